Context: an optimization exercise on an open-source flow, tuned for small area. The choices shown serve that exercise and are no tape-out recipe.
The RTL was checked by simulation tests, not by an equivalence proof against the original design.
Order is by start time. A run may have started before the one above it ended, and the first run may already hold edits.
Not every run is shown, and edits may drop behaviour that the tests do not exercise.
Power and IR drop assume default switching activity.

==> flow/design.v <==
`timescale 1ns / 1ps
module spi_master #( parameter integer DIV_COEF = 0 ) (
    input               clk_in,          
    input               nrst,            
    input               request,         
    input   [4:0]       nbits,           
    input  [31:0]       mosi_data,       
    output [31:0]       miso_data,       
    output              ready,           
    output              spi_oe,          
    output              spi_csn,         
    output              spi_sck,         
    output              spi_mosi,        
    output              spi_mosi_oe,     
    input               spi_mosi_in,     
    input               spi_miso         
);
    localparam PROFILE = "3W __";
    localparam
        STATE_Idle = 0,
        STATE_Run = 1,
        STATE_High = 2,
        STATE_Low = 3,
        STATE_Finish = 4,
        STATE_End = 5,
        STATE_Config = 6;
    reg [2:0] state;
    reg csnff;
    reg sckff;
    reg mosiff;
    reg readyff;
    reg [31:0] mosi_reg;
    reg [31:0] miso_reg;
    reg [4:0] nbits_reg;
    reg [4:0] bit_counter;
    reg oe;
    reg rd;
    reg spi3w;
    reg rd_tri;
    assign spi_mosi_oe = !(!oe || (spi3w && rd_tri));
    assign spi_mosi = mosiff;
    assign ready = readyff;
    assign miso_data = miso_reg;
    assign spi_oe = oe;
    assign spi_csn = csnff;
    assign spi_sck = sckff;
    localparam integer div_coef_i = (DIV_COEF == 0) ? 10000 : DIV_COEF - 1;
    localparam [15:0] div_coef_ = div_coef_i[15:0];
    reg divider_out;
    reg [15:0] divider;
    reg [15:0] div_coef;
    reg configure;
    always @(posedge clk_in) begin
        if (!nrst || configure) begin
            divider <= 0;
            divider_out <= 0;
            if (!nrst) begin
                div_coef <= div_coef_;
            end
            if (nrst && configure) begin
                div_coef <= (nbits == 5'd0) && (mosi_data[31] && mosi_data[23]) ? mosi_data[15:0] : div_coef;
            end
        end else begin
            if (divider <= div_coef) begin
                divider <= divider + 16'd1;
                divider_out <= 0;
            end else begin
                divider <= 0;
                divider_out <= 1;
            end
        end
    end
    always @(posedge clk_in) begin
        if (!nrst) begin
            rd_tri <= 0;
            spi3w <= 0;
            configure <= 0;
            oe <= 0;
            rd <= 0;
            csnff <= 1;
            sckff <= 1;
            mosiff <= 1;
            readyff <= 0;
            mosi_reg <= 0;
            miso_reg <= 0;
            nbits_reg <= 0;
            bit_counter <= 0;
            state <= STATE_Idle;
        end else begin
            case (state)
                STATE_Idle: begin
                    configure <= 0;
                    csnff <= 1;
                    sckff <= 1;
                    mosiff <= 1;
                    if (request) begin
                        if (nbits == 5'd0) begin
                            spi3w <= (nbits == 5'd0) && (mosi_data[31] && mosi_data[24]) ? mosi_data[16] : spi3w;
                            configure <= 1;      
                        end else begin
                            oe <= 1;
                            mosi_reg <= mosi_data;
                            nbits_reg <= nbits;
                            bit_counter <= nbits;
                            csnff <= 0;
                            readyff <= 0;
                            state <= STATE_Run;
                        end
                    end
                end
                STATE_Run: begin
                    if (nbits_reg == 5'd31) begin
                        rd <= mosi_reg[31];
                        state <= STATE_High;
                    end else begin
                        mosi_reg <= mosi_reg << 1;
                        nbits_reg <= nbits_reg + 5'd1;
                    end
                end
                STATE_High: if (divider_out) begin
                    sckff <= 0;
                    mosiff <= mosi_reg[31];
                    state <= STATE_Low;
                        if (bit_counter == (nbits - 5'd8)) begin
                            if (spi3w && rd) begin
                                rd_tri <= 1;
                            end
                        end
                end
                STATE_Low: if (divider_out) begin
                    sckff <= 1;
                    miso_reg <= {miso_reg[30:0], spi3w ? spi_mosi_in : rd ? spi_miso : 1'b0};
                    if (bit_counter == 5'd0) begin
                        state <= STATE_Finish;
                    end else begin
                        bit_counter <= bit_counter - 5'd1;
                        mosi_reg <= mosi_reg << 1;
                        state <= STATE_High;
                    end
                end
                STATE_Finish: if (divider_out) begin
                    csnff <= 1;
                    state <= STATE_End;
                end
                STATE_End: if (divider_out) begin
                    readyff <= 1;
                    rd <= 0;
                    oe <= 0;
                    rd_tri <= 0;
                    state <= STATE_Idle;
                end
            endcase
        end
    end
endmodule
==> flow/run.sh <==
#!/bin/bash
# synth_recipe.tcl (not shown) runs the flow's synth.tcl, then flattens the netlist and writes it again
# the make line also repeats each setting of config.mk as NAME=value (left out here)
make -C /OpenROAD-flow-scripts/flow DESIGN_CONFIG=/design/flow/config.mk WORK_HOME=/design/flow/orfs CLKGATE_MAP_FILE= SYNTH_SCRIPT=/design/flow/synth_recipe.tcl finish
==> flow/config.mk <==
export PLATFORM = sky130hd
export DESIGN_NAME = spi_master
export DESIGN_NICKNAME = spi_master
export VERILOG_FILES = /design/flow/design.v
export SDC_FILE = /design/flow/constraint.sdc
export NUM_CORES = 4
export LEC_CHECK = 0
export CAP_MARGIN = 20
export CORE_MARGIN = 2
export CORE_UTILIZATION = 40
export SLEW_MARGIN = 20
==> flow/constraint.sdc <==
create_clock -name core_clock -period 5.0 [get_ports {clk_in}]
set_input_delay 1.0000 -clock core_clock [delete_from_list [all_inputs] [get_ports {clk_in}]]
set_output_delay 1.0000 -clock core_clock [all_outputs]
set_load 0.01 [all_outputs]
==> out/results.env, run 1 <==
ROUTED-WL-MET2_UM=6184
GLOBAL_ROUTE.USAGE.TOTAL_PCT=16.63
STATIC-LEAKAGE-POWER_nW=2.842
CTS_HOLD_BUF=0
CTS_POST_SETUP_BUFFERS_INSERTED=0
PLACED_AREA_MM2=0.006648
NUMPLACEDINSTANCES=863
POST_SYNTHESIS_COMPOUND_GATE_AREA_FRACTION_PCT=18.11
FINISH.CELL_COUNT_WITHOUT_FILLERS=895
GRT.OVERFLOW.TOTAL=0
CTS_NUM_SINKS=119
POSTSYNTHCELLCOUNT=640
RUN_STATUS='no timing/DRC/antenna violations'
BUFFER_PORTS.INSERTED=79
DRT-MET1-WL_UM=5831
SYNTHMUXAREASHARE_PCT=5.877
DRTITER0DRC=316
ANTENNA_VIOLATING_NETS_POST_ROUTE=0
NUMBER_OF_NETS_IN_THE_FINISHED_DESIGN=767
DR_WL_MET3_UM=480
SHARE_OF_FINAL_LAYOUT_STANDARD_CELLS_STRONGER_THAN_DRIVE_STRENGTH_1_PCT=10.91
FINAL.SETUP.TNS_NS=0
POST_SYNTHESIS_NET_COUNT=705
WORST_HOLD_PATH_TYPE='register to register'
POSTCTSRESIZEDCELLS=0
SYNTH_TOP_AREA_SHARE_PCT=35.61
MAX_SLEW_VIOLATION_COUNT=0
TIMING_LIMITED_MAXIMUM_FREQUENCY_GHz=0.3347
ROUTE.DETAILED.WL_PER_INST_UM=14.24
H-TREE-DEPTH=4
POWER.DENSITY_mW_PER_MM2=472.4
CRITICAL_PATH_ARRIVAL_NS=3.03
FINALCLOCKSKEW_NS=0.008758
YOSYS-TOP-CELLS-AREA='sky130_fd_sc_hd__dfxtp_1, sky130_fd_sc_hd__edfxtp_1, sky130_fd_sc_hd__a211oi_2, sky130_fd_sc_hd__nand2_1, sky130_fd_sc_hd__mux2i_1'
DESIGN_AREA_MM2=0.007297
SYNTH-SEQ-AREA-SHARE_PCT=43.91
YOSYSWARNINGS=1
UNREPAIRED_SETUP_ENDPOINTS_AFTER_GLOBAL_ROUTING='no'
FINAL_PERIOD_MINUS_WORST_SETUP_SLACK_NS=2.988
POST_SYNTH_FA_HA_MAJ_AREA_FRACTION_PCT=4.970
ROUTED-VIA-COUNT=4676
TIMING_HOLD_VIOLATIONS_FINAL=0
BUFFER_TYPE_AT_THE_CLOCK_TREE_ROOT='sky130_fd_sc_hd__clkbuf_16'
IOPINCOUNT=80
DRT-PASS1-ITER-COUNT=7
DRC=0
AVERAGE_CELL_AREA_AFTER_SYNTHESIS_UM2=9.048
SLEW-LIMIT-HEADROOM_PCT=50.18
DESIGN.CORE.AREA_MM2=0.01399
CTS.CLK_SLEW.WORST_PATHS_NS=0.05
SYNTH_TOP_FAMILY_BY_AREA='simple AND/OR/NAND/NOR gates'
GRT_MAX_DEGREE=65
NUMBER_OF_GLOBAL_ROUTE_VIAS_BEFORE_REPAIR=4344
DIE_H_UM=124.3
STARTPOINT_TYPE='input pin'
TIMING.CRITICAL_PATH.REQUIRED_NS=5.04
CP-END-KIND='register'
SYN_TO_FINAL_GROWTH_PCT=26.02
CRITPATHMAXFANOUT=16
SYNTH_XOR_XNOR_AREA_SHARE_PCT=3.025
DIE_AREA_MM2=0.01545
ROWS=43
GRT_FIRST_PASS_WIRELENGTH_UM=21180
TOP_LAYER_USED='met4'
CTS_TREE='done'
CLOCK_INSERTION_DELAY_WORST_SKEW_NS=0.42
SYNTH_LARGEST_AREA_CELL='sky130_fd_sc_hd__dfxtp_1'
DIE_WIDTH_UM=124.3
ANTENNA_FOUND_INITIAL=0
AVG_VIAS_PER_CELL=5.225
CRIT_SHARE_POST_ROUTE_PCT=59.76
IR_WORST_VDD_mV=0.3060
TIMING.FINAL.SETUP_VIOLATIONS=0
NUM_ANTENNA_CELLS=0
POST_SYNTH_AND_OR_NAND_NOR_AREA_FRACTION_PCT=18.93
POST_SYNTHESIS_INSTANCE_AREA_MM2=0.005791
DETAIL_ROUTE.WIRELENGTH_UM=12750
SYNTH_SEQ_CELLS=119
PLACEMENT.SETUP.WORST_SLACK_NS=1.579
CRITICAL_PATH_CLASS='input pin to register'
INITIAL_UTILIZATION_PCT=41.40
YOSYS.CELL_TYPES.COUNT=48
MAXIMUM_ROOT_TO_SINK_BUFFER_COUNT=2
PLACE_CONGESTION=0.8684
HPWLAFTERDP_UM=8787
MAX_CAP_VIOLATIONS=0
WHS_NS=0.4572
CTS_BUFFERS=17
WORST_SLACK_NS=2.012
TIGHTEST_SLEW_NS=0.7473
## routing by layer
| metal | vias up | global-route usage, % |
|---|---|---|
| li1 | 2392 | - |
| met1 | 2168 | 20.75 |
| met2 | 99 | 27.16 |
| met3 | 17 | 4.124 |
| met4 | 0 | 7.535 |
| met5 | - | 0 |
## Yosys cell counts, drive strengths merged
cell	n
or4b	1
nor2	54
or2	6
o21ai	14
nand3	13
a21oi	61
xor2	8
clkbuf	28
nor4	4
o221a	1
nor2b	3
or3	3
dfxtp	103
o211ai	2
or3b	1
a211oi	50
and3	14
o22ai	2
nor4b	1
o31ai	4
and2	2
nor3b	2
nand4	11
buf	14
ha	23
xnor2	12
o32ai	3
mux2i	34
a222oi	1
a21boi	2
and4	2
or4	1
nand3b	2
and4b	1
nand2	91
nor3	12
inv	25
o2bb2ai	1
edfxtp	16
a221oi	1
a41o	1
nand2b	10
## cell families after synthesis
family          Yosys count
compound gates          143
xor+xnor                 20
fa+ha+maj                23
buf+inv                  67
flops                   119
mux                      34
simple gates            234
## cells in the final DEF (no fill, tap or decap), drive strengths merged, types with 3 or more instances in the layout
cell	n
dfxtp	103
nand2	91
clkdlybuf4s50	79
a21oi	61
nor2	54
a211oi	50
mux2i	34
inv	26
ha	23
clkbuf	21
edfxtp	16
and3	14
o21ai	14
nand3	13
nor3	12
xnor2	12
nand4	11
nand2b	10
xor2	8
or2	6
buf	6
nor4	4
o31ai	4
bufinv	4
clkinv	4
nor2b	3
o32ai	3
or3	3
## power by group
part           switching [mW]  leakage (nW)  internal [mW]  total (mW)
combinational           0.495          1.54          0.378       0.872
sequential              0.123         0.989           1.13        1.25
clock                   0.435         0.315          0.889        1.32
## path summary, 6_finish.rpt
kind                      from      endpoint  slack (ns)  depth (start not counted)
setup / recovery      nbits[1]   div_coef[0]        2.01                          4
hold / removal    miso_reg[30]  miso_reg[31]        0.46                          2
setup reg to reg      state[0]  mosi_reg[13]        2.08                          7
hold reg to reg   miso_reg[30]  miso_reg[31]        0.46                          2
## per-stage QoR
step | total power, mW | utilization [%]
5_1_grt | 3.639 | 52.16
2_1_floorplan | 2.000 | -
4_1_cts | 3.482 | 52.16
6_report | 3.447 | 52.16
3_3_place_gp | 2.116 | 47.52
3_5_place_dp | 2.147 | 47.52
## area by class of cell
cell class | instances | area (um2)
Fill cell | 1286 | 6691
Clock inverter | 11 | 167.7
Multi-Input combinational cell | 454 | 2950
Tap cell | 180 | 225.2
Sequential cell | 119 | 2542
Timing Repair Buffer | 85 | 835.8
Clock buffer | 21 | 481.7
Inverter | 25 | 93.84
## critical path, cell delays in order
cell                              delay [ns]
sky130_fd_sc_hd__clkdlybuf4s50_1        0.52
sky130_fd_sc_hd__or4_1                  0.58
sky130_fd_sc_hd__nor2_1                 0.28
sky130_fd_sc_hd__a41o_1                 0.65
==> run 2: changes to the inputs <==
==> flow/design.v (replaced) <==
`timescale 1ns / 1ps
module spi_master #( parameter integer DIV_COEF = 0 ) (
    input               clk_in,          
    input               nrst,            
    input               request,         
    input   [4:0]       nbits,           
    input  [31:0]       mosi_data,       
    output [31:0]       miso_data,       
    output              ready,           
    output              spi_oe,          
    output              spi_csn,         
    output              spi_sck,         
    output              spi_mosi,        
    output              spi_mosi_oe,     
    input               spi_mosi_in,     
    input               spi_miso         
);
    localparam integer div_coef_i = (DIV_COEF == 0) ? 10000 : DIV_COEF - 1;
    localparam [15:0] div_coef_ = div_coef_i[15:0];
    localparam [2:0]
        S_IDLE0  = 3'd0,     
        S_IDLE1  = 3'd1,     
        S_RUN    = 3'd2,     
        S_FIRST  = 3'd3,     
        S_HIGH   = 3'd4,
        S_LOW    = 3'd5,
        S_FINISH = 3'd6,
        S_END    = 3'd7;
    reg [2:0]  state;
    reg [4:0]  cnt;          
    reg [31:0] miso_reg;
    reg        rd;
    reg        rd_tri;
    reg        spi3w;
    wire idle = (state == S_IDLE0) || (state == S_IDLE1);
    wire cfg_req = request && (nbits == 5'd0);
    wire mosi_bit = mosi_data[cnt];
    assign ready = (state == S_IDLE1);
    assign spi_oe = !idle;
    assign spi_csn = idle || (state == S_END);
    assign spi_sck = (state != S_LOW);
    assign spi_mosi = (state == S_RUN || state == S_FIRST) ? 1'b1 : mosi_bit;
    assign spi_mosi_oe = !idle && !(spi3w && rd_tri);
    assign miso_data = miso_reg;
    reg [15:0] divider;
    reg [15:0] div_coef;
    reg configure;
    wire div_hit = (divider == div_coef);
    wire tick = &divider;    
    always @(posedge clk_in) begin
        if (!nrst)
            div_coef <= div_coef_;
        else if (configure && (nbits == 5'd0) && mosi_data[31] && mosi_data[23])
            div_coef <= mosi_data[15:0];
        if (!nrst || configure || div_hit)
            divider <= 16'hFFFF;
        else
            divider <= divider + 16'd1;
    end
    always @(posedge clk_in) begin
        if (!nrst) begin
            configure <= 1'b0;
            spi3w <= 1'b0;
            state <= S_IDLE0;
        end else begin
            configure <= idle && cfg_req;
            if (idle && cfg_req && mosi_data[31] && mosi_data[24])
                spi3w <= mosi_data[16];
            case (state)
                S_IDLE0, S_IDLE1: if (request && !cfg_req) state <= S_RUN;
                S_RUN:    if (cnt == nbits) state <= S_FIRST;
                S_FIRST:  if (tick) state <= S_LOW;
                S_HIGH:   if (tick) state <= S_LOW;
                S_LOW:    if (tick) state <= (cnt == 5'd0) ? S_FINISH : S_HIGH;
                S_FINISH: if (tick) state <= S_END;
                S_END:    if (tick) state <= S_IDLE1;
            endcase
        end
    end
    always @(posedge clk_in) begin
        case (state)
            S_IDLE0, S_IDLE1: begin
                cnt <= 5'd31;
                rd_tri <= 1'b0;
            end
            S_RUN: begin
                if (cnt == nbits)
                    rd <= mosi_bit;
                else
                    cnt <= cnt - 5'd1;
            end
            S_HIGH: if (tick) begin
                cnt <= cnt - 5'd1;
                if (cnt == nbits - 5'd7 && spi3w && rd)
                    rd_tri <= 1'b1;
            end
            S_LOW: if (tick)
                miso_reg <= {miso_reg[30:0], spi3w ? spi_mosi_in : rd ? spi_miso : 1'b0};
            default: ;
        endcase
    end
endmodule
==> run 2 against run 1 <==
Still clean. First-iteration DRC count fell by 71%. Cell area fell by 36%. Total power fell by 54%. Critical path depth rose by 3. Worst hold slack got worse by 0.0078 ns. Register-to-register slack improved by 0.36 ns. Critical path type is now input pin to output port. Critical endpoint is now spi_mosi.
==> out/results.env, run 2 <==
RUN_STATUS='no timing/DRC/antenna violations'  # unchanged
TIMING_HOLD_VIOLATIONS_FINAL=0  # unchanged
FILLERS=831  # was 1,286
PLACE_CONGESTION=0.8347  # was 0.8684
POST_SYNTHESIS_INSTANCE_AREA_MM2=0.003652  # was 0.005791 mm2
YS_DOMINANT_REG_CELL='sky130_fd_sc_hd__edfxtp_1'  # was sky130_fd_sc_hd__dfxtp_1
FINAL_PERIOD_MINUS_WORST_SETUP_SLACK_NS=3.745  # was 2.988 ns
ANTENNA_VIOLATING_NETS_POST_ROUTE=0  # unchanged
CRITICAL_PATH_ARRIVAL_NS=2.75  # was 3.03 ns
MOST_INSTANTIATED_LIBRARY_CELL_AFTER_SYNTHESIS='sky130_fd_sc_hd__nand2_1'  # was sky130_fd_sc_hd__dfxtp_1
NUM_ANTENNA_CELLS=0  # unchanged
MULTIINPUTGATEAREA_MM2=0.001609  # was 0.002950 mm2
DIE_WIDTH_UM=99.56  # was 124.3 um
CRIT_SHARE_POST_ROUTE_PCT=74.90  # was 59.76%
FINAL_COMMON_CELL='sky130_fd_sc_hd__clkdlybuf4s50_1'  # was sky130_fd_sc_hd__dfxtp_1
IOPINCOUNT=80  # unchanged
GLOBAL_ROUTE.USAGE.TOTAL_PCT=16.53  # was 16.63%
SYNTH_SEQ_CELLS=76  # was 119
MAXIMUM_ROOT_TO_SINK_BUFFER_COUNT=2  # unchanged
HPWLAFTERDP_UM=5917  # was 8787 um
MAX_SLEW_VIOLATION_COUNT=0  # unchanged
SHARE_OF_FINAL_LAYOUT_STANDARD_CELLS_STRONGER_THAN_DRIVE_STRENGTH_1_PCT=8.983  # was 10.91%
CTS_NUM_SINKS=76  # was 119
POST_SYNTHESIS_NET_COUNT=388  # was 705
SYNTH_TOP_AREA_SHARE_PCT=32.07  # was 35.61%
AVG_VIAS_PER_CELL=5.092  # was 5.225
DESIGN_AREA_MM2=0.004703  # was 0.007297 mm2
TIGHTEST_SLEW_NS=0.8997  # was 0.7473 ns
CRITICAL_PATH_CLASS='input pin to output port'  # was input pin to register
YOSYS.CELL_TYPES.COUNT=54  # was 48
SYN_TO_FINAL_GROWTH_PCT=28.78  # was 26.02%
SYNTH.TOP_CELLS.BY_COUNT='sky130_fd_sc_hd__nand2_1, sky130_fd_sc_hd__edfxtp_1, sky130_fd_sc_hd__dfxtp_1'  # was sky130_fd_sc_hd__dfxtp_1, sky130_fd_sc_hd__nand2_1, sky130_fd_sc_hd__a21oi_1
POSTCTSRESIZEDCELLS=0  # unchanged
IR_WORST_VDD_mV=0.1682  # was 0.3060 mV
CTS_BUFFERS=9  # was 17
CTS_HOLD_BUF=0  # unchanged
ROWS=34  # was 43
SYNTH-ASYNC-RESET-RATIO_PCT=0  # unchanged
ROUTE.DETAILED.WL_PER_INST_UM=14.95  # was 14.24 um
PLACED_AREA_MM2=0.004503  # was 0.006648 mm2
PWR-SHARE-SEQ_PCT=47.8  # was 36.3%
YOSYSWARNINGS=1  # unchanged
DRT-PASS1-ITER-COUNT=4  # was 7
SYNTH_LARGEST_AREA_CELL='sky130_fd_sc_hd__edfxtp_1'  # was sky130_fd_sc_hd__dfxtp_1
DIE_AREA_MM2=0.009911  # was 0.01545 mm2
FINALCLOCKSKEW_NS=0.01170  # was 0.008758 ns
DRC=0  # unchanged
BUFFER_TYPE_AT_THE_CLOCK_TREE_ROOT='sky130_fd_sc_hd__clkbuf_8'  # was sky130_fd_sc_hd__clkbuf_16
FINAL.SETUP.TNS_NS=0  # unchanged
INITIAL_UTILIZATION_PCT=41.47  # was 41.40%
GRT.OVERFLOW.TOTAL=0  # unchanged
SWITCHING_SHARE_PCT=30.22  # was 30.54%
SYNTH_EDF_COUNT=39  # was 16
BUFFER_PORTS.INSERTED=79  # unchanged
MAX_CAP_VIOLATIONS=0  # unchanged
YOSYS-TOP-CELLS-AREA='sky130_fd_sc_hd__edfxtp_1, sky130_fd_sc_hd__dfxtp_1, sky130_fd_sc_hd__nand2_1, sky130_fd_sc_hd__xnor2_1, sky130_fd_sc_hd__mux2i_1'  # was sky130_fd_sc_hd__dfxtp_1, sky130_fd_sc_hd__edfxtp_1, sky130_fd_sc_hd__a211oi_2, sky130_fd_sc_hd__nand2_1, sky130_fd_sc_hd__mux2i_1
CTS_POST_SETUP_BUFFERS_INSERTED=0  # unchanged
GRT_FIRST_PASS_WIRELENGTH_UM=12910  # was 21,180 um
POWER.DENSITY_mW_PER_MM2=340.5  # was 472.4 mW/mm2
CTS.CLK_SLEW.WORST_PATHS_NS=0.08  # was 0.05 ns
CTS_TREE='done'  # unchanged
MOSTFREQUENTLAYOUTCELLS='sky130_fd_sc_hd__clkdlybuf4s50_1, sky130_fd_sc_hd__nand2_1, sky130_fd_sc_hd__edfxtp_1, sky130_fd_sc_hd__dfxtp_1, sky130_fd_sc_hd__xnor2_1'  # was sky130_fd_sc_hd__dfxtp_1, sky130_fd_sc_hd__nand2_1, sky130_fd_sc_hd__clkdlybuf4s50_1, sky130_fd_sc_hd__a21oi_1, sky130_fd_sc_hd__nor2_1
SLEW-LIMIT-HEADROOM_PCT=39.76  # was 50.18%
DIE_H_UM=99.56  # was 124.3 um
ANTENNA_FOUND_INITIAL=0  # unchanged
H-TREE-DEPTH=3  # was 4
LARGEST_REGISTER_FFS=32
P_INT_mW=1.118  # was 2.394 mW
STATIC-LEAKAGE-POWER_nW=1.718  # was 2.842 nW
SEQUENTIAL_CELL_AREA_MM2=0.001912  # was 0.002542 mm2
AVERAGE_CELL_AREA_AFTER_SYNTHESIS_UM2=10.71  # was 9.048 um2
P_CLK_SHARE_PCT=28.9  # was 38.4%
SYNTH-SEQ-AREA-SHARE_PCT=52.35  # was 43.91%
STARTPOINT_TYPE='input pin'  # unchanged
CLOCK_INSERTION_DELAY_WORST_SKEW_NS=0.33  # was 0.42 ns
WORST_HOLD_PATH_TYPE='register to register'  # unchanged
ROUTED-VIA-COUNT=2704  # was 4,676
DETAIL_ROUTE.WIRELENGTH_UM=7938  # was 12,750 um
NUMBER_OF_GLOBAL_ROUTE_VIAS_BEFORE_REPAIR=2662  # was 4,344
TIMING_LIMITED_MAXIMUM_FREQUENCY_GHz=0.2670  # was 0.3347 GHz
TIMING.FINAL.SETUP_VIOLATIONS=0  # unchanged
COMB_POWER_SHARE_PCT=23.3  # was 25.3%
NUMBER_OF_NETS_IN_THE_FINISHED_DESIGN=465  # was 767
GRT_MAX_DEGREE=33  # was 65
DESIGN.CORE.AREA_MM2=0.008806  # was 0.01399 mm2
CP-END-KIND='output port'  # was register
DRTITER0DRC=92  # was 316
POSTSYNTHCELLCOUNT=341  # was 640
TOTAL_SWITCHING_POWER_mW=0.4840  # was 1.053 mW
TIMING.CRITICAL_PATH.REQUIRED_NS=4.00  # was 5.04 ns
CRITPATHMAXFANOUT=2  # was 16
UNREPAIRED_SETUP_ENDPOINTS_AFTER_GLOBAL_ROUTING='no'  # unchanged
## run 2: cell count changes after synthesis, sizes merged, moves of 16 or more
cell,change
a211oi,-50
ha,-18
a21oi,-57
mux2i,-17
nand2,-21
nor2,-48
edfxtp,+23
dfxtp,-66
inv,-16
clkbuf,-21
## run 2: worst max-delay path, cell delays in order
cell and delay [ns]:
sky130_fd_sc_hd__clkdlybuf4s50_1 0.49, sky130_fd_sc_hd__mux2i_1 0.08, sky130_fd_sc_hd__a311oi_1 0.27, sky130_fd_sc_hd__and3_1 0.19, sky130_fd_sc_hd__a31oi_1 0.05, sky130_fd_sc_hd__nand4_1 0.12, sky130_fd_sc_hd__clkdlybuf4s50_1 0.54
## run 2: power groups by stage
stage / combinational (mW) / clock [mW] / sequential, mW
finish: 0.373 / 0.463 / 0.766
global route: 0.415 / 0.499 / 0.776
CTS: 0.378 / 0.475 / 0.766
detailed placement: 0.376 / 0 / 0.779
global placement: 0.368 / 0 / 0.778
floorplan: 0.283 / 0 / 0.750
## run 2: layout make-up
| cell class | instances | area share (%) |
|---|---|---|
| tap | 108 | 2.873 |
| clock inverter | 7 | 1.623 |
| inverter | 9 | 0.7183 |
| multi-input combinational | 240 | 34.21 |
| timing repair buffer | 82 | 17.29 |
| clock buffer | 9 | 2.634 |
| sequential | 76 | 40.65 |
## run 2: per-layer routing
| layer | track usage (%) | vias up | share of wire (%) |
|---|---|---|---|
| met2 | 26.20 | 66 | 46 |
| met5 | 0 | - | 0 |
| met4 | 5.479 | 0 | 0.86 |
| met1 | 22.37 | 1261 | 50 |
| met3 | 3.865 | 5 | 4.0 |
| li1 | - | 1372 | - |
## run 2: cell families (layout without fill, tap and decap cells)
kind of cell | Yosys count | after routing | synth area share [%]
AOI/OAI and AO/OA | 48 | 48 | 9.593
xor gates and xnor gates | 36 | 36 | 8.633
adders and majority gates | 5 | 5 | 1.713
buffers and inverters | 25 | 107 | 3.734
DFF | 76 | 76 | 52.35
muxes | 17 | 17 | 4.659
and+or+nand+nor | 134 | 134 | 19.32
## run 2: worst paths after layout
kind | to | start | slack [ns] | depth (start not counted)
max | spi_mosi | mosi_data[15] | 1.25 | 7
min | divider[0] | divider[0] | 0.45 | 1
max reg2reg | cnt[3] | divider[0] | 2.44 | 5
min reg2reg | divider[0] | divider[0] | 0.45 | 1
## run 2: through the flow
stage          setup slack [ns]  utilization [%]  cells  total power [mW]  hold WS [ns]
6_report                  1.255            53.41    531             1.602        0.4495
5_1_grt                   1.098            53.41    531             1.689        0.4624
4_1_cts                   1.275            53.41    531             1.619        0.4541
3_5_place_dp              1.294            51.14    515             1.155        0.4347
3_3_place_gp              1.275            51.14    515             1.146        0.4286
2_1_floorplan             1.069                -    341             1.033        0.4076
==> run 3: changes to the inputs <==
==> flow/flow/run.sh (new file) <==
#!/bin/bash
# Standard ORFS layout (standard.sh) with two changes:
#  - port buffers use the smallest buffer cell (buffer_ports -buffer_cell)
#  - CTS does not insert dummy loads
set -euo pipefail
export BUFFER_PORTS_ARGS="-buffer_cell sky130_fd_sc_hd__buf_1"
export CTS_ARGS="-sink_clustering_enable -repair_clock_nets -dont_use_dummy_load"
bash standard.sh > standard.log 2>&1
==> flow/standard.sh (new file) <==
#!/bin/bash
# synth_recipe.tcl (not shown) runs the flow's synth.tcl, then flattens the netlist and writes it again
# the make line also repeats each setting of config.mk as NAME=value (left out here)
make -C /OpenROAD-flow-scripts/flow DESIGN_CONFIG=/design/flow/config.mk WORK_HOME=/design/flow/orfs CLKGATE_MAP_FILE= SYNTH_SCRIPT=/design/flow/synth_recipe.tcl "${@:-finish}"
removed: flow/run.sh
==> run 3 against run 2 <==
Setup slack improved by 0.32 ns. Sequential share of layout area rose by 5.7 points. First-iteration DRC count down 11%. Non-clock buffer count decreased by 1. Total power fell by 9.3%. Fmax grew 9.3%. Global-route usage decreased by 0.63 points. Register-to-register slack better by 0.04 ns. Combinational power shrank 16%. Sequential power up 2.9%. Synthesized cell count unchanged. Critical path type is now register to output port.
==> out/results.env, run 3 <==
BUFFER_TYPE_AT_THE_CLOCK_TREE_ROOT='sky130_fd_sc_hd__clkbuf_8'  # unchanged
TIMING.RR.START='divider[0]'  # unchanged
CRITICAL_PATH_CLASS='register to output port'  # was input pin to output port
DRC=0  # unchanged
NUM_ANTENNA_CELLS=0  # unchanged
ROWS=34  # unchanged
CTS.CLK_SLEW.WORST_PATHS_NS=0.09  # was 0.08 ns
DRT-PASS1-ITER-COUNT=4  # unchanged
CTS_POST_SETUP_BUFFERS_INSERTED=0  # unchanged
PLACED_AREA_MM2=0.004001  # was 0.004503 mm2
CTS_BUFFERS=9  # unchanged
TIGHTEST_SLEW_NS=0.9723  # was 0.8997 ns
WORST_HOLD_PATH_TYPE='register to register'  # unchanged
SYNTH.TOP_CELLS.BY_COUNT='sky130_fd_sc_hd__nand2_1, sky130_fd_sc_hd__edfxtp_1, sky130_fd_sc_hd__dfxtp_1'  # unchanged
DETAIL_ROUTE.WIRELENGTH_UM=7639  # was 7938 um
SYNTH_LARGEST_AREA_CELL='sky130_fd_sc_hd__edfxtp_1'  # unchanged
WORST_CASE_REGISTER_TO_REGISTER_SETUP_SLACK_NS=2.48  # was 2.44 ns
WHS_NS=0.4301  # was 0.4495 ns
FINISH.CELL_COUNT_WITHOUT_FILLERS=523  # was 531
HOLD_DEPTH=0  # was 1
YOSYS.CELL_TYPES.COUNT=54  # unchanged
ROUTE.DETAILED.WL_PER_INST_UM=14.61  # was 14.95 um
SYNTH_SEQ_CELLS=76  # unchanged
GRT_FIRST_PASS_WIRELENGTH_UM=12360  # was 12,910 um
RUN_STATUS='no timing/DRC/antenna violations'  # unchanged
INITIAL_UTILIZATION_PCT=41.47  # unchanged
FINAL_PERIOD_MINUS_WORST_SETUP_SLACK_NS=3.427  # was 3.745 ns
NUMBER_OF_GLOBAL_ROUTE_VIAS_BEFORE_REPAIR=2529  # was 2,662
SYN_TO_FINAL_GROWTH_PCT=12.95  # was 28.78%
SYNTH_TOP_AREA_SHARE_PCT=32.07  # unchanged
FINAL.SETUP.TNS_NS=0  # unchanged
DESIGN.CORE.AREA_MM2=0.008806  # unchanged
YOSYSWARNINGS=1  # unchanged
NUMBER_OF_NETS_IN_THE_FINISHED_DESIGN=464  # was 465
TIMING_LIMITED_MAXIMUM_FREQUENCY_GHz=0.2918  # was 0.2670 GHz
FINAL_CORE_UTILIZATION_PCT=46.85  # was 53.41%
GLOBAL_ROUTE.USAGE.TOTAL_PCT=15.90  # was 16.53%
DIE_H_UM=99.56  # unchanged
CRITPATHMAXFANOUT=21  # was 2
PLACEMENT.SETUP.WORST_SLACK_NS=1.893  # was 1.294 ns
YS_DOMINANT_REG_CELL='sky130_fd_sc_hd__edfxtp_1'  # unchanged
WORSTREGTOREGCELLS=5  # unchanged
POSTCTSRESIZEDCELLS=0  # unchanged
GRT.OVERFLOW.TOTAL=0  # unchanged
POWER.DENSITY_mW_PER_MM2=352.3  # was 340.5 mW/mm2
BUFFER_PORTS.INSERTED=79  # unchanged
AVERAGE_CELL_AREA_AFTER_SYNTHESIS_UM2=10.71  # unchanged
REPORT.POWER.TOTAL_mW=1.453  # was 1.602 mW
TIMING.FINAL.SETUP_VIOLATIONS=0  # unchanged
POSTSYNTHCELLCOUNT=341  # unchanged
SYNTH-SEQ-AREA-SHARE_PCT=52.35  # unchanged
POST_SYNTHESIS_INSTANCE_AREA_MM2=0.003652  # unchanged
UNREPAIRED_SETUP_ENDPOINTS_AFTER_GLOBAL_ROUTING='no'  # unchanged
DIE_AREA_MM2=0.009911  # unchanged
ROUTED-VIA-COUNT=2743  # was 2,704
CTS_TREE='done'  # unchanged
DESIGN_AREA_MM2=0.004125  # was 0.004703 mm2
STATIC-LEAKAGE-POWER_nW=1.470  # was 1.718 nW
FINAL_COMMON_CELL='sky130_fd_sc_hd__buf_1'  # was sky130_fd_sc_hd__clkdlybuf4s50_1
POST_SYNTHESIS_NET_COUNT=388  # unchanged
CTS_NUM_SINKS=76  # unchanged
ANTENNA_VIOLATING_NETS_POST_ROUTE=0  # unchanged
FINALCLOCKSKEW_NS=0.02853  # was 0.01170 ns
FILLERS=838  # was 831
SYNTH_EDF_COUNT=39  # unchanged
CLOCK_INSERTION_DELAY_WORST_SKEW_NS=0.35  # was 0.33 ns
AVG_VIAS_PER_CELL=5.245  # was 5.092
H-TREE-DEPTH=3  # unchanged
DIE_WIDTH_UM=99.56  # unchanged
REGTOREGENDPOINT='cnt[1]'  # was cnt[3]
MAX_CAP_VIOLATIONS=0  # unchanged
MAXIMUM_ROOT_TO_SINK_BUFFER_COUNT=2  # unchanged
MOST_INSTANTIATED_LIBRARY_CELL_AFTER_SYNTHESIS='sky130_fd_sc_hd__nand2_1'  # unchanged
CAPTURE_ENDPOINT_OF_THE_WORST_HOLD_PATH='miso_reg[31]'  # was divider[0]
CRITPATHLAUNCH='cnt[0]'  # was mosi_data[15]
DRTITER0DRC=82  # was 92
PLACE_CONGESTION=0.7826  # was 0.8347
TIMING.CRITICAL_PATH.REQUIRED_NS=4.00  # about the same
CRITICAL_PATH_ARRIVAL_NS=2.43  # was 2.75 ns
CP-END-KIND='output port'  # unchanged
CTS_HOLD_BUF=0  # unchanged
ANTENNA_FOUND_INITIAL=0  # unchanged
WORST_SLACK_NS=1.573  # was 1.255 ns
CRIT_SHARE_POST_ROUTE_PCT=68.54  # was 74.90%
LARGEST_REGISTER_FFS=32  # unchanged
GRT_MAX_DEGREE=33  # unchanged
MAX_SLEW_VIOLATION_COUNT=0  # unchanged
NUMPLACEDINSTANCES=514  # was 515
MOSTFREQUENTLAYOUTCELLS='sky130_fd_sc_hd__buf_1, sky130_fd_sc_hd__nand2_1, sky130_fd_sc_hd__edfxtp_1, sky130_fd_sc_hd__dfxtp_1, sky130_fd_sc_hd__xnor2_1'  # was sky130_fd_sc_hd__clkdlybuf4s50_1, sky130_fd_sc_hd__nand2_1, sky130_fd_sc_hd__edfxtp_1, sky130_fd_sc_hd__dfxtp_1, sky130_fd_sc_hd__xnor2_1
SLEW-LIMIT-HEADROOM_PCT=35.18  # was 39.76%
TIMING_HOLD_VIOLATIONS_FINAL=0  # unchanged
SYNTH-ASYNC-RESET-RATIO_PCT=0  # unchanged
STARTPOINT_TYPE='register'  # was input pin
IR_WORST_VDD_mV=0.1164  # was 0.1682 mV
WORST_HOLD_STARTPOINT='miso_reg[30]'  # was divider[0]
HPWLAFTERDP_UM=5690  # was 5917 um
IOPINCOUNT=80  # unchanged
YOSYS-TOP-CELLS-AREA='sky130_fd_sc_hd__edfxtp_1, sky130_fd_sc_hd__dfxtp_1, sky130_fd_sc_hd__nand2_1, sky130_fd_sc_hd__xnor2_1, sky130_fd_sc_hd__mux2i_1'  # unchanged
SHARE_OF_FINAL_LAYOUT_STANDARD_CELLS_STRONGER_THAN_DRIVE_STRENGTH_1_PCT=7.229  # was 8.983%
[run 3: cell families (layout without fill, tap and decap cells)]
family / Yosys count / count (layout) / synth area share, %
buffers and inverters: 25 / 99 / 3.734
adders and majority gates: 5 / 5 / 1.713
xor gates and xnor gates: 36 / 36 / 8.633
and+or+nand+nor: 134 / 134 / 19.32
AOI/OAI and AO/OA: 48 / 48 / 9.593
muxes: 17 / 17 / 4.659
DFF: 76 / 76 / 52.35
[run 3: routing by layer]
layer  up-vias  GRT usage, %  routed length, um  share of wire, %
met5         -             0                  0                 0
met4         0         6.849                 71              0.93
met3         6         3.022                426               5.6
met2        97         23.75               3501                46
met1      1275         22.54               3640                48
li1       1365             -                  -                 -
[run 3: worst max-delay path, stage by stage, from the launching register on]
cell,delay (ns)
sky130_fd_sc_hd__edfxtp_1,0.98
sky130_fd_sc_hd__mux2i_1,0.31
sky130_fd_sc_hd__a22oi_1,0.14
sky130_fd_sc_hd__and3_1,0.20
sky130_fd_sc_hd__a31oi_1,0.19
sky130_fd_sc_hd__nand4_1,0.13
sky130_fd_sc_hd__buf_1,0.14
[run 3: final cells by class]
type | count | area, um2 | area share, %
Inverter | 9 | 33.78 | 0.8189
Sequential cell | 76 | 1912 | 46.35
Multi-Input combinational cell | 240 | 1609 | 39.01
Timing Repair Buffer | 81 | 311.5 | 7.552
Tap cell | 108 | 135.1 | 3.276
Clock buffer | 9 | 123.9 | 3.003
[run 3: worst max-delay path by stage]
stage | depth (start not counted) | to | slack, ns
floorplan | 5 | miso_reg[0] | 1.07
global placement | 6 | spi_mosi | 1.98
detailed placement | 6 | spi_mosi | 1.89
CTS | 6 | spi_mosi | 1.54
global route | 6 | spi_mosi | 1.40
finish | 6 | spi_mosi | 1.57
[run 3: power by group]
group	switching, mW	leakage (nW)	total (mW)	internal [mW]
sequential	0.0893	0.651	0.788	0.699
combinational	0.161	0.755	0.314	0.153
clock	0.190	0.0647	0.351	0.161
total	0.441	1.47	1.45	1.01
==> run 4: changes to the inputs <==
==> flow/flow/run.sh (replaced) <==
#!/bin/bash
# Standard ORFS layout (standard.sh) with two changes:
#  - port buffers use the smallest buffer cell (buffer_ports -buffer_cell)
#  - CTS does not insert dummy loads
set -euo pipefail
export BUFFER_PORTS_ARGS="-buffer_cell sky130_fd_sc_hd__buf_1"
export CTS_ARGS="-sink_clustering_enable -repair_clock_nets -dont_use_dummy_load -buf_list sky130_fd_sc_hd__clkbuf_8"
bash standard.sh > standard.log 2>&1
==> run 4 against run 3 <==
Still clean on timing, DRC and antenna. Area after synthesis unchanged. Cell area unchanged. Die area unchanged. Via count unchanged. Largest power group unchanged. Highest routed layer unchanged.
==> out/results.env, run 4 <==
ANTENNA_FOUND_INITIAL=0  # unchanged
PLACE_CONGESTION=0.7826  # unchanged
MAX_SLEW_VIOLATION_COUNT=0  # unchanged
REPORT.POWER.TOTAL_mW=1.453  # unchanged
ROWS=34  # unchanged
DIE_H_UM=99.56  # unchanged
YOSYS.CELL_TYPES.COUNT=54  # unchanged
NUMBER_OF_GLOBAL_ROUTE_VIAS_BEFORE_REPAIR=2529  # unchanged
CTS_HOLD_BUF=0  # unchanged
DRT-PASS1-ITER-COUNT=4  # unchanged
CTS_TREE='done'  # unchanged
AVERAGE_CELL_AREA_AFTER_SYNTHESIS_UM2=10.71  # unchanged
SYNTH_LARGEST_AREA_CELL='sky130_fd_sc_hd__edfxtp_1'  # unchanged
DETAIL_ROUTE.WIRELENGTH_UM=7639  # unchanged
NUM_ANTENNA_CELLS=0  # unchanged
FINALCLOCKSKEW_NS=0.02853  # unchanged
FINAL_COMMON_CELL='sky130_fd_sc_hd__buf_1'  # unchanged
CTS.CLK_SLEW.WORST_PATHS_NS=0.09  # about the same
TIMING_HOLD_VIOLATIONS_FINAL=0  # unchanged
MOST_INSTANTIATED_LIBRARY_CELL_AFTER_SYNTHESIS='sky130_fd_sc_hd__nand2_1'  # unchanged
CRITICAL_PATH_CLASS='register to output port'  # unchanged
USE_MET2_PCT=23.75  # unchanged
ROUTE.DETAILED.WL_PER_INST_UM=14.61  # unchanged
TIMING_LIMITED_MAXIMUM_FREQUENCY_GHz=0.2918  # unchanged
SHARE_OF_FINAL_LAYOUT_STANDARD_CELLS_STRONGER_THAN_DRIVE_STRENGTH_1_PCT=7.229  # unchanged
SLEW-LIMIT-HEADROOM_PCT=35.18  # unchanged
DRC=0  # unchanged
DESIGN.CORE.AREA_MM2=0.008806  # unchanged
LARGEST_REGISTER_FFS=32  # unchanged
IR_WORST_VDD_mV=0.1164  # unchanged
POSTCTSRESIZEDCELLS=0  # unchanged
MAX_CAP_VIOLATIONS=0  # unchanged
GRT_FIRST_PASS_WIRELENGTH_UM=12360  # unchanged
YOSYS-TOP-CELLS-AREA='sky130_fd_sc_hd__edfxtp_1, sky130_fd_sc_hd__dfxtp_1, sky130_fd_sc_hd__nand2_1, sky130_fd_sc_hd__xnor2_1, sky130_fd_sc_hd__mux2i_1'  # unchanged
GLOBAL_ROUTE.USAGE.TOTAL_PCT=15.90  # unchanged
DIE_AREA_MM2=0.009911  # unchanged
HPWLAFTERDP_UM=5690  # unchanged
ANTENNA_VIOLATING_NETS_POST_ROUTE=0  # unchanged
POSTSYNTHCELLCOUNT=341  # unchanged
STARTPOINT_TYPE='register'  # unchanged
CP-END-KIND='output port'  # unchanged
INITIAL_UTILIZATION_PCT=41.47  # unchanged
SYNTH_EDF_COUNT=39  # unchanged
CLOCK_INSERTION_DELAY_WORST_SKEW_NS=0.35  # about the same
IOPINCOUNT=80  # unchanged
CRIT_SHARE_POST_ROUTE_PCT=68.54  # unchanged
FINAL.SETUP.TNS_NS=0  # unchanged
FILLERS=838  # unchanged
GRT_UTIL_MET3_PCT=3.022  # unchanged
GRT_MOST_USED_LAYER='met2'  # unchanged
GRT_MAX_DEGREE=33  # unchanged
PLACEMENT.SETUP.WORST_SLACK_NS=1.893  # unchanged
YS_DOMINANT_REG_CELL='sky130_fd_sc_hd__edfxtp_1'  # unchanged
BUFFER_TYPE_AT_THE_CLOCK_TREE_ROOT='sky130_fd_sc_hd__clkbuf_8'  # unchanged
YOSYSWARNINGS=1  # unchanged
CTS_BUFFERS=9  # unchanged
DIE_WIDTH_UM=99.56  # unchanged
POWER.DENSITY_mW_PER_MM2=352.3  # unchanged
AVG_VIAS_PER_CELL=5.245  # unchanged
GRT.OVERFLOW.TOTAL=0  # unchanged
BUFFER_PORTS.INSERTED=79  # unchanged
MOSTFREQUENTLAYOUTCELLS='sky130_fd_sc_hd__buf_1, sky130_fd_sc_hd__nand2_1, sky130_fd_sc_hd__edfxtp_1, sky130_fd_sc_hd__dfxtp_1, sky130_fd_sc_hd__xnor2_1'  # unchanged
CTS_NUM_SINKS=76  # unchanged
GLOBALROUTEMET1UTIL_PCT=22.54  # unchanged
POST_SYNTHESIS_NET_COUNT=388  # unchanged
FINAL_PERIOD_MINUS_WORST_SETUP_SLACK_NS=3.427  # unchanged
TIMING.CRITICAL_PATH.REQUIRED_NS=4.00  # about the same
NUMBER_OF_NETS_IN_THE_FINISHED_DESIGN=464  # unchanged
UNREPAIRED_SETUP_ENDPOINTS_AFTER_GLOBAL_ROUTING='no'  # unchanged
SYN_TO_FINAL_GROWTH_PCT=12.95  # unchanged
SYNTH_TOP_AREA_SHARE_PCT=32.07  # unchanged
SYNTH.TOP_CELLS.BY_COUNT='sky130_fd_sc_hd__nand2_1, sky130_fd_sc_hd__edfxtp_1, sky130_fd_sc_hd__dfxtp_1'  # unchanged
MAXIMUM_ROOT_TO_SINK_BUFFER_COUNT=2  # unchanged
DRTITER0DRC=82  # unchanged
POST_SYNTHESIS_INSTANCE_AREA_MM2=0.003652  # unchanged
WHS_NS=0.4301  # unchanged
CRITICAL_PATH_ARRIVAL_NS=2.43  # about the same
SYNTH_SEQ_CELLS=76  # unchanged
CTS_POST_SETUP_BUFFERS_INSERTED=0  # unchanged
RUN_STATUS='no timing/DRC/antenna violations'  # unchanged
TIMING.FINAL.SETUP_VIOLATIONS=0  # unchanged
STATIC-LEAKAGE-POWER_nW=1.470  # unchanged
SYNTH-ASYNC-RESET-RATIO_PCT=0  # unchanged
SYNTH-SEQ-AREA-SHARE_PCT=52.35  # unchanged
H-TREE-DEPTH=3  # unchanged
TIGHTEST_SLEW_NS=0.9723  # unchanged
ROUTED-VIA-COUNT=2743  # unchanged
WORST_HOLD_PATH_TYPE='register to register'  # unchanged
CRITPATHMAXFANOUT=21  # unchanged
WORST_SLACK_NS=1.573  # unchanged
-- run 4: final cells by class --
class | instances | area, um2 | share of cell area (%)
multi-input cells | 240 | 1609 | 39.01
flip-flops and latches | 76 | 1912 | 46.35
inverters | 9 | 33.78 | 0.8189
repair buffers | 81 | 311.5 | 7.552
well taps | 108 | 135.1 | 3.276
clock buffers | 9 | 123.9 | 3.003
-- run 4: logic make-up after synthesis --
logic type / share of synthesized area, %
AOI/OAI and AO/OA: 9.593
xor gates and xnor gates: 8.633
adders and majority gates: 1.713
buffers and inverters: 3.734
DFF: 52.35
muxes: 4.659
and+or+nand+nor: 19.32
-- run 4: worst max-delay path, cell delays in order, from the launching register on --
cell and delay [ns]:
sky130_fd_sc_hd__edfxtp_1 0.98, sky130_fd_sc_hd__mux2i_1 0.31, sky130_fd_sc_hd__a22oi_1 0.14, sky130_fd_sc_hd__and3_1 0.20, sky130_fd_sc_hd__a31oi_1 0.19, sky130_fd_sc_hd__nand4_1 0.13, sky130_fd_sc_hd__buf_1 0.14
-- run 4: power by group --
part | internal, mW | total [mW] | switching (mW) | leakage [nW]
clock | 0.161 | 0.351 | 0.190 | 0.0647
combinational | 0.153 | 0.314 | 0.161 | 0.755
sequential | 0.699 | 0.788 | 0.0893 | 0.651
total | 1.01 | 1.45 | 0.441 | 1.47
-- run 4: layer usage --
layer,up-vias,part of all wire [%]
li1,1365,-
met1,1275,48
met2,97,46
met3,6,5.6
met4,0,0.93
met5,-,0
-- run 4: path summary, 6_finish.rpt --
kind,start,endpoint,slack [ns],cells after the start
max,cnt[0],spi_mosi,1.57,6
min,miso_reg[30],miso_reg[31],0.43,0
max reg2reg,divider[0],cnt[1],2.48,5
min reg2reg,miso_reg[30],miso_reg[31],0.43,0
-- run 4: per-stage QoR --
stage / cell area [um2] / std cells / util [%]
floorplan: 3652 / 341 / -
global placement: 4001 / 514 / 45.44
detailed placement: 4001 / 514 / 45.44
CTS: 4125 / 523 / 46.85
global route: 4125 / 523 / 46.85
finish: 4125 / 523 / 46.85
==> run 5: changes to the inputs <==
--- a/flow/design.v
+++ b/flow/design.v
@@ -30,7 +30,6 @@
     reg [4:0]  cnt;          
     reg [31:0] miso_reg;
     reg        rd;
-    reg        rd_tri;
     reg        spi3w;
     wire idle = (state == S_IDLE0) || (state == S_IDLE1);
     wire cfg_req = request && (nbits == 5'd0);
@@ -40,22 +39,24 @@
     assign spi_csn = idle || (state == S_END);
     assign spi_sck = (state != S_LOW);
     assign spi_mosi = (state == S_RUN || state == S_FIRST) ? 1'b1 : mosi_bit;
-    assign spi_mosi_oe = !idle && !(spi3w && rd_tri);
+    wire rd_tri = ({1'b0, cnt} + 6'd8 <= {1'b0, nbits});
+    assign spi_mosi_oe = !idle && !(spi3w && rd && rd_tri);
     assign miso_data = miso_reg;
     reg [15:0] divider;
     reg [15:0] div_coef;
+    reg divider_out;
     reg configure;
-    wire div_hit = (divider == div_coef);
-    wire tick = &divider;    
+    wire [15:0] coef_d = !nrst ? div_coef_ :
+        (configure && (nbits == 5'd0) && mosi_data[31] && mosi_data[23]) ? mosi_data[15:0] : div_coef;
+    wire wrap = &divider;
+    wire tick = divider_out;
     always @(posedge clk_in) begin
-        if (!nrst)
-            div_coef <= div_coef_;
-        else if (configure && (nbits == 5'd0) && mosi_data[31] && mosi_data[23])
-            div_coef <= mosi_data[15:0];
-        if (!nrst || configure || div_hit)
-            divider <= 16'hFFFF;
+        div_coef <= coef_d;
+        if (!nrst || configure || wrap)
+            divider <= coef_d;
         else
-            divider <= divider + 16'd1;
+            divider <= divider - 16'd1;
+        divider_out <= nrst && !configure && wrap;
     end
     always @(posedge clk_in) begin
         if (!nrst) begin
@@ -81,7 +82,6 @@
         case (state)
             S_IDLE0, S_IDLE1: begin
                 cnt <= 5'd31;
-                rd_tri <= 1'b0;
             end
             S_RUN: begin
                 if (cnt == nbits)
@@ -89,11 +89,8 @@
                 else
                     cnt <= cnt - 5'd1;
             end
-            S_HIGH: if (tick) begin
+            S_HIGH: if (tick)
                 cnt <= cnt - 5'd1;
-                if (cnt == nbits - 5'd7 && spi3w && rd)
-                    rd_tri <= 1'b1;
-            end
             S_LOW: if (tick)
                 miso_reg <= {miso_reg[30:0], spi3w ? spi_mosi_in : rd ? spi_miso : 1'b0};
             default: ;
==> flow/flow/run.sh (replaced) <==
#!/bin/bash
# Standard ORFS layout (standard.sh) with smaller port buffers and a
# CTS without dummy loads.
set -euo pipefail
export BUFFER_PORTS_ARGS="-buffer_cell sky130_fd_sc_hd__buf_1"
export CTS_ARGS="-sink_clustering_enable -repair_clock_nets -dont_use_dummy_load -buf_list sky130_fd_sc_hd__clkbuf_16 -sink_clustering_size 40 -sink_clustering_max_diameter 200"
bash standard.sh > standard.log 2>&1
==> run 5 against run 4 <==
Total power decreased by 9.1%. Clock skew decreased by 0.018 ns. Critical endpoint is now spi_mosi_oe. Register-to-register slack improved by 0.16 ns. Still clean. Final cell count shrank 8.4%. Sequential share of layout area grew 0.34 points. Clock-buffer cell count unchanged. Wire length decreased by 1.9%.
==> out/results.env, run 5 <==
SYNTH_TOP_AREA_SHARE_PCT=33.01  # was 32.07%
STARTPOINT_TYPE='input pin'  # was register
GRT_MAX_DEGREE=33  # unchanged
MAXIMUM_ROOT_TO_SINK_BUFFER_COUNT=2  # unchanged
DRT-MET1-WL_UM=3688  # was 3640 um
MAX_SLEW_VIOLATION_COUNT=0  # unchanged
CRITICAL_PATH_ARRIVAL_NS=2.43  # about the same
YOSYS.CELL_TYPES.COUNT=47  # was 54
DR_WL_MET3_UM=514  # was 426 um
IOPINCOUNT=80  # unchanged
BUFFER_TYPE_AT_THE_CLOCK_TREE_ROOT='sky130_fd_sc_hd__clkbuf_16'  # was sky130_fd_sc_hd__clkbuf_8
AVG_VIAS_PER_CELL=5.213  # was 5.245
SYNTH.TOP_CELLS.BY_COUNT='sky130_fd_sc_hd__dfxtp_1, sky130_fd_sc_hd__edfxtp_1, sky130_fd_sc_hd__nor2_1'  # was sky130_fd_sc_hd__nand2_1, sky130_fd_sc_hd__edfxtp_1, sky130_fd_sc_hd__dfxtp_1
POST_SYNTHESIS_INSTANCE_AREA_MM2=0.003457  # was 0.003652 mm2
TOP_LAYER_USED='met4'  # unchanged
TIGHTEST_SLEW_NS=1.063  # was 0.9723 ns
STATIC-LEAKAGE-POWER_nW=1.501  # was 1.470 nW
POSTCTSRESIZEDCELLS=0  # unchanged
SYN_TO_FINAL_GROWTH_PCT=17.84  # was 12.95%
SYNTH-ASYNC-RESET-RATIO_PCT=0  # unchanged
MOSTFREQUENTLAYOUTCELLS='sky130_fd_sc_hd__buf_1, sky130_fd_sc_hd__edfxtp_1, sky130_fd_sc_hd__dfxtp_1, sky130_fd_sc_hd__nor2_1, sky130_fd_sc_hd__mux2i_1'  # was sky130_fd_sc_hd__buf_1, sky130_fd_sc_hd__nand2_1, sky130_fd_sc_hd__edfxtp_1, sky130_fd_sc_hd__dfxtp_1, sky130_fd_sc_hd__xnor2_1
ROUTED-WL-MET2_UM=3237  # was 3501 um
INITIAL_UTILIZATION_PCT=41.66  # was 41.47%
SLEW-LIMIT-HEADROOM_PCT=28.87  # was 35.18%
NUM_ANTENNA_CELLS=0  # unchanged
SYNTH_LARGEST_AREA_CELL='sky130_fd_sc_hd__edfxtp_1'  # unchanged
GRT_FIRST_PASS_WIRELENGTH_UM=12360  # unchanged
ROWS=33  # was 34
CRIT_SHARE_POST_ROUTE_PCT=68.52  # was 68.54%
PLACEMENT.SETUP.WORST_SLACK_NS=1.597  # was 1.893 ns
FINAL_PERIOD_MINUS_WORST_SETUP_SLACK_NS=3.426  # was 3.427 ns
ANTENNA_FOUND_INITIAL=0  # unchanged
TIMING.CRITICAL_PATH.REQUIRED_NS=4.00  # about the same
CRITPATHMAXFANOUT=4  # was 21
GLOBAL_ROUTE.USAGE.TOTAL_PCT=16.55  # was 15.90%
CTS_NUM_SINKS=76  # unchanged
ROUTED-VIA-COUNT=2497  # was 2,743
ANTENNA_VIOLATING_NETS_POST_ROUTE=0  # unchanged
CLOCK_INSERTION_DELAY_WORST_SKEW_NS=0.33  # was 0.35 ns
DRC=0  # unchanged
SHARE_OF_FINAL_LAYOUT_STANDARD_CELLS_STRONGER_THAN_DRIVE_STRENGTH_1_PCT=8.289  # was 7.229%
TIMING_HOLD_VIOLATIONS_FINAL=0  # unchanged
RUN_STATUS='no timing/DRC/antenna violations'  # unchanged
YOSYS-TOP-CELLS-AREA='sky130_fd_sc_hd__edfxtp_1, sky130_fd_sc_hd__dfxtp_1, sky130_fd_sc_hd__mux2i_1, sky130_fd_sc_hd__ha_1, sky130_fd_sc_hd__nor2_1'  # was sky130_fd_sc_hd__edfxtp_1, sky130_fd_sc_hd__dfxtp_1, sky130_fd_sc_hd__nand2_1, sky130_fd_sc_hd__xnor2_1, sky130_fd_sc_hd__mux2i_1
FINISH.CELL_COUNT_WITHOUT_FILLERS=479  # was 523
PLACE_CONGESTION=0.8170  # was 0.7826
ROUTE.DETAILED.WL_PER_INST_UM=15.65  # was 14.61 um
CTS_POST_SETUP_BUFFERS_INSERTED=0  # unchanged
FINAL.SETUP.TNS_NS=0  # unchanged
CP-END-KIND='output port'  # unchanged
IR_WORST_VDD_mV=0.1345  # was 0.1164 mV
WORST_HOLD_PATH_TYPE='register to register'  # unchanged
GRT.OVERFLOW.TOTAL=0  # unchanged
DRTITER0DRC=114  # was 82
BUFFER_PORTS.INSERTED=79  # unchanged
DIE_WIDTH_UM=96.97  # was 99.56 um
SYNTH_SEQ_CELLS=76  # unchanged
YOSYSWARNINGS=1  # unchanged
MAX_CAP_VIOLATIONS=0  # unchanged
CTS.CLK_SLEW.WORST_PATHS_NS=0.05  # was 0.09 ns
CTS_HOLD_BUF=0  # unchanged
FINALCLOCKSKEW_NS=0.01101  # was 0.02853 ns
NUMBER_OF_NETS_IN_THE_FINISHED_DESIGN=428  # was 464
DIE_AREA_MM2=0.009402  # was 0.009911 mm2
DRT-PASS1-ITER-COUNT=4  # unchanged
TIMING_LIMITED_MAXIMUM_FREQUENCY_GHz=0.2919  # was 0.2918 GHz
HPWLAFTERDP_UM=5507  # was 5690 um
NUMBER_OF_GLOBAL_ROUTE_VIAS_BEFORE_REPAIR=2405  # was 2,529
YS_DOMINANT_REG_CELL='sky130_fd_sc_hd__edfxtp_1'  # unchanged
SYNTH_EDF_COUNT=38  # was 39
WORST_SLACK_NS=1.574  # was 1.573 ns
CTS_TREE='done'  # unchanged
SYNTH-SEQ-AREA-SHARE_PCT=55.01  # was 52.35%
POST_SYNTHESIS_NET_COUNT=347  # was 388
CRITICAL_PATH_CLASS='input pin to output port'  # was register to output port
POSTSYNTHCELLCOUNT=295  # was 341
TIMING.FINAL.SETUP_VIOLATIONS=0  # unchanged
LARGEST_REGISTER_FFS=32  # unchanged
H-TREE-DEPTH=3  # unchanged
FINAL_COMMON_CELL='sky130_fd_sc_hd__buf_1'  # unchanged
DETAIL_ROUTE.WIRELENGTH_UM=7496  # was 7639 um
POWER.DENSITY_mW_PER_MM2=324.4  # was 352.3 mW/mm2
DIE_H_UM=96.97  # was 99.56 um
AVERAGE_CELL_AREA_AFTER_SYNTHESIS_UM2=11.72  # was 10.71 um2
NUMPLACEDINSTANCES=470  # was 514
UNREPAIRED_SETUP_ENDPOINTS_AFTER_GLOBAL_ROUTING='no'  # unchanged
CTS_BUFFERS=9  # unchanged
FILLERS=768  # was 838
DESIGN.CORE.AREA_MM2=0.008299  # was 0.008806 mm2
REPORT.POWER.TOTAL_mW=1.321  # was 1.453 mW
run 5: per-stage QoR:
| stage | instance area, um2 | hold slack [ns] | utilization [%] |
|---|---|---|---|
| 6_report | 4074 | 0.4448 | 49.09 |
| 2_1_floorplan | 3457 | 0.4125 | - |
| 5_1_grt | 4074 | 0.4563 | 49.09 |
| 4_1_cts | 4074 | 0.4486 | 49.09 |
| 3_3_place_gp | 3849 | 0.4336 | 46.37 |
| 3_5_place_dp | 3849 | 0.4348 | 46.37 |
run 5: final cells by class:
class	instances	area, um2	share of cell area (%)
Sequential cell	76	1902	46.68
Multi-Input combinational cell	193	1444	35.44
Timing Repair Buffer	82	319.1	7.832
Clock buffer	9	225.2	5.528
Tap cell	105	131.4	3.225
Inverter	14	52.55	1.290
run 5: kinds of logic after synthesis:
logic type | Yosys count | share of synthesized area, %
AO/OA/AOI/OAI | 27 | 5.212
XOR/XNOR | 19 | 4.814
adder cells (fa/ha/maj) | 10 | 3.836
buffers and inverters | 26 | 3.221
flip-flops | 76 | 55.01
multiplexers | 40 | 13.43
AND/OR/NAND/NOR | 97 | 14.48
run 5: worst paths after layout:
check | startpoint | end | slack, ns | cells past startpoint
worst max register to register | cnt[0] | cnt[3] | 2.64 | 8
worst min register to register | miso_reg[17] | miso_reg[18] | 0.44 | 0
worst min-delay path | miso_reg[17] | miso_reg[18] | 0.44 | 0
worst max-delay path | nbits[4] | spi_mosi_oe | 1.57 | 8
run 5: worst max-delay path: stages:
cell and delay [ns]:
sky130_fd_sc_hd__buf_1 0.22, sky130_fd_sc_hd__inv_1 0.09, sky130_fd_sc_hd__fa_1 0.49, sky130_fd_sc_hd__nand2b_1 0.08, sky130_fd_sc_hd__a21oi_1 0.13, sky130_fd_sc_hd__o22ai_1 0.09, sky130_fd_sc_hd__a31oi_1 0.16, sky130_fd_sc_hd__buf_1 0.17
run 5: where the power goes:
group / internal [mW] / total, mW / leakage, nW / switching [mW]
Sequential: 0.663 / 0.681 / 0.647 / 0.0179
Clock: 0.315 / 0.526 / 0.111 / 0.211
Combinational: 0.0541 / 0.115 / 0.743 / 0.0606
run 5: layer usage:
metal | global-route usage [%] | vias to the layer above
li1 | - | 1221
met1 | 23.89 | 1179
met2 | 24.57 | 92
met3 | 4.769 | 5
met4 | 4.009 | 0
met5 | 0 | -
==> run 6: changes to the inputs <==
==> flow/flow/run.sh (replaced) <==
#!/bin/bash
# Standard ORFS layout (standard.sh) with smaller port buffers and a
# CTS without dummy loads.
set -euo pipefail
export BUFFER_PORTS_ARGS="-buffer_cell sky130_fd_sc_hd__buf_1"
export CTS_ARGS="-sink_clustering_enable -repair_clock_nets -dont_use_dummy_load -buf_list sky130_fd_sc_hd__clkbuf_8 -sink_clustering_size 25 -sink_clustering_max_diameter 100"
bash standard.sh > standard.log 2>&1
==> run 6 against run 5 <==
Sequential cell count stayed put. Area after synthesis unchanged. Sequential power hardly changed. Clock skew increased by 0.0089 ns. Still clean on timing, DRC and antenna. Setup slack better by 0.0096 ns. Via count fell by 0.32%.
==> out/results.env, run 6 <==
RUN_STATUS='no timing/DRC/antenna violations'  # unchanged
HPWLAFTERDP_UM=5507  # unchanged
ROUTE.DETAILED.WL_PER_INST_UM=15.66  # was 15.65 um
CRITPATHMAXFANOUT=4  # unchanged
SYNTH_TOP_FAMILY_BY_AREA='simple AND/OR/NAND/NOR gates'  # unchanged
SYNTH.TOP_CELLS.BY_COUNT='sky130_fd_sc_hd__dfxtp_1, sky130_fd_sc_hd__edfxtp_1, sky130_fd_sc_hd__nor2_1'  # unchanged
POSTSYNTHCELLCOUNT=295  # unchanged
DESIGN.CORE.AREA_MM2=0.008299  # unchanged
GRT_MOST_USED_LAYER='met2'  # unchanged
POST_SYNTHESIS_NET_COUNT=347  # unchanged
AVERAGE_CELL_AREA_AFTER_SYNTHESIS_UM2=11.72  # unchanged
CTS_BUFFERS=9  # unchanged
DRT-PASS1-ITER-COUNT=4  # unchanged
MOSTFREQUENTLAYOUTCELLS='sky130_fd_sc_hd__buf_1, sky130_fd_sc_hd__edfxtp_1, sky130_fd_sc_hd__dfxtp_1, sky130_fd_sc_hd__nor2_1, sky130_fd_sc_hd__mux2i_1'  # unchanged
YOSYSWARNINGS=1  # unchanged
COMB_POWER_SHARE_PCT=10.0  # was 8.7%
POST_SYNTHESIS_INSTANCE_AREA_MM2=0.003457  # unchanged
DRTITER0DRC=98  # was 114
CTS_POST_SETUP_BUFFERS_INSERTED=0  # unchanged
AVG_VIAS_PER_CELL=5.196  # was 5.213
POSTCTSRESIZEDCELLS=0  # unchanged
TOTAL_SWITCHING_POWER_mW=0.2667  # was 0.2892 mW
CRITICAL_PATH_ARRIVAL_NS=2.42  # was 2.43 ns
GRT_MAX_DEGREE=33  # unchanged
CP-END-KIND='output port'  # unchanged
BUFFER_TYPE_AT_THE_CLOCK_TREE_ROOT='sky130_fd_sc_hd__clkbuf_8'  # was sky130_fd_sc_hd__clkbuf_16
DETAIL_ROUTE.WIRELENGTH_UM=7501  # was 7496 um
WORST_SLACK_NS=1.584  # was 1.574 ns
CTS_HOLD_BUF=0  # unchanged
GRT_UTIL_MET3_PCT=3.974  # was 4.769%
YS_DOMINANT_REG_CELL='sky130_fd_sc_hd__edfxtp_1'  # unchanged
MAX_SLEW_VIOLATION_COUNT=0  # unchanged
WORST_CASE_REGISTER_TO_REGISTER_SETUP_SLACK_NS=2.65  # was 2.64 ns
TIMING.RR.START='cnt[0]'  # unchanged
WORSTREGTOREGCELLS=8  # unchanged
CRIT_SHARE_POST_ROUTE_PCT=68.33  # was 68.52%
STATIC-LEAKAGE-POWER_nW=1.455  # was 1.501 nW
TIMING_HOLD_VIOLATIONS_FINAL=0  # unchanged
BUFFER_PORTS.INSERTED=79  # unchanged
INITIAL_UTILIZATION_PCT=41.66  # unchanged
WORST_HOLD_STARTPOINT='miso_reg[17]'  # unchanged
CTS_TREE='done'  # unchanged
CTS.CLK_SLEW.WORST_PATHS_NS=0.06  # was 0.05 ns
FINAL.SETUP.TNS_NS=0  # unchanged
FINAL_PERIOD_MINUS_WORST_SETUP_SLACK_NS=3.416  # was 3.426 ns
GLOBALROUTEMET1UTIL_PCT=23.33  # was 23.89%
TIGHTEST_SLEW_NS=1.065  # was 1.063 ns
MAXIMUM_ROOT_TO_SINK_BUFFER_COUNT=2  # unchanged
WHS_NS=0.4470  # was 0.4448 ns
SWITCHING_SHARE_PCT=23.33  # was 21.88%
WORST_HOLD_PATH_TYPE='register to register'  # unchanged
POST_SYNTH_FA_HA_MAJ_AREA_FRACTION_PCT=3.836  # unchanged
FINALCLOCKSKEW_NS=0.01990  # was 0.01101 ns
P_INT_mW=0.8767  # was 1.032 mW
LARGEST_REGISTER_FFS=32  # unchanged
ROUTED-VIA-COUNT=2489  # was 2,497
HOLD_DEPTH=0  # unchanged
SYN_TO_FINAL_GROWTH_PCT=14.91  # was 17.84%
DIE_AREA_MM2=0.009402  # unchanged
DIE_WIDTH_UM=96.97  # unchanged
GRT_FIRST_PASS_WIRELENGTH_UM=12300  # was 12,360 um
IOPINCOUNT=80  # unchanged
SYNTH_EDF_COUNT=38  # unchanged
H-TREE-DEPTH=3  # unchanged
FINAL_COMMON_CELL='sky130_fd_sc_hd__buf_1'  # unchanged
PLACEMENT.SETUP.WORST_SLACK_NS=1.597  # unchanged
SYNTHMUXAREASHARE_PCT=13.43  # unchanged
SYNTH_XOR_XNOR_AREA_SHARE_PCT=4.814  # unchanged
ROWS=33  # unchanged
STARTPOINT_TYPE='input pin'  # unchanged
MAX_CAP_VIOLATIONS=0  # unchanged
SYNTH-ASYNC-RESET-RATIO_PCT=0  # unchanged
CAPTURE_ENDPOINT_OF_THE_WORST_HOLD_PATH='miso_reg[18]'  # unchanged
ANTENNA_VIOLATING_NETS_POST_ROUTE=0  # unchanged
GRT.OVERFLOW.TOTAL=0  # unchanged
CRITICAL_PATH_CLASS='input pin to output port'  # unchanged
TIMING.CRITICAL_PATH.REQUIRED_NS=4.00  # about the same
NUM_ANTENNA_CELLS=0  # unchanged
PWR-SHARE-SEQ_PCT=59.4  # was 51.5%
UNREPAIRED_SETUP_ENDPOINTS_AFTER_GLOBAL_ROUTING='no'  # unchanged
POST_SYNTH_AND_OR_NAND_NOR_AREA_FRACTION_PCT=14.48  # unchanged
USE_MET2_PCT=24.73  # was 24.57%
POST_SYNTHESIS_COMPOUND_GATE_AREA_FRACTION_PCT=5.212  # unchanged
REGTOREGENDPOINT='cnt[3]'  # unchanged
SYNTH-SEQ-AREA-SHARE_PCT=55.01  # unchanged
YOSYS.CELL_TYPES.COUNT=47  # unchanged
CLOCK_INSERTION_DELAY_WORST_SKEW_NS=0.34  # was 0.33 ns
YOSYS-TOP-CELLS-AREA='sky130_fd_sc_hd__edfxtp_1, sky130_fd_sc_hd__dfxtp_1, sky130_fd_sc_hd__mux2i_1, sky130_fd_sc_hd__ha_1, sky130_fd_sc_hd__nor2_1'  # unchanged
TIMING_LIMITED_MAXIMUM_FREQUENCY_GHz=0.2927  # was 0.2919 GHz
SYNTH_LARGEST_AREA_CELL='sky130_fd_sc_hd__edfxtp_1'  # unchanged
TIMING.FINAL.SETUP_VIOLATIONS=0  # unchanged
SLEW-LIMIT-HEADROOM_PCT=28.75  # was 28.87%
SYNTH_TOP_AREA_SHARE_PCT=33.01  # unchanged
P_CLK_SHARE_PCT=30.5  # was 39.8%
ANTENNA_FOUND_INITIAL=0  # unchanged
PLACE_CONGESTION=0.8170  # unchanged
NUMBER_OF_NETS_IN_THE_FINISHED_DESIGN=428  # unchanged
DIE_H_UM=96.97  # unchanged
GLOBAL_ROUTE.USAGE.TOTAL_PCT=16.42  # was 16.55%
SHARE_OF_FINAL_LAYOUT_STANDARD_CELLS_STRONGER_THAN_DRIVE_STRENGTH_1_PCT=8.289  # unchanged
NUMBER_OF_GLOBAL_ROUTE_VIAS_BEFORE_REPAIR=2439  # was 2,405
IR_WORST_VDD_mV=0.1143  # was 0.1345 mV
SYNTH_SEQ_CELLS=76  # unchanged
DRC=0  # unchanged
POWER.DENSITY_mW_PER_MM2=287.8  # was 324.4 mW/mm2
CTS_NUM_SINKS=76  # unchanged
[run 6: cell count changes in the layout (fill, tap and decap cells not counted)]
cell	before	now
sky130_fd_sc_hd__clkbuf_16	9	0
sky130_fd_sc_hd__clkbuf_8	0	9
[run 6: cell type report]
| type | instances | area, um2 |
|---|---|---|
| fillers | 784 | 4327 |
| flip-flops and latches | 76 | 1902 |
| multi-input cells | 193 | 1444 |
| repair buffers | 82 | 319.1 |
| well taps | 105 | 131.4 |
| clock buffers | 9 | 123.9 |
| inverters | 14 | 52.55 |
[run 6: worst max path at each step]
stage | start | end | slack (ns)
floorplan | mosi_data[15] | spi_mosi | 1.95
detailed placement | nbits[4] | spi_mosi_oe | 1.60
CTS | nbits[4] | spi_mosi_oe | 1.58
global route | nbits[4] | spi_mosi_oe | 1.43
finish | nbits[4] | spi_mosi_oe | 1.58
global placement | mosi_data[7] | spi_mosi | 1.62
[run 6: metrics by stage]
stage / util [%] / cell area (um2) / power, mW / instances
3_3_place_gp: 46.37 / 3849 / 0.8054 / 470
6_report: 47.87 / 3973 / 1.143 / 479
5_1_grt: 47.87 / 3973 / 1.198 / 479
3_5_place_dp: 46.37 / 3849 / 0.8084 / 470
2_1_floorplan: - / 3457 / 0.7691 / 295
4_1_cts: 47.87 / 3973 / 1.157 / 479
[run 6: logic make-up (layout without fill, tap and decap cells)]
logic type,Yosys count,in the layout
flops,76,76
simple gates,97,97
compound gates,27,27
buf+inv,26,105
mux,40,40
fa+ha+maj,10,10
xor+xnor,19,19
[run 6: worst max-delay path: stages]
cell,delay [ns]
sky130_fd_sc_hd__buf_1,0.22
sky130_fd_sc_hd__inv_1,0.09
sky130_fd_sc_hd__fa_1,0.49
sky130_fd_sc_hd__nand2b_1,0.07
sky130_fd_sc_hd__a21oi_1,0.13
sky130_fd_sc_hd__o22ai_1,0.09
sky130_fd_sc_hd__a31oi_1,0.16
sky130_fd_sc_hd__buf_1,0.17
[run 6: power by group through the flow]
stage / Sequential, mW / Clock (mW) / Combinational, mW
2_1_floorplan: 0.685 / 0 / 0.0839
3_3_place_gp: 0.693 / 0 / 0.112
3_5_place_dp: 0.693 / 0 / 0.115
4_1_cts: 0.679 / 0.361 / 0.116
5_1_grt: 0.682 / 0.388 / 0.128
6_report: 0.680 / 0.349 / 0.115
[run 6: per-layer routing]
layer | wire length (um) | vias to the layer above
met4 | 92 | 0
li1 | - | 1214
met3 | 448 | 10
met1 | 3746 | 1168
met5 | 0 | -
met2 | 3214 | 97
==> run 7: changes to the inputs <==
==> flow/flow/run.sh (replaced) <==
#!/bin/bash
# Standard ORFS layout (standard.sh) with smaller port buffers and a
# CTS without dummy loads.
set -euo pipefail
export BUFFER_PORTS_ARGS="-buffer_cell sky130_fd_sc_hd__buf_1"
export CTS_ARGS="-sink_clustering_enable -repair_clock_nets -dont_use_dummy_load -buf_list sky130_fd_sc_hd__clkbuf_4 -root_buf sky130_fd_sc_hd__clkbuf_8"
bash standard.sh > standard.log 2>&1
--- a/flow/config.mk
+++ b/flow/config.mk
@@ -7,5 +7,5 @@
 export LEC_CHECK = 0
 export CAP_MARGIN = 20
 export CORE_MARGIN = 2
-export CORE_UTILIZATION = 40
+export CORE_UTILIZATION = 65
 export SLEW_MARGIN = 20
==> run 7 against run 6 <==
Combinational power is 5% lower. Clock-buffer cell count stayed put. Non-clock buffer count is 1 lower. Sequential cell count stayed put. Global-route usage is 10 points higher. Wire length is 3.0% lower. Area after synthesis stayed put. Critical path depth is 2 lower. Setup slack worse by 0.28 ns. Core utilization is 29 points higher. Clock skew is 0.0083 ns lower. Highest routed layer unchanged.
==> out/results.env, run 7 <==
RUN_STATUS='no timing/DRC/antenna violations'  # unchanged
GRT_FIRST_PASS_WIRELENGTH_UM=12030  # was 12,300 um
DRTITER0DRC=166  # was 98
SYNTH_LARGEST_AREA_CELL='sky130_fd_sc_hd__edfxtp_1'  # unchanged
ROWS=26  # was 33
YOSYSWARNINGS=1  # unchanged
SYNTH_EDF_COUNT=38  # unchanged
AVG_VIAS_PER_CELL=5.729  # was 5.196
INITIAL_UTILIZATION_PCT=67.69  # was 41.66%
SYNTH.TOP_CELLS.BY_COUNT='sky130_fd_sc_hd__dfxtp_1, sky130_fd_sc_hd__edfxtp_1, sky130_fd_sc_hd__nor2_1'  # unchanged
BUFFER_PORTS.INSERTED=79  # unchanged
POWER.DENSITY_mW_PER_MM2=291.4  # was 287.8 mW/mm2
ANTENNA_FOUND_INITIAL=0  # unchanged
SHARE_OF_FINAL_LAYOUT_STANDARD_CELLS_STRONGER_THAN_DRIVE_STRENGTH_1_PCT=8.043  # was 8.289%
WORST_HOLD_PATH_TYPE='register to register'  # unchanged
REPORT.POWER.TOTAL_mW=1.143  # about the same
TIMING.FINAL.SETUP_VIOLATIONS=0  # unchanged
PLACED_AREA_MM2=0.003797  # was 0.003849 mm2
SYNTH-ASYNC-RESET-RATIO_PCT=0  # unchanged
SYNTH_SEQ_CELLS=76  # unchanged
FINAL_COMMON_CELL='sky130_fd_sc_hd__buf_1'  # unchanged
GRT_MAX_DEGREE=33  # unchanged
DRC=0  # unchanged
ROUTED-VIA-COUNT=2538  # was 2,489
H-TREE-DEPTH=3  # unchanged
SYNTH_TOP_AREA_SHARE_PCT=33.01  # unchanged
POST_SYNTHESIS_INSTANCE_AREA_MM2=0.003457  # unchanged
FILLERS=388  # was 784
MAX_CAP_VIOLATIONS=0  # unchanged
POSTSYNTHCELLCOUNT=295  # unchanged
POST_SYNTH_AND_OR_NAND_NOR_AREA_FRACTION_PCT=14.48  # unchanged
FINAL_PERIOD_MINUS_WORST_SETUP_SLACK_NS=3.699  # was 3.416 ns
ROUTE.DETAILED.WL_PER_INST_UM=16.43  # was 15.66 um
STATIC-LEAKAGE-POWER_nW=1.450  # was 1.455 nW
IR_WORST_VDD_mV=0.2227  # was 0.1143 mV
DIE_AREA_MM2=0.005918  # was 0.009402 mm2
POSTCTSRESIZEDCELLS=0  # unchanged
GRT.OVERFLOW.TOTAL=0  # unchanged
TIMING.CRITICAL_PATH.REQUIRED_NS=4.00  # about the same
CTS_TREE='done'  # unchanged
POST_SYNTHESIS_COMPOUND_GATE_AREA_FRACTION_PCT=5.212  # unchanged
NUMBER_OF_GLOBAL_ROUTE_VIAS_BEFORE_REPAIR=2438  # was 2,439
MAXIMUM_ROOT_TO_SINK_BUFFER_COUNT=2  # unchanged
WHS_NS=0.4465  # was 0.4470 ns
AVERAGE_CELL_AREA_AFTER_SYNTHESIS_UM2=11.72  # unchanged
FINAL.SETUP.TNS_NS=0  # unchanged
DRT-PASS1-ITER-COUNT=4  # unchanged
SYNTH_XOR_XNOR_AREA_SHARE_PCT=4.814  # unchanged
DESIGN_AREA_MM2=0.003921  # was 0.003973 mm2
SYNTHMUXAREASHARE_PCT=13.43  # unchanged
SYN_TO_FINAL_GROWTH_PCT=13.43  # was 14.91%
UNREPAIRED_SETUP_ENDPOINTS_AFTER_GLOBAL_ROUTING='no'  # unchanged
NUM_ANTENNA_CELLS=0  # unchanged
GLOBAL_ROUTE.USAGE.TOTAL_PCT=26.64  # was 16.42%
STARTPOINT_TYPE='register'  # was input pin
CRITICAL_PATH_ARRIVAL_NS=2.70  # was 2.42 ns
DETAIL_ROUTE.WIRELENGTH_UM=7277  # was 7501 um
CTS_NUM_SINKS=76  # unchanged
TIMING_LIMITED_MAXIMUM_FREQUENCY_GHz=0.2703  # was 0.2927 GHz
DESIGN.CORE.AREA_MM2=0.005107  # was 0.008299 mm2
CLOCK_INSERTION_DELAY_WORST_SKEW_NS=0.34  # about the same
TIGHTEST_SLEW_NS=1.061  # was 1.065 ns
CP-END-KIND='output port'  # unchanged
SYNTH_TOP_FAMILY_BY_AREA='simple AND/OR/NAND/NOR gates'  # unchanged
YOSYS-TOP-CELLS-AREA='sky130_fd_sc_hd__edfxtp_1, sky130_fd_sc_hd__dfxtp_1, sky130_fd_sc_hd__mux2i_1, sky130_fd_sc_hd__ha_1, sky130_fd_sc_hd__nor2_1'  # unchanged
ANTENNA_VIOLATING_NETS_POST_ROUTE=0  # unchanged
POST_SYNTHESIS_NET_COUNT=347  # unchanged
HPWLAFTERDP_UM=5231  # was 5507 um
CTS_BUFFERS=9  # unchanged
MAX_SLEW_VIOLATION_COUNT=0  # unchanged
NUMBER_OF_NETS_IN_THE_FINISHED_DESIGN=427  # was 428
BUFFER_TYPE_AT_THE_CLOCK_TREE_ROOT='sky130_fd_sc_hd__clkbuf_8'  # unchanged
CTS.CLK_SLEW.WORST_PATHS_NS=0.07  # was 0.06 ns
FINALCLOCKSKEW_NS=0.01163  # was 0.01990 ns
DIE_WIDTH_UM=76.93  # was 96.97 um
PLACE_CONGESTION=0.8717  # was 0.8170
CRITPATHMAXFANOUT=15  # was 4
CRIT_SHARE_POST_ROUTE_PCT=73.98  # was 68.33%
CRITICAL_PATH_CLASS='register to output port'  # was input pin to output port
YOSYS.CELL_TYPES.COUNT=47  # unchanged
CTS_HOLD_BUF=0  # unchanged
DIE_H_UM=76.93  # was 96.97 um
YS_DOMINANT_REG_CELL='sky130_fd_sc_hd__edfxtp_1'  # unchanged
POST_SYNTH_FA_HA_MAJ_AREA_FRACTION_PCT=3.836  # unchanged
IOPINCOUNT=80  # unchanged
SLEW-LIMIT-HEADROOM_PCT=29.05  # was 28.75%
CTS_POST_SETUP_BUFFERS_INSERTED=0  # unchanged
LARGEST_REGISTER_FFS=32  # unchanged
TIMING_HOLD_VIOLATIONS_FINAL=0  # unchanged
MOSTFREQUENTLAYOUTCELLS='sky130_fd_sc_hd__buf_1, sky130_fd_sc_hd__edfxtp_1, sky130_fd_sc_hd__dfxtp_1, sky130_fd_sc_hd__nor2_1, sky130_fd_sc_hd__mux2i_1'  # unchanged
SYNTH-SEQ-AREA-SHARE_PCT=55.01  # unchanged
==> run 7: cell counts after synthesis <==
No cell type changed its count.
==> run 7: logic make-up after synthesis <==
family	count (synthesis)
AND/OR/NAND/NOR	97
flip-flops	76
multiplexers	40
AO/OA/AOI/OAI	27
buffers and inverters	26
XOR/XNOR	19
adder cells (fa/ha/maj)	10
==> run 7: final cells by class <==
class                      instances  area (um2)  area share, %
inverter                          14       52.55          1.340
sequential                        76        1902          48.50
multi-input combinational        193        1444          36.82
timing repair buffer              81       311.5          7.945
tap                               70       87.58          2.234
clock buffer                       9       123.9          3.159
==> run 7: worst max-delay path: stages (launching register included) <==
cell and delay, ns:
sky130_fd_sc_hd__edfxtp_1 0.92, sky130_fd_sc_hd__mux4_2 0.62, sky130_fd_sc_hd__and2_1 0.18, sky130_fd_sc_hd__a211oi_1 0.22, sky130_fd_sc_hd__a31oi_1 0.10, sky130_fd_sc_hd__o21bai_1 0.18, sky130_fd_sc_hd__buf_1 0.14
==> run 7: through the flow <==
step | util [%] | setup WS, ns | instances
after floorplan | - | 1.953 | 295
after global placement | 74.35 | 1.630 | 434
after detailed placement | 74.35 | 1.547 | 434
after CTS | 76.78 | 1.302 | 443
after global routing | 76.78 | 1.158 | 443
final | 76.78 | 1.301 | 443
==> run 7: metal layers <==
metal / up-vias / part of all wire (%) / track usage [%]
met1: 1195 / 44 / 35.69
met2: 112 / 47 / 42.11
met5: - / 0 / 0
met4: 0 / 1.7 / 8.182
li1: 1218 / - / -
met3: 13 / 7.1 / 7.882
==> run 7: path summary, 6_finish.rpt <==
| kind | from | to | slack [ns] | cells past startpoint |
|---|---|---|---|---|
| worst min register to register | miso_reg[29] | miso_reg[30] | 0.45 | 0 |
| worst max register to register | cnt[0] | cnt[3] | 2.21 | 7 |
| worst max-delay path | cnt[0] | spi_mosi | 1.30 | 6 |
| worst min-delay path | miso_reg[29] | miso_reg[30] | 0.45 | 0 |
==> run 7: power breakdown <==
part | switching (mW) | internal [mW] | leakage, nW | total (mW)
Sequential | 0.0237 | 0.662 | 0.647 | 0.686
Combinational | 0.0558 | 0.0533 | 0.739 | 0.109
Clock | 0.187 | 0.161 | 0.0647 | 0.348

## re-timing with driven ports
How much do the figures lean on ideal ports? The routed layouts below were timed once more, with nothing changed but the port constraints. Step 1: set_driving_cell puts a clkbuf_16 on clk_in and a buf_2 on each other input, an assumption about the parent block. Step 2 adds t to the input delays and takes it off the output delays; t is the mean of the earliest and latest rising clock arrival at the registers after step 1. Input paths then give back, and output paths get back, about the clock's delay inside the block. a / b / c = no drivers / after step 1 / after step 2; a / b = the first two.
run	t (ns)	slack for setup (ns)	hold slack, ns	clock arrival spread, ns	slew at the worst register clock pin (ns)
run 1	0.451	2.012 / 2.029 / 1.578	0.457 / 0.457 / 0.457	0.009 / 0.009	0.06 / 0.06
run 2	0.360	1.255 / 1.234 / 1.234	0.449 / 0.449 / 0.449	0.011 / 0.012	0.09 / 0.09
run 3	0.364	1.573 / 1.541 / 1.905	0.430 / 0.430 / 0.430	0.029 / 0.029	0.09 / 0.09
run 4	0.364	1.573 / 1.541 / 1.905	0.430 / 0.430 / 0.430	0.029 / 0.029	0.09 / 0.09
run 5	0.356	1.574 / 1.548 / 1.548	0.445 / 0.445 / 0.445	0.012 / 0.012	0.06 / 0.06
run 6	0.364	1.584 / 1.557 / 1.557	0.447 / 0.447 / 0.447	0.021 / 0.020	0.08 / 0.08
run 7	0.368	1.301 / 1.271 / 1.498	0.446 / 0.446 / 0.446	0.012 / 0.012	0.07 / 0.07
After both steps setup and hold are still met in every run listed. For run 1, which loses most, drivers alone change the setup slack by +0.017 ns; drivers and shift together by -0.434 ns.
